Context: an optimization exercise on an open-source flow, tuned for small area. The choices shown serve that exercise and are no tape-out recipe.
Where RTL was checked, it was by simulation tests only, not by an equivalence proof against the original.
Order is by start time. A run may have started before the one above it ended, and the first run may already hold edits.
The series may have gaps, and a smaller design here may also do less where the tests do not look.
For runs 1 to 3, 10 and 11, only the layout was checked, not whether the RTL still works.
Power figures rest on the tool's default switching activity, not on a simulated workload.

==> flow/design.v <==
module add16(input [15:0] a, input [15:0] b, input ci, output [15:0] s, output co);
wire [16:0] c;
assign c[0] = ci;
genvar i;
generate
    for (i = 0; i < 16; i = i + 1) begin : b_
        mfa u (.a(a[i]), .b(b[i]), .c(c[i]), .s(s[i]), .co(c[i+1]));
    end
endgenerate
assign co = c[16];
endmodule
module inc16(input [15:0] a, output [15:0] s);
wire [15:0] c;
assign s[0] = ~a[0];
assign c[0] = a[0];
genvar i;
generate
    for (i = 1; i < 16; i = i + 1) begin : b_
        mha u (.a(a[i]), .b(c[i-1]), .s(s[i]), .co(c[i]));
    end
endgenerate
endmodule
module add16_4(input [15:0] a, input [3:0] b, output [15:0] s);
wire [15:0] c;
mha u0 (.a(a[0]), .b(b[0]), .s(s[0]), .co(c[0]));
genvar i;
generate
    for (i = 1; i < 4; i = i + 1) begin : f_
        mfa u (.a(a[i]), .b(b[i]), .c(c[i-1]), .s(s[i]), .co(c[i]));
    end
    for (i = 4; i < 16; i = i + 1) begin : h_
        mha u (.a(a[i]), .b(c[i-1]), .s(s[i]), .co(c[i]));
    end
endgenerate
endmodule
module mfa(input a, input b, input c, output s, output co);
assign s  = a ^ b ^ c;
assign co = (a & b) | (a & c) | (b & c);
endmodule
module mha(input a, input b, output s, output co);
assign s  = a ^ b;
assign co = a & b;
endmodule
module ao222n(input a, input b, input c, input d, input e, input f, output y);
assign y = ~((a & b) | (c & d) | (e & f));
endmodule
module bsel(input one, input two, input neg, input x, input y, output q);
assign q = ((one & x) | (two & y)) ^ neg;
endmodule
module mul16(input [15:0] a, input [15:0] b, output [15:0] p);
wire one0 = b[0] ^ 1'b0;
wire two0 = (b[1] & ~b[0] & ~1'b0) | (~b[1] & b[0] & 1'b0);
wire neg0 = b[1];
wire q0_0 = one0 & a[0];
wire r0 = neg0 & ~q0_0;
wire q0_1; bsel g0_1 (.one(one0), .two(two0), .neg(neg0), .x(a[1]), .y(a[0]), .q(q0_1));
wire q0_2; bsel g0_2 (.one(one0), .two(two0), .neg(neg0), .x(a[2]), .y(a[1]), .q(q0_2));
wire q0_3; bsel g0_3 (.one(one0), .two(two0), .neg(neg0), .x(a[3]), .y(a[2]), .q(q0_3));
wire q0_4; bsel g0_4 (.one(one0), .two(two0), .neg(neg0), .x(a[4]), .y(a[3]), .q(q0_4));
wire q0_5; bsel g0_5 (.one(one0), .two(two0), .neg(neg0), .x(a[5]), .y(a[4]), .q(q0_5));
wire q0_6; bsel g0_6 (.one(one0), .two(two0), .neg(neg0), .x(a[6]), .y(a[5]), .q(q0_6));
wire q0_7; bsel g0_7 (.one(one0), .two(two0), .neg(neg0), .x(a[7]), .y(a[6]), .q(q0_7));
wire q0_8; bsel g0_8 (.one(one0), .two(two0), .neg(neg0), .x(a[8]), .y(a[7]), .q(q0_8));
wire q0_9; bsel g0_9 (.one(one0), .two(two0), .neg(neg0), .x(a[9]), .y(a[8]), .q(q0_9));
wire q0_10; bsel g0_10 (.one(one0), .two(two0), .neg(neg0), .x(a[10]), .y(a[9]), .q(q0_10));
wire q0_11; bsel g0_11 (.one(one0), .two(two0), .neg(neg0), .x(a[11]), .y(a[10]), .q(q0_11));
wire q0_12; bsel g0_12 (.one(one0), .two(two0), .neg(neg0), .x(a[12]), .y(a[11]), .q(q0_12));
wire q0_13; bsel g0_13 (.one(one0), .two(two0), .neg(neg0), .x(a[13]), .y(a[12]), .q(q0_13));
wire q0_14; bsel g0_14 (.one(one0), .two(two0), .neg(neg0), .x(a[14]), .y(a[13]), .q(q0_14));
wire q0_15; bsel g0_15 (.one(one0), .two(two0), .neg(neg0), .x(a[15]), .y(a[14]), .q(q0_15));
wire one1 = b[2] ^ b[1];
wire two1 = (b[3] & ~b[2] & ~b[1]) | (~b[3] & b[2] & b[1]);
wire neg1 = b[3];
wire q1_0 = one1 & a[0];
wire r1 = neg1 & ~q1_0;
wire q1_1; bsel g1_1 (.one(one1), .two(two1), .neg(neg1), .x(a[1]), .y(a[0]), .q(q1_1));
wire q1_2; bsel g1_2 (.one(one1), .two(two1), .neg(neg1), .x(a[2]), .y(a[1]), .q(q1_2));
wire q1_3; bsel g1_3 (.one(one1), .two(two1), .neg(neg1), .x(a[3]), .y(a[2]), .q(q1_3));
wire q1_4; bsel g1_4 (.one(one1), .two(two1), .neg(neg1), .x(a[4]), .y(a[3]), .q(q1_4));
wire q1_5; bsel g1_5 (.one(one1), .two(two1), .neg(neg1), .x(a[5]), .y(a[4]), .q(q1_5));
wire q1_6; bsel g1_6 (.one(one1), .two(two1), .neg(neg1), .x(a[6]), .y(a[5]), .q(q1_6));
wire q1_7; bsel g1_7 (.one(one1), .two(two1), .neg(neg1), .x(a[7]), .y(a[6]), .q(q1_7));
wire q1_8; bsel g1_8 (.one(one1), .two(two1), .neg(neg1), .x(a[8]), .y(a[7]), .q(q1_8));
wire q1_9; bsel g1_9 (.one(one1), .two(two1), .neg(neg1), .x(a[9]), .y(a[8]), .q(q1_9));
wire q1_10; bsel g1_10 (.one(one1), .two(two1), .neg(neg1), .x(a[10]), .y(a[9]), .q(q1_10));
wire q1_11; bsel g1_11 (.one(one1), .two(two1), .neg(neg1), .x(a[11]), .y(a[10]), .q(q1_11));
wire q1_12; bsel g1_12 (.one(one1), .two(two1), .neg(neg1), .x(a[12]), .y(a[11]), .q(q1_12));
wire q1_13; bsel g1_13 (.one(one1), .two(two1), .neg(neg1), .x(a[13]), .y(a[12]), .q(q1_13));
wire one2 = b[4] ^ b[3];
wire two2 = (b[5] & ~b[4] & ~b[3]) | (~b[5] & b[4] & b[3]);
wire neg2 = b[5];
wire q2_0 = one2 & a[0];
wire r2 = neg2 & ~q2_0;
wire q2_1; bsel g2_1 (.one(one2), .two(two2), .neg(neg2), .x(a[1]), .y(a[0]), .q(q2_1));
wire q2_2; bsel g2_2 (.one(one2), .two(two2), .neg(neg2), .x(a[2]), .y(a[1]), .q(q2_2));
wire q2_3; bsel g2_3 (.one(one2), .two(two2), .neg(neg2), .x(a[3]), .y(a[2]), .q(q2_3));
wire q2_4; bsel g2_4 (.one(one2), .two(two2), .neg(neg2), .x(a[4]), .y(a[3]), .q(q2_4));
wire q2_5; bsel g2_5 (.one(one2), .two(two2), .neg(neg2), .x(a[5]), .y(a[4]), .q(q2_5));
wire q2_6; bsel g2_6 (.one(one2), .two(two2), .neg(neg2), .x(a[6]), .y(a[5]), .q(q2_6));
wire q2_7; bsel g2_7 (.one(one2), .two(two2), .neg(neg2), .x(a[7]), .y(a[6]), .q(q2_7));
wire q2_8; bsel g2_8 (.one(one2), .two(two2), .neg(neg2), .x(a[8]), .y(a[7]), .q(q2_8));
wire q2_9; bsel g2_9 (.one(one2), .two(two2), .neg(neg2), .x(a[9]), .y(a[8]), .q(q2_9));
wire q2_10; bsel g2_10 (.one(one2), .two(two2), .neg(neg2), .x(a[10]), .y(a[9]), .q(q2_10));
wire q2_11; bsel g2_11 (.one(one2), .two(two2), .neg(neg2), .x(a[11]), .y(a[10]), .q(q2_11));
wire one3 = b[6] ^ b[5];
wire two3 = (b[7] & ~b[6] & ~b[5]) | (~b[7] & b[6] & b[5]);
wire neg3 = b[7];
wire q3_0 = one3 & a[0];
wire r3 = neg3 & ~q3_0;
wire q3_1; bsel g3_1 (.one(one3), .two(two3), .neg(neg3), .x(a[1]), .y(a[0]), .q(q3_1));
wire q3_2; bsel g3_2 (.one(one3), .two(two3), .neg(neg3), .x(a[2]), .y(a[1]), .q(q3_2));
wire q3_3; bsel g3_3 (.one(one3), .two(two3), .neg(neg3), .x(a[3]), .y(a[2]), .q(q3_3));
wire q3_4; bsel g3_4 (.one(one3), .two(two3), .neg(neg3), .x(a[4]), .y(a[3]), .q(q3_4));
wire q3_5; bsel g3_5 (.one(one3), .two(two3), .neg(neg3), .x(a[5]), .y(a[4]), .q(q3_5));
wire q3_6; bsel g3_6 (.one(one3), .two(two3), .neg(neg3), .x(a[6]), .y(a[5]), .q(q3_6));
wire q3_7; bsel g3_7 (.one(one3), .two(two3), .neg(neg3), .x(a[7]), .y(a[6]), .q(q3_7));
wire q3_8; bsel g3_8 (.one(one3), .two(two3), .neg(neg3), .x(a[8]), .y(a[7]), .q(q3_8));
wire q3_9; bsel g3_9 (.one(one3), .two(two3), .neg(neg3), .x(a[9]), .y(a[8]), .q(q3_9));
wire one4 = b[8] ^ b[7];
wire two4 = (b[9] & ~b[8] & ~b[7]) | (~b[9] & b[8] & b[7]);
wire neg4 = b[9];
wire q4_0 = one4 & a[0];
wire r4 = neg4 & ~q4_0;
wire q4_1; bsel g4_1 (.one(one4), .two(two4), .neg(neg4), .x(a[1]), .y(a[0]), .q(q4_1));
wire q4_2; bsel g4_2 (.one(one4), .two(two4), .neg(neg4), .x(a[2]), .y(a[1]), .q(q4_2));
wire q4_3; bsel g4_3 (.one(one4), .two(two4), .neg(neg4), .x(a[3]), .y(a[2]), .q(q4_3));
wire q4_4; bsel g4_4 (.one(one4), .two(two4), .neg(neg4), .x(a[4]), .y(a[3]), .q(q4_4));
wire q4_5; bsel g4_5 (.one(one4), .two(two4), .neg(neg4), .x(a[5]), .y(a[4]), .q(q4_5));
wire q4_6; bsel g4_6 (.one(one4), .two(two4), .neg(neg4), .x(a[6]), .y(a[5]), .q(q4_6));
wire q4_7; bsel g4_7 (.one(one4), .two(two4), .neg(neg4), .x(a[7]), .y(a[6]), .q(q4_7));
wire one5 = b[10] ^ b[9];
wire two5 = (b[11] & ~b[10] & ~b[9]) | (~b[11] & b[10] & b[9]);
wire neg5 = b[11];
wire q5_0 = one5 & a[0];
wire r5 = neg5 & ~q5_0;
wire q5_1; bsel g5_1 (.one(one5), .two(two5), .neg(neg5), .x(a[1]), .y(a[0]), .q(q5_1));
wire q5_2; bsel g5_2 (.one(one5), .two(two5), .neg(neg5), .x(a[2]), .y(a[1]), .q(q5_2));
wire q5_3; bsel g5_3 (.one(one5), .two(two5), .neg(neg5), .x(a[3]), .y(a[2]), .q(q5_3));
wire q5_4; bsel g5_4 (.one(one5), .two(two5), .neg(neg5), .x(a[4]), .y(a[3]), .q(q5_4));
wire q5_5; bsel g5_5 (.one(one5), .two(two5), .neg(neg5), .x(a[5]), .y(a[4]), .q(q5_5));
wire one6 = b[12] ^ b[11];
wire two6 = (b[13] & ~b[12] & ~b[11]) | (~b[13] & b[12] & b[11]);
wire neg6 = b[13];
wire q6_0 = one6 & a[0];
wire r6 = neg6 & ~q6_0;
wire q6_1; bsel g6_1 (.one(one6), .two(two6), .neg(neg6), .x(a[1]), .y(a[0]), .q(q6_1));
wire q6_2; bsel g6_2 (.one(one6), .two(two6), .neg(neg6), .x(a[2]), .y(a[1]), .q(q6_2));
wire q6_3; bsel g6_3 (.one(one6), .two(two6), .neg(neg6), .x(a[3]), .y(a[2]), .q(q6_3));
wire one7 = b[14] ^ b[13];
wire two7 = (b[15] & ~b[14] & ~b[13]) | (~b[15] & b[14] & b[13]);
wire neg7 = b[15];
wire q7_0 = one7 & a[0];
wire r7 = neg7 & ~q7_0;
wire q7_1; bsel g7_1 (.one(one7), .two(two7), .neg(neg7), .x(a[1]), .y(a[0]), .q(q7_1));
assign p[0] = q0_0;   
wire s1, c1; mha u1 (.a(q0_1), .b(r0), .s(s1), .co(c1));
assign p[1] = s1;   
wire s2, c2; mfa u2 (.a(q1_0), .b(q0_2), .c(c1), .s(s2), .co(c2));
assign p[2] = s2;   
wire s3, c3; mfa u3 (.a(q0_3), .b(q1_1), .c(r1), .s(s3), .co(c3));
wire s4, c4; mha u4 (.a(s3), .b(c2), .s(s4), .co(c4));
assign p[3] = s4;   
wire s5, c5; mfa u5 (.a(q2_0), .b(q0_4), .c(q1_2), .s(s5), .co(c5));
wire s6, c6; mfa u6 (.a(c3), .b(s5), .c(c4), .s(s6), .co(c6));
assign p[4] = s6;   
wire s7, c7; mfa u7 (.a(q0_5), .b(q1_3), .c(q2_1), .s(s7), .co(c7));
wire s8, c8; mfa u8 (.a(r2), .b(c5), .c(s7), .s(s8), .co(c8));
wire s9, c9; mha u9 (.a(s8), .b(c6), .s(s9), .co(c9));
assign p[5] = s9;   
wire s10, c10; mfa u10 (.a(q3_0), .b(q0_6), .c(q1_4), .s(s10), .co(c10));
wire s11, c11; mfa u11 (.a(q2_2), .b(c7), .c(s10), .s(s11), .co(c11));
wire s12, c12; mfa u12 (.a(c8), .b(s11), .c(c9), .s(s12), .co(c12));
assign p[6] = s12;   
wire s13, c13; mfa u13 (.a(q0_7), .b(q1_5), .c(q2_3), .s(s13), .co(c13));
wire s14, c14; mfa u14 (.a(q3_1), .b(r3), .c(c10), .s(s14), .co(c14));
wire s15, c15; mfa u15 (.a(s13), .b(c11), .c(s14), .s(s15), .co(c15));
wire s16, c16; mha u16 (.a(s15), .b(c12), .s(s16), .co(c16));
assign p[7] = s16;   
wire s17, c17; mfa u17 (.a(q4_0), .b(q0_8), .c(q1_6), .s(s17), .co(c17));
wire s18, c18; mfa u18 (.a(q2_4), .b(q3_2), .c(c13), .s(s18), .co(c18));
wire s19, c19; mfa u19 (.a(s17), .b(c14), .c(s18), .s(s19), .co(c19));
wire s20, c20; mfa u20 (.a(c15), .b(s19), .c(c16), .s(s20), .co(c20));
assign p[8] = s20;   
wire s21, c21; mfa u21 (.a(q0_9), .b(q1_7), .c(q2_5), .s(s21), .co(c21));
wire s22, c22; mfa u22 (.a(q3_3), .b(q4_1), .c(r4), .s(s22), .co(c22));
wire s23, c23; mfa u23 (.a(c17), .b(s21), .c(s22), .s(s23), .co(c23));
wire s24, c24; mfa u24 (.a(c18), .b(s23), .c(c19), .s(s24), .co(c24));
wire s25, c25; mha u25 (.a(s24), .b(c20), .s(s25), .co(c25));
assign p[9] = s25;   
wire s26, c26; mfa u26 (.a(q5_0), .b(q0_10), .c(q1_8), .s(s26), .co(c26));
wire s27, c27; mfa u27 (.a(q2_6), .b(q3_4), .c(q4_2), .s(s27), .co(c27));
wire s28, c28; mfa u28 (.a(c21), .b(c22), .c(s26), .s(s28), .co(c28));
wire s29, c29; mfa u29 (.a(s27), .b(c23), .c(s28), .s(s29), .co(c29));
wire s30, c30; mfa u30 (.a(s29), .b(c24), .c(c25), .s(s30), .co(c30));
assign p[10] = s30;   
wire s31, c31; mfa u31 (.a(q0_11), .b(q1_9), .c(q2_7), .s(s31), .co(c31));
wire s32, c32; mfa u32 (.a(q3_5), .b(q4_3), .c(q5_1), .s(s32), .co(c32));
wire s33, c33; mfa u33 (.a(r5), .b(c26), .c(c27), .s(s33), .co(c33));
wire s34, c34; mfa u34 (.a(s31), .b(s32), .c(c28), .s(s34), .co(c34));
wire s35, c35; mfa u35 (.a(s33), .b(c29), .c(s34), .s(s35), .co(c35));
wire s36, c36; mha u36 (.a(s35), .b(c30), .s(s36), .co(c36));
assign p[11] = s36;   
wire s37, c37; mfa u37 (.a(q6_0), .b(q0_12), .c(q1_10), .s(s37), .co(c37));
wire s38, c38; mfa u38 (.a(q2_8), .b(q3_6), .c(q4_4), .s(s38), .co(c38));
wire s39, c39; mfa u39 (.a(q5_2), .b(c31), .c(c32), .s(s39), .co(c39));
wire s40, c40; mfa u40 (.a(s37), .b(s38), .c(c33), .s(s40), .co(c40));
wire s41, c41; mfa u41 (.a(s39), .b(c34), .c(s40), .s(s41), .co(c41));
wire s42, c42; mfa u42 (.a(c35), .b(s41), .c(c36), .s(s42), .co(c42));
assign p[12] = s42;   
wire s43, c43; mfa u43 (.a(q0_13), .b(q1_11), .c(q2_9), .s(s43), .co(c43));
wire s44, c44; mfa u44 (.a(q3_7), .b(q4_5), .c(q5_3), .s(s44), .co(c44));
wire s45, c45; mfa u45 (.a(q6_1), .b(r6), .c(c37), .s(s45), .co(c45));
wire s46, c46; mfa u46 (.a(c38), .b(s43), .c(s44), .s(s46), .co(c46));
wire s47, c47; mfa u47 (.a(c39), .b(s45), .c(s46), .s(s47), .co(c47));
wire s48, c48; mfa u48 (.a(c40), .b(s47), .c(c41), .s(s48), .co(c48));
wire s49, c49; mha u49 (.a(s48), .b(c42), .s(s49), .co(c49));
assign p[13] = s49;   
wire s50, c50; mfa u50 (.a(q7_0), .b(q0_14), .c(q1_12), .s(s50), .co(c50));
wire s51, c51; mfa u51 (.a(q2_10), .b(q3_8), .c(q4_6), .s(s51), .co(c51));
wire s52, c52; mfa u52 (.a(q5_4), .b(q6_2), .c(c43), .s(s52), .co(c52));
wire s53, c53; mfa u53 (.a(c44), .b(s50), .c(s51), .s(s53), .co(c53));
wire s54, c54; mfa u54 (.a(c45), .b(c46), .c(s52), .s(s54), .co(c54));
wire s55, c55; mfa u55 (.a(s53), .b(c47), .c(s54), .s(s55), .co(c55));
wire s56, c56; mfa u56 (.a(s55), .b(c48), .c(c49), .s(s56), .co(c56));
assign p[14] = s56;   
wire x57 = q0_15 ^ q1_13;
wire x58 = q2_11 ^ q3_9;
wire x59 = q4_7 ^ q5_5;
wire x60 = q6_3 ^ q7_1;
wire x61 = r7 ^ x57;
wire x62 = x58 ^ x59;
wire x63 = x60 ^ c50;
wire x64 = c51 ^ x61;
wire x65 = x62 ^ x63;
wire x66 = x64 ^ c52;
wire x67 = c53 ^ x65;
wire x68 = x66 ^ x67;
wire x69 = c54 ^ x68;
wire x70 = x69 ^ c55;
wire x71 = x70 ^ c56;
assign p[15] = x71;   
endmodule
module rdport(input [15:0] sel, input [239:0] r, output [15:0] o);
genvar i;
generate
    for (i = 0; i < 16; i = i + 1) begin : b
        wire [4:0] x;
        ao222n u0 (sel[1],  r[  0+i], sel[2],  r[ 16+i], sel[3],  r[ 32+i], x[0]);
        ao222n u1 (sel[4],  r[ 48+i], sel[5],  r[ 64+i], sel[6],  r[ 80+i], x[1]);
        ao222n u2 (sel[7],  r[ 96+i], sel[8],  r[112+i], sel[9],  r[128+i], x[2]);
        ao222n u3 (sel[10], r[144+i], sel[11], r[160+i], sel[12], r[176+i], x[3]);
        ao222n u4 (sel[13], r[192+i], sel[14], r[208+i], sel[15], r[224+i], x[4]);
        assign o[i] = ~&x;
    end
endgenerate
endmodule
`timescale 1ns / 1ps
module part1(clk, rst, imem_addr, imem_data, dmem_addr, dmem_wdata, dmem_we, dmem_re, dmem_rdata, wb_we, wb_addr, wb_data);
input clk;
input rst;
output [15:0] imem_addr;
input  [15:0] imem_data;
output [15:0] dmem_addr;
output [15:0] dmem_wdata;
output dmem_we;
output dmem_re;
input  [15:0] dmem_rdata;
output wb_we;
output [3:0] wb_addr;
output [15:0] wb_data;
function [15:0] rev16;
    input [15:0] v;
    integer n;
    begin
        for (n = 0; n < 16; n = n + 1) rev16[n] = v[15-n];
    end
endfunction
reg [15:0] pc;
reg [15:0] a_x;      
reg [15:0] b_x;      
reg [15:0] npc_x;    
reg [3:0]  imm_x;    
reg [3:0]  op_x;     
reg [3:0]  wa_x;     
reg [15:0] res_m;
reg [15:0] sd_m;
reg [3:0]  wa_m;
reg        wen_m, we_m, re_m;
reg [15:0] wd_w;
reg [3:0]  wa_w;
reg        wen_w;
wire [15:0] wdr = wd_w & {16{~rst}};
wire [239:0] rf;
genvar gi;
generate
    for (gi = 1; gi < 16; gi = gi + 1) begin : g_rf
        reg [15:0] q;
        wire en = rst | (wen_w && wa_w == gi);
        wire [15:0] d = (gi == 1) ? (wdr | {13'd0, rst, 1'b0, rst}) : wdr;
        always @(posedge clk)
            if (en)
                q <= d;
        assign rf[(gi-1)*16 +: 16] = q;
    end
endgenerate
wire [15:0] inst = imem_data;
wire [3:0] op = inst[15:12];
wire [3:0] fA = inst[11:8];
wire [3:0] fB = inst[7:4];
wire [3:0] fC = inst[3:0];
wire d_sll = (op == 4'h4);
wire d_srl = (op == 4'h5);
wire d_sw  = (op == 4'h9);
wire d_beq = (op == 4'ha);
wire d_jr  = (op == 4'hb);
wire d_j   = (op == 4'hc);
wire d_jal = (op == 4'hd);
wire [3:0] ra2 = (d_sll | d_srl) ? 4'd0 : (d_sw | d_beq) ? fA : fC;
wire [15:0] sel1, sel2;
genvar gs;
generate
    for (gs = 0; gs < 16; gs = gs + 1) begin : g_sel
        assign sel1[gs] = (fB == gs);
        assign sel2[gs] = (ra2 == gs);
    end
endgenerate
wire [15:0] rd1, rd2;
rdport rp1 (.sel(sel1), .r(rf), .o(rd1));
rdport rp2 (.sel(sel2), .r(rf), .o(rd2));
wire x_beq = (op_x == 4'ha);
wire x_jal = (op_x == 4'hd);
wire x_mem = op_x[3];
wire x_sub = ~op_x[3] & ((op_x[2:0] == 3'd1) | (op_x[2:0] == 3'd6));
wire zero_x = (a_x == b_x);
wire [15:0] b2 = x_mem ? {12'd0, imm_x} : b_x;
wire [15:0] sum;
wire cout;
add16 u_add (.a(a_x), .b(b2 ^ {16{x_sub}}), .ci(x_sub), .s(sum), .co(cout));
wire le = ~cout | zero_x;
wire [15:0] prod;
mul16 u_mul (.a(a_x), .b(b_x), .p(prod));
reg [15:0] res;
always @(*) begin
    case (op_x[2:0])
        3'd0, 3'd1: res = sum;
        3'd2: res = a_x & b_x;
        3'd3: res = a_x ^ b_x;
        3'd5: res = rev16(prod);
        3'd6: res = {15'd0, le};
        default: res = prod;
    endcase
    if (x_jal) res = npc_x;
end
wire taken = x_beq & zero_x;
wire [15:0] btgt, pc1;
add16_4 u_bt (.a(npc_x), .b(imm_x), .s(btgt));
inc16 u_inc (.a(pc), .s(pc1));
wire [15:0] pc_n = d_jr ? rd1 :
                   (d_j | d_jal) ? {pc1[15:12], inst[11:0]} :
                   taken ? btgt : pc1;
wire x_wen = ~op_x[3] | (op_x == 4'h8) | x_jal;
always @(posedge clk) begin
    pc <= rst ? 16'd0 : pc_n;
    a_x   <= d_srl ? rev16(rd1) : rd1;
    b_x   <= rd2 | ({16{d_sll | d_srl}} & (16'd1 << fC));
    npc_x <= pc1;
    imm_x <= fC;
    op_x  <= rst ? 4'hf : op;
    wa_x  <= d_jal ? 4'hf : fA;
    res_m <= res;
    sd_m  <= b_x;
    wa_m  <= wa_x;
    wen_m <= ~rst & x_wen & (wa_x != 4'd0);
    we_m  <= ~rst & (op_x == 4'h9);
    re_m  <= ~rst & (op_x == 4'h8);
    wd_w  <= re_m ? dmem_rdata : res_m;
    wa_w  <= wa_m;
    wen_w <= ~rst & wen_m;
end
assign imem_addr  = pc;
assign dmem_addr  = res_m;
assign dmem_wdata = sd_m;
assign dmem_we    = we_m;
assign dmem_re    = re_m;
assign wb_we      = wen_w;
assign wb_addr    = wa_w;
assign wb_data    = wd_w;
endmodule
==> flow/run.sh <==
#!/bin/bash
# synth_recipe.tcl (not shown) runs the flow's synth.tcl, then flattens the netlist and writes it again
# the make line also repeats each setting of config.mk as NAME=value (left out here)
make -C /OpenROAD-flow-scripts/flow DESIGN_CONFIG=/design/flow/config.mk WORK_HOME=/design/flow/orfs CLKGATE_MAP_FILE= SYNTH_SCRIPT=/design/flow/synth_recipe.tcl finish
==> flow/config.mk <==
export PLATFORM = sky130hd
export DESIGN_NAME = part1
export DESIGN_NICKNAME = part1
export VERILOG_FILES = /design/flow/design.v
export SDC_FILE = /design/flow/constraint.sdc
export NUM_CORES = 4
export LEC_CHECK = 0
export CAP_MARGIN = 20
export CORE_MARGIN = 2
export CORE_UTILIZATION = 55
export CTS_BUF_LIST = sky130_fd_sc_hd__clkbuf_4
export SLEW_MARGIN = 20
export SYNTH_HIERARCHICAL = 1
==> flow/constraint.sdc <==
create_clock -name core_clock -period 10.0 [get_ports {clk}]
set_input_delay 2.0000 -clock core_clock [delete_from_list [all_inputs] [get_ports {clk}]]
set_output_delay 2.0000 -clock core_clock [all_outputs]
set_load 0.01 [all_outputs]
==> results.py, run 1 <==
metrics = {
    "run_status": {
        "outcome": "no timing/DRC/antenna violations",
    },
    "die": {
        "die_h_um": 190,
        "initial_utilization_pct": 55.5,
        "ioPinCount": 105,
        "coreArea_um2": 34300,
        "num_rows": 68,
        "dieArea_um2": 36100,
        "die_w_um": 190,
    },
    "power_and_ir_drop": {
        "pwr_density_cell_nw_per_um2": 390,
        "total_power_mw": 8.68,
        "p_leak_nw": 8.11,
        "ir_drop_mv": 0.979,
    },
    "sta": {
        "period_needed_ps": 8640,
        "setup_tns_ps": 0,
        "fmax_mhz": 116,
        "slew_headroom_pct": 23.2,
        "clock_skew_ps": 84.4,
        "hold_viol_final": 0,
        "report.final.setup_viol": 0,
        "rsz0062_at_grt": "no",
        "final-max-slew-violation-count": 0,
        "fin_crit_sh_pct": 86.4,
        "layout_setup_ws_ps": 1360,
        "tightest_slew_ps": 1140,
    },
    "setup_path": {
        "r2r_start": "op_x[0]",
        "end_kind": "flip-flop",
        "arrival_ps": 9350,
        "ff2ff_setup_slack_ps": 1360,
        "cp-start-kind": "flip-flop",
        "reg2regPathDepth": 25,
        "critical_path.max_fanout": 26,
        "worstReg2RegEnd": "res_m[15]",
        "worstSetupPathType": "reg -> reg",
        "critPathRequiredTime_ps": 10710,
    },
    "worst_hold_path": {
        "min_from": "wa_m[0]",
        "hold_depth": 0,
        "holdCritPathClass": "reg -> reg",
        "worstHoldEndpoint": "wa_w[0]",
    },
    "cells_and_area": {
        "final_cell_mix": "240 x edfxtp_1, 160 x a222oi_1, 136 x dfxtp_1, 131 x clkbuf_4, 104 x clkdlybuf4s50_1",
        "final_cell_count_no_fill": 2156,
        "final_common_cell": "edfxtp_1",
        "nets": 1786,
        "syn2layout_area_growth_pct": 16.7,
        "design_area_um2": 22200,
        "drive_above_1_share_pct": 21.0,
    },
    "detailed_routing": {
        "drc": 0,
        "first_pass_iters": 12,
        "drtIter0Drc": 1909,
        "route.vias.total": 14300,
        "ant_nets": 0,
        "routedWlPerCell_um": 27.7,
        "routed_wl_um": 59600,
        "viasPerCell": 6.64,
    },
    "clocking": {
        "cts_setup_buffers": 0,
        "cts_tree": "yes",
        "htreeDepth": 3,
        "cts_resized": 0,
        "clockBufferDepth": 3,
        "root_buffer": "clkbuf_4",
        "clk_pin_slew_ps": 60,
        "clock_sinks": 376,
        "clk_latency_ps": 820,
        "cts_buffers": 95,
        "hold_buffers": 0,
    },
    "global_route": {
        "grt_max_degree": 44,
        "grt_pass1_wl_um": 87900,
        "grt_overflow": 0,
        "antenna_found_initial": 2,
        "grt_pass1_vias": 14300,
        "track_usage_pct": 33.1,
    },
    "placement": {
        "hpwl_um": 40400,
        "detailed_place.area_um2": 21000,
        "gp_congestion": 0.847,
        "placed_cells": 1990,
        "place_ws_ps": 1480,
        "io_buffers": 104,
    },
    "synthesis": {
        "syn-num-nets": 1580,
        "syn_inst": 1427,
        "netlist_area_um2": 19000,
        "synth_warnings": 7,
        "avgSynthCellArea_um2": 13.3,
    },
    "flow_run": {
        "maxCapViolations": 0,
    },
}
-- per-layer routing --
layer	up-vias	track usage [%]	routed length, um
li1	6325	-	-
met2	723	55.4	29200
met5	-	0	0
met3	141	6.42	4470
met1	7120	41.8	23600
met4	0	15.0	2330
-- metrics by stage --
step | utilization [%] | hold WS (ps)
6_report | 64.8 | 330
5_1_grt | 64.8 | 345
4_1_cts | 64.7 | 331
3_5_place_dp | 61.3 | 315
3_3_place_gp | 61.3 | 312
2_1_floorplan | - | 310
-- state kept, by name, indices dropped and copies added, names as in the netlist, 16 cells and up --
signal  cells
g_rf.q    240
a_x        16
b_x        16
npc_x      16
pc         16
res_m      16
sd_m       16
wd_w       16
-- final cells by class --
type	instances	area (um^2)
clock inverters	33	190
flip-flops and latches	376	9930
fillers	2634	12100
clock buffers	130	976
well taps	455	569
inverters	6	22.5
multi-input cells	979	8950
diodes	2	5.00
repair buffers	175	1580
-- power by group --
| part | total [mW] | internal, mW | switching (mW) |
|---|---|---|---|
| sequential | 2.32 | 2.06 | 0.258 |
| combinational | 5.09 | 2.31 | 2.78 |
| clock | 1.28 | 0.652 | 0.624 |
-- worst max-delay path, stage by stage, from the launching register on --
cell and delay, ps:
dfxtp_1 350, buf_4 370, nand3b_1 190, o21a_1 130, buf_4 260, xor2_1 160, o21ai_0 120, fa_1 450
fa_1 400, fa_1 400, fa_1 400, fa_1 400, fa_1 390, fa_1 400, fa_1 410, fa_1 400
fa_1 390, fa_1 400, fa_1 410, fa_1 400, fa_1 400, fa_1 400, fa_1 490, nor2_1 40
a211oi_1 240, o22a_1 170
-- how the worst max path moves through the flow --
stage / slack (ps) / end / start / cells after the start
after floorplan: 2080 / res_m[15] / op_x[3] / 23
after global placement: 1630 / res_m[15] / op_x[0] / 25
after detailed placement: 1480 / res_m[15] / op_x[0] / 25
after CTS: 1480 / res_m[15] / op_x[0] / 25
after global routing: 1070 / res_m[15] / op_x[0] / 25
final: 1360 / res_m[15] / op_x[0] / 25
==> run 2: changes to the inputs <==
--- a/flow/config.mk
+++ b/flow/config.mk
@@ -9,4 +9,4 @@
 export CORE_MARGIN = 2
-export CORE_UTILIZATION = 55
-export CTS_BUF_LIST = sky130_fd_sc_hd__clkbuf_4
+export CORE_UTILIZATION = 40
+export CTS_BUF_LIST = sky130_fd_sc_hd__clkbuf_2 sky130_fd_sc_hd__clkbuf_4
 export SLEW_MARGIN = 20
==> run 2 against run 1 <==
Compared with the run above:
- still clean
- non-clock buffer count shrank 2
- worst setup slack lost 210 ps
- hold slack lost 4.7 ps
- clock power grew 6%
- clock-buffer cell count grew 18
- register-to-register slack lost 210 ps
- cell area grew 1.1%
- via count grew 1.6%
- total power grew 0.89%
- sequential share of layout area shrank 0.49 points
- wire length grew 4.9%
- global-route usage shrank 8.1 points
- critical path type unchanged
- largest cell class unchanged
- highest routed layer unchanged
==> results.py, run 2 <==
metrics = {
    "synthesis": {
        "synth_warnings": 7,
        "syn-num-nets": 1580,
        "netlist_area_um2": 19000,
        "syn_inst": 1427,
        "avgSynthCellArea_um2": 13.3,
    },
    "sta": {
        "hold_viol_final": 0,
        "setup_tns_ps": 0,
        "report.final.setup_viol": 0,
        "period_needed_ps": 8850,
        "slew_headroom_pct": 22.6,
        "fin_crit_sh_pct": 88.5,
        "final-max-slew-violation-count": 0,
        "rsz0062_at_grt": "no",
        "fmax_mhz": 113,
        "tightest_slew_ps": 1150,
        "timing.hold.ws_ps": 325,
        "clock_skew_ps": 43.7,
    },
    "cells_and_area": {
        "largest_reg_flops": 240,
        "final_cell_mix": "240 x edfxtp_1, 160 x a222oi_1, 148 x clkbuf_4, 135 x dfxtp_1, 104 x clkdlybuf4s50_1",
        "multi_input_area_um2": 8930,
        "final_common_cell": "edfxtp_1",
        "syn2layout_area_growth_pct": 18.0,
        "regMostFlops": "g_rf.q",
        "nets": 1789,
        "drive_above_1_share_pct": 21.6,
        "seqCellArea_um2": 9930,
        "n_fill_cell": 4207,
    },
    "die": {
        "ioPinCount": 105,
        "num_rows": 79,
        "die_w_um": 222,
        "coreArea_um2": 46800,
        "dieArea_um2": 49400,
        "initial_utilization_pct": 40.7,
        "die_h_um": 222,
    },
    "setup_path": {
        "worst_path_most_repeated_cell": "fa_1",
        "critical_path.max_fanout": 17,
        "cp-start-kind": "flip-flop",
        "end_kind": "flip-flop",
        "ff2ff_setup_slack_ps": 1150,
        "worstReg2RegEnd": "res_m[15]",
        "r2r_start": "op_x[0]",
        "cpPeakStageDelay_ps": 590,
        "critPathRequiredTime_ps": 10790,
        "worstSetupPathType": "reg -> reg",
        "crit_slowest_cell": "dfxtp_1",
        "arrival_ps": 9640,
        "reg2regPathDepth": 25,
    },
    "clocking": {
        "clk_pin_slew_ps": 70,
        "htreeDepth": 3,
        "clockBufferDepth": 3,
        "clk_latency_ps": 860,
        "clock_sinks": 376,
        "root_buffer": "clkbuf_4",
        "cts_resized": 0,
        "cts_tree": "yes",
        "hold_buffers": 0,
        "cts_buffers": 100,
        "cts_setup_buffers": 0,
    },
    "global_route": {
        "grt_max_degree": 32,
        "grt_pass1_vias": 14600,
        "grt_overflow": 0,
        "grt_pass1_wl_um": 92200,
        "antenna_found_initial": 2,
        "track_usage_pct": 25.0,
    },
    "power_and_ir_drop": {
        "pwr-share-comb_pct": 57.6,
        "p_leak_nw": 8.15,
        "p_switching_mw": 3.72,
        "ir_drop_mv": 0.787,
        "p_int_mw": 5.03,
        "swShare_pct": 42.5,
        "pwr_density_cell_nw_per_um2": 389,
        "p_clk_share_pct": 15.5,
        "p_seq_share_pct": 26.9,
    },
    "detailed_routing": {
        "first_pass_iters": 10,
        "ant_nets": 0,
        "route.vias.total": 14500,
        "drtIter0Drc": 2111,
        "viasPerCell": 6.27,
        "drc": 0,
        "routedWlPerCell_um": 27.0,
        "routed_wl_um": 62600,
    },
    "worst_hold_path": {
        "min_from": "wa_m[1]",
        "holdCritPathClass": "reg -> reg",
        "worstHoldEndpoint": "wa_w[1]",
        "hold_depth": 0,
    },
    "run_status": {
        "outcome": "no timing/DRC/antenna violations",
    },
    "placement": {
        "gp_congestion": 0.863,
        "io_buffers": 104,
        "hpwl_um": 41900,
    },
    "flow_run": {
        "maxCapViolations": 0,
    },
}
## run 2: layout make-up
class / count / share of cell area (%)
inverters: 6 / 0.100
diodes: 5 / 0.0557
multi-input cells: 979 / 39.7
flip-flops and latches: 376 / 44.2
clock inverters: 26 / 0.690
repair buffers: 173 / 6.94
well taps: 607 / 3.38
clock buffers: 148 / 4.94
## run 2: worst max-delay path, delay by kind of cell, from the launching register on
| family | cells | cell delay (ps) |
|---|---|---|
| buffers and inverters | 2 | 640 |
| flip-flops | 1 | 590 |
| AO/OA/AOI/OAI | 4 | 630 |
| adder cells (fa/ha/maj) | 16 | 6510 |
| AND/OR/NAND/NOR | 2 | 210 |
| XOR/XNOR | 1 | 180 |
## run 2: metal layers
layer  track usage, %  vias to the layer above  part of all wire (%)
met5                0                        -                     0
met2             41.3                      724                    48
met4             9.76                        0                   3.8
li1                 -                     6339                     -
met3             5.26                      162                   7.8
met1             32.3                     7318                    41
## run 2: worst max path at each step
stage / from / to
after floorplan: op_x[3] / res_m[15]
after global placement: op_x[0] / res_m[15]
after detailed placement: op_x[0] / res_m[15]
after CTS: op_x[0] / res_m[15]
after global routing: op_x[0] / res_m[15]
final: op_x[0] / res_m[15]
## run 2: power by group through the flow
stage | registers (mW) | clock network, mW | logic (mW)
6_report | 2.35 | 1.36 | 5.04
5_1_grt | 2.38 | 1.47 | 5.48
4_1_cts | 2.35 | 1.39 | 5.12
3_5_place_dp | 2.38 | 0 | 5.08
3_3_place_gp | 2.37 | 0 | 5.03
2_1_floorplan | 2.34 | 0 | 4.01
## run 2: stage by stage
stage	setup slack [ps]	instances	cell area [um^2]	power, mW	util [%]
5_1_grt	801	2319	22500	9.33	48.1
2_1_floorplan	2080	1427	19000	6.35	-
6_report	1150	2320	22500	8.75	48.1
3_3_place_gp	1390	2139	21200	7.40	45.3
4_1_cts	1210	2314	22400	8.86	48.0
3_5_place_dp	1230	2140	21200	7.46	45.3
==> run 3: changes to the inputs <==
--- a/flow/design.v
+++ b/flow/design.v
@@ -46,6 +46,15 @@
 endmodule
-module bsel(input one, input two, input neg, input x, input y, output q);
-assign q = ((one & x) | (two & y)) ^ neg;
+module oa22n(input a, input b, input c, input d, output y);
+assign y = ~((a | b) & (c | d));
+endmodule
+module xor2m(input a, input b, output y);
+assign y = a ^ b;
+endmodule
+module bsel(input onen, input twon, input neg, input xn, input yn, output q);
+wire t;
+oa22n u0 (.a(onen), .b(xn), .c(twon), .d(yn), .y(t));
+xor2m u1 (.a(t), .b(neg), .y(q));
 endmodule
 module mul16(input [15:0] a, input [15:0] b, output [15:0] p);
+wire [15:0] an = ~a;
 wire one0 = b[0] ^ 1'b0;
@@ -53,19 +62,21 @@
 wire neg0 = b[1];
+wire onen0 = ~one0;
+wire twon0 = ~two0;
 wire q0_0 = one0 & a[0];
 wire r0 = neg0 & ~q0_0;
-wire q0_1; bsel g0_1 (.one(one0), .two(two0), .neg(neg0), .x(a[1]), .y(a[0]), .q(q0_1));
-wire q0_2; bsel g0_2 (.one(one0), .two(two0), .neg(neg0), .x(a[2]), .y(a[1]), .q(q0_2));
-wire q0_3; bsel g0_3 (.one(one0), .two(two0), .neg(neg0), .x(a[3]), .y(a[2]), .q(q0_3));
-wire q0_4; bsel g0_4 (.one(one0), .two(two0), .neg(neg0), .x(a[4]), .y(a[3]), .q(q0_4));
-wire q0_5; bsel g0_5 (.one(one0), .two(two0), .neg(neg0), .x(a[5]), .y(a[4]), .q(q0_5));
-wire q0_6; bsel g0_6 (.one(one0), .two(two0), .neg(neg0), .x(a[6]), .y(a[5]), .q(q0_6));
-wire q0_7; bsel g0_7 (.one(one0), .two(two0), .neg(neg0), .x(a[7]), .y(a[6]), .q(q0_7));
-wire q0_8; bsel g0_8 (.one(one0), .two(two0), .neg(neg0), .x(a[8]), .y(a[7]), .q(q0_8));
-wire q0_9; bsel g0_9 (.one(one0), .two(two0), .neg(neg0), .x(a[9]), .y(a[8]), .q(q0_9));
-wire q0_10; bsel g0_10 (.one(one0), .two(two0), .neg(neg0), .x(a[10]), .y(a[9]), .q(q0_10));
-wire q0_11; bsel g0_11 (.one(one0), .two(two0), .neg(neg0), .x(a[11]), .y(a[10]), .q(q0_11));
-wire q0_12; bsel g0_12 (.one(one0), .two(two0), .neg(neg0), .x(a[12]), .y(a[11]), .q(q0_12));
-wire q0_13; bsel g0_13 (.one(one0), .two(two0), .neg(neg0), .x(a[13]), .y(a[12]), .q(q0_13));
-wire q0_14; bsel g0_14 (.one(one0), .two(two0), .neg(neg0), .x(a[14]), .y(a[13]), .q(q0_14));
-wire q0_15; bsel g0_15 (.one(one0), .two(two0), .neg(neg0), .x(a[15]), .y(a[14]), .q(q0_15));
+wire q0_1; bsel g0_1 (.onen(onen0), .twon(twon0), .neg(neg0), .xn(an[1]), .yn(an[0]), .q(q0_1));
+wire q0_2; bsel g0_2 (.onen(onen0), .twon(twon0), .neg(neg0), .xn(an[2]), .yn(an[1]), .q(q0_2));
+wire q0_3; bsel g0_3 (.onen(onen0), .twon(twon0), .neg(neg0), .xn(an[3]), .yn(an[2]), .q(q0_3));
+wire q0_4; bsel g0_4 (.onen(onen0), .twon(twon0), .neg(neg0), .xn(an[4]), .yn(an[3]), .q(q0_4));
+wire q0_5; bsel g0_5 (.onen(onen0), .twon(twon0), .neg(neg0), .xn(an[5]), .yn(an[4]), .q(q0_5));
+wire q0_6; bsel g0_6 (.onen(onen0), .twon(twon0), .neg(neg0), .xn(an[6]), .yn(an[5]), .q(q0_6));
+wire q0_7; bsel g0_7 (.onen(onen0), .twon(twon0), .neg(neg0), .xn(an[7]), .yn(an[6]), .q(q0_7));
+wire q0_8; bsel g0_8 (.onen(onen0), .twon(twon0), .neg(neg0), .xn(an[8]), .yn(an[7]), .q(q0_8));
+wire q0_9; bsel g0_9 (.onen(onen0), .twon(twon0), .neg(neg0), .xn(an[9]), .yn(an[8]), .q(q0_9));
+wire q0_10; bsel g0_10 (.onen(onen0), .twon(twon0), .neg(neg0), .xn(an[10]), .yn(an[9]), .q(q0_10));
+wire q0_11; bsel g0_11 (.onen(onen0), .twon(twon0), .neg(neg0), .xn(an[11]), .yn(an[10]), .q(q0_11));
+wire q0_12; bsel g0_12 (.onen(onen0), .twon(twon0), .neg(neg0), .xn(an[12]), .yn(an[11]), .q(q0_12));
+wire q0_13; bsel g0_13 (.onen(onen0), .twon(twon0), .neg(neg0), .xn(an[13]), .yn(an[12]), .q(q0_13));
+wire q0_14; bsel g0_14 (.onen(onen0), .twon(twon0), .neg(neg0), .xn(an[14]), .yn(an[13]), .q(q0_14));
+wire q0_15; bsel g0_15 (.onen(onen0), .twon(twon0), .neg(neg0), .xn(an[15]), .yn(an[14]), .q(q0_15));
 wire one1 = b[2] ^ b[1];
@@ -73,17 +84,19 @@
 wire neg1 = b[3];
+wire onen1 = ~one1;
+wire twon1 = ~two1;
 wire q1_0 = one1 & a[0];
 wire r1 = neg1 & ~q1_0;
-wire q1_1; bsel g1_1 (.one(one1), .two(two1), .neg(neg1), .x(a[1]), .y(a[0]), .q(q1_1));
-wire q1_2; bsel g1_2 (.one(one1), .two(two1), .neg(neg1), .x(a[2]), .y(a[1]), .q(q1_2));
-wire q1_3; bsel g1_3 (.one(one1), .two(two1), .neg(neg1), .x(a[3]), .y(a[2]), .q(q1_3));
-wire q1_4; bsel g1_4 (.one(one1), .two(two1), .neg(neg1), .x(a[4]), .y(a[3]), .q(q1_4));
-wire q1_5; bsel g1_5 (.one(one1), .two(two1), .neg(neg1), .x(a[5]), .y(a[4]), .q(q1_5));
-wire q1_6; bsel g1_6 (.one(one1), .two(two1), .neg(neg1), .x(a[6]), .y(a[5]), .q(q1_6));
-wire q1_7; bsel g1_7 (.one(one1), .two(two1), .neg(neg1), .x(a[7]), .y(a[6]), .q(q1_7));
-wire q1_8; bsel g1_8 (.one(one1), .two(two1), .neg(neg1), .x(a[8]), .y(a[7]), .q(q1_8));
-wire q1_9; bsel g1_9 (.one(one1), .two(two1), .neg(neg1), .x(a[9]), .y(a[8]), .q(q1_9));
-wire q1_10; bsel g1_10 (.one(one1), .two(two1), .neg(neg1), .x(a[10]), .y(a[9]), .q(q1_10));
-wire q1_11; bsel g1_11 (.one(one1), .two(two1), .neg(neg1), .x(a[11]), .y(a[10]), .q(q1_11));
-wire q1_12; bsel g1_12 (.one(one1), .two(two1), .neg(neg1), .x(a[12]), .y(a[11]), .q(q1_12));
-wire q1_13; bsel g1_13 (.one(one1), .two(two1), .neg(neg1), .x(a[13]), .y(a[12]), .q(q1_13));
+wire q1_1; bsel g1_1 (.onen(onen1), .twon(twon1), .neg(neg1), .xn(an[1]), .yn(an[0]), .q(q1_1));
+wire q1_2; bsel g1_2 (.onen(onen1), .twon(twon1), .neg(neg1), .xn(an[2]), .yn(an[1]), .q(q1_2));
+wire q1_3; bsel g1_3 (.onen(onen1), .twon(twon1), .neg(neg1), .xn(an[3]), .yn(an[2]), .q(q1_3));
+wire q1_4; bsel g1_4 (.onen(onen1), .twon(twon1), .neg(neg1), .xn(an[4]), .yn(an[3]), .q(q1_4));
+wire q1_5; bsel g1_5 (.onen(onen1), .twon(twon1), .neg(neg1), .xn(an[5]), .yn(an[4]), .q(q1_5));
+wire q1_6; bsel g1_6 (.onen(onen1), .twon(twon1), .neg(neg1), .xn(an[6]), .yn(an[5]), .q(q1_6));
+wire q1_7; bsel g1_7 (.onen(onen1), .twon(twon1), .neg(neg1), .xn(an[7]), .yn(an[6]), .q(q1_7));
+wire q1_8; bsel g1_8 (.onen(onen1), .twon(twon1), .neg(neg1), .xn(an[8]), .yn(an[7]), .q(q1_8));
+wire q1_9; bsel g1_9 (.onen(onen1), .twon(twon1), .neg(neg1), .xn(an[9]), .yn(an[8]), .q(q1_9));
+wire q1_10; bsel g1_10 (.onen(onen1), .twon(twon1), .neg(neg1), .xn(an[10]), .yn(an[9]), .q(q1_10));
+wire q1_11; bsel g1_11 (.onen(onen1), .twon(twon1), .neg(neg1), .xn(an[11]), .yn(an[10]), .q(q1_11));
+wire q1_12; bsel g1_12 (.onen(onen1), .twon(twon1), .neg(neg1), .xn(an[12]), .yn(an[11]), .q(q1_12));
+wire q1_13; bsel g1_13 (.onen(onen1), .twon(twon1), .neg(neg1), .xn(an[13]), .yn(an[12]), .q(q1_13));
 wire one2 = b[4] ^ b[3];
@@ -91,15 +104,17 @@
 wire neg2 = b[5];
+wire onen2 = ~one2;
+wire twon2 = ~two2;
 wire q2_0 = one2 & a[0];
 wire r2 = neg2 & ~q2_0;
-wire q2_1; bsel g2_1 (.one(one2), .two(two2), .neg(neg2), .x(a[1]), .y(a[0]), .q(q2_1));
-wire q2_2; bsel g2_2 (.one(one2), .two(two2), .neg(neg2), .x(a[2]), .y(a[1]), .q(q2_2));
-wire q2_3; bsel g2_3 (.one(one2), .two(two2), .neg(neg2), .x(a[3]), .y(a[2]), .q(q2_3));
-wire q2_4; bsel g2_4 (.one(one2), .two(two2), .neg(neg2), .x(a[4]), .y(a[3]), .q(q2_4));
-wire q2_5; bsel g2_5 (.one(one2), .two(two2), .neg(neg2), .x(a[5]), .y(a[4]), .q(q2_5));
-wire q2_6; bsel g2_6 (.one(one2), .two(two2), .neg(neg2), .x(a[6]), .y(a[5]), .q(q2_6));
-wire q2_7; bsel g2_7 (.one(one2), .two(two2), .neg(neg2), .x(a[7]), .y(a[6]), .q(q2_7));
-wire q2_8; bsel g2_8 (.one(one2), .two(two2), .neg(neg2), .x(a[8]), .y(a[7]), .q(q2_8));
-wire q2_9; bsel g2_9 (.one(one2), .two(two2), .neg(neg2), .x(a[9]), .y(a[8]), .q(q2_9));
-wire q2_10; bsel g2_10 (.one(one2), .two(two2), .neg(neg2), .x(a[10]), .y(a[9]), .q(q2_10));
-wire q2_11; bsel g2_11 (.one(one2), .two(two2), .neg(neg2), .x(a[11]), .y(a[10]), .q(q2_11));
+wire q2_1; bsel g2_1 (.onen(onen2), .twon(twon2), .neg(neg2), .xn(an[1]), .yn(an[0]), .q(q2_1));
+wire q2_2; bsel g2_2 (.onen(onen2), .twon(twon2), .neg(neg2), .xn(an[2]), .yn(an[1]), .q(q2_2));
+wire q2_3; bsel g2_3 (.onen(onen2), .twon(twon2), .neg(neg2), .xn(an[3]), .yn(an[2]), .q(q2_3));
+wire q2_4; bsel g2_4 (.onen(onen2), .twon(twon2), .neg(neg2), .xn(an[4]), .yn(an[3]), .q(q2_4));
+wire q2_5; bsel g2_5 (.onen(onen2), .twon(twon2), .neg(neg2), .xn(an[5]), .yn(an[4]), .q(q2_5));
+wire q2_6; bsel g2_6 (.onen(onen2), .twon(twon2), .neg(neg2), .xn(an[6]), .yn(an[5]), .q(q2_6));
+wire q2_7; bsel g2_7 (.onen(onen2), .twon(twon2), .neg(neg2), .xn(an[7]), .yn(an[6]), .q(q2_7));
+wire q2_8; bsel g2_8 (.onen(onen2), .twon(twon2), .neg(neg2), .xn(an[8]), .yn(an[7]), .q(q2_8));
+wire q2_9; bsel g2_9 (.onen(onen2), .twon(twon2), .neg(neg2), .xn(an[9]), .yn(an[8]), .q(q2_9));
+wire q2_10; bsel g2_10 (.onen(onen2), .twon(twon2), .neg(neg2), .xn(an[10]), .yn(an[9]), .q(q2_10));
+wire q2_11; bsel g2_11 (.onen(onen2), .twon(twon2), .neg(neg2), .xn(an[11]), .yn(an[10]), .q(q2_11));
 wire one3 = b[6] ^ b[5];
@@ -107,13 +122,15 @@
 wire neg3 = b[7];
+wire onen3 = ~one3;
+wire twon3 = ~two3;
 wire q3_0 = one3 & a[0];
 wire r3 = neg3 & ~q3_0;
-wire q3_1; bsel g3_1 (.one(one3), .two(two3), .neg(neg3), .x(a[1]), .y(a[0]), .q(q3_1));
-wire q3_2; bsel g3_2 (.one(one3), .two(two3), .neg(neg3), .x(a[2]), .y(a[1]), .q(q3_2));
-wire q3_3; bsel g3_3 (.one(one3), .two(two3), .neg(neg3), .x(a[3]), .y(a[2]), .q(q3_3));
-wire q3_4; bsel g3_4 (.one(one3), .two(two3), .neg(neg3), .x(a[4]), .y(a[3]), .q(q3_4));
-wire q3_5; bsel g3_5 (.one(one3), .two(two3), .neg(neg3), .x(a[5]), .y(a[4]), .q(q3_5));
-wire q3_6; bsel g3_6 (.one(one3), .two(two3), .neg(neg3), .x(a[6]), .y(a[5]), .q(q3_6));
-wire q3_7; bsel g3_7 (.one(one3), .two(two3), .neg(neg3), .x(a[7]), .y(a[6]), .q(q3_7));
-wire q3_8; bsel g3_8 (.one(one3), .two(two3), .neg(neg3), .x(a[8]), .y(a[7]), .q(q3_8));
-wire q3_9; bsel g3_9 (.one(one3), .two(two3), .neg(neg3), .x(a[9]), .y(a[8]), .q(q3_9));
+wire q3_1; bsel g3_1 (.onen(onen3), .twon(twon3), .neg(neg3), .xn(an[1]), .yn(an[0]), .q(q3_1));
+wire q3_2; bsel g3_2 (.onen(onen3), .twon(twon3), .neg(neg3), .xn(an[2]), .yn(an[1]), .q(q3_2));
+wire q3_3; bsel g3_3 (.onen(onen3), .twon(twon3), .neg(neg3), .xn(an[3]), .yn(an[2]), .q(q3_3));
+wire q3_4; bsel g3_4 (.onen(onen3), .twon(twon3), .neg(neg3), .xn(an[4]), .yn(an[3]), .q(q3_4));
+wire q3_5; bsel g3_5 (.onen(onen3), .twon(twon3), .neg(neg3), .xn(an[5]), .yn(an[4]), .q(q3_5));
+wire q3_6; bsel g3_6 (.onen(onen3), .twon(twon3), .neg(neg3), .xn(an[6]), .yn(an[5]), .q(q3_6));
+wire q3_7; bsel g3_7 (.onen(onen3), .twon(twon3), .neg(neg3), .xn(an[7]), .yn(an[6]), .q(q3_7));
+wire q3_8; bsel g3_8 (.onen(onen3), .twon(twon3), .neg(neg3), .xn(an[8]), .yn(an[7]), .q(q3_8));
+wire q3_9; bsel g3_9 (.onen(onen3), .twon(twon3), .neg(neg3), .xn(an[9]), .yn(an[8]), .q(q3_9));
 wire one4 = b[8] ^ b[7];
@@ -121,11 +138,13 @@
 wire neg4 = b[9];
+wire onen4 = ~one4;
+wire twon4 = ~two4;
 wire q4_0 = one4 & a[0];
 wire r4 = neg4 & ~q4_0;
-wire q4_1; bsel g4_1 (.one(one4), .two(two4), .neg(neg4), .x(a[1]), .y(a[0]), .q(q4_1));
-wire q4_2; bsel g4_2 (.one(one4), .two(two4), .neg(neg4), .x(a[2]), .y(a[1]), .q(q4_2));
-wire q4_3; bsel g4_3 (.one(one4), .two(two4), .neg(neg4), .x(a[3]), .y(a[2]), .q(q4_3));
-wire q4_4; bsel g4_4 (.one(one4), .two(two4), .neg(neg4), .x(a[4]), .y(a[3]), .q(q4_4));
-wire q4_5; bsel g4_5 (.one(one4), .two(two4), .neg(neg4), .x(a[5]), .y(a[4]), .q(q4_5));
-wire q4_6; bsel g4_6 (.one(one4), .two(two4), .neg(neg4), .x(a[6]), .y(a[5]), .q(q4_6));
-wire q4_7; bsel g4_7 (.one(one4), .two(two4), .neg(neg4), .x(a[7]), .y(a[6]), .q(q4_7));
+wire q4_1; bsel g4_1 (.onen(onen4), .twon(twon4), .neg(neg4), .xn(an[1]), .yn(an[0]), .q(q4_1));
+wire q4_2; bsel g4_2 (.onen(onen4), .twon(twon4), .neg(neg4), .xn(an[2]), .yn(an[1]), .q(q4_2));
+wire q4_3; bsel g4_3 (.onen(onen4), .twon(twon4), .neg(neg4), .xn(an[3]), .yn(an[2]), .q(q4_3));
+wire q4_4; bsel g4_4 (.onen(onen4), .twon(twon4), .neg(neg4), .xn(an[4]), .yn(an[3]), .q(q4_4));
+wire q4_5; bsel g4_5 (.onen(onen4), .twon(twon4), .neg(neg4), .xn(an[5]), .yn(an[4]), .q(q4_5));
+wire q4_6; bsel g4_6 (.onen(onen4), .twon(twon4), .neg(neg4), .xn(an[6]), .yn(an[5]), .q(q4_6));
+wire q4_7; bsel g4_7 (.onen(onen4), .twon(twon4), .neg(neg4), .xn(an[7]), .yn(an[6]), .q(q4_7));
 wire one5 = b[10] ^ b[9];
@@ -133,9 +152,11 @@
 wire neg5 = b[11];
+wire onen5 = ~one5;
+wire twon5 = ~two5;
 wire q5_0 = one5 & a[0];
 wire r5 = neg5 & ~q5_0;
-wire q5_1; bsel g5_1 (.one(one5), .two(two5), .neg(neg5), .x(a[1]), .y(a[0]), .q(q5_1));
-wire q5_2; bsel g5_2 (.one(one5), .two(two5), .neg(neg5), .x(a[2]), .y(a[1]), .q(q5_2));
-wire q5_3; bsel g5_3 (.one(one5), .two(two5), .neg(neg5), .x(a[3]), .y(a[2]), .q(q5_3));
-wire q5_4; bsel g5_4 (.one(one5), .two(two5), .neg(neg5), .x(a[4]), .y(a[3]), .q(q5_4));
-wire q5_5; bsel g5_5 (.one(one5), .two(two5), .neg(neg5), .x(a[5]), .y(a[4]), .q(q5_5));
+wire q5_1; bsel g5_1 (.onen(onen5), .twon(twon5), .neg(neg5), .xn(an[1]), .yn(an[0]), .q(q5_1));
+wire q5_2; bsel g5_2 (.onen(onen5), .twon(twon5), .neg(neg5), .xn(an[2]), .yn(an[1]), .q(q5_2));
+wire q5_3; bsel g5_3 (.onen(onen5), .twon(twon5), .neg(neg5), .xn(an[3]), .yn(an[2]), .q(q5_3));
+wire q5_4; bsel g5_4 (.onen(onen5), .twon(twon5), .neg(neg5), .xn(an[4]), .yn(an[3]), .q(q5_4));
+wire q5_5; bsel g5_5 (.onen(onen5), .twon(twon5), .neg(neg5), .xn(an[5]), .yn(an[4]), .q(q5_5));
 wire one6 = b[12] ^ b[11];
@@ -143,7 +164,9 @@
 wire neg6 = b[13];
+wire onen6 = ~one6;
+wire twon6 = ~two6;
 wire q6_0 = one6 & a[0];
 wire r6 = neg6 & ~q6_0;
-wire q6_1; bsel g6_1 (.one(one6), .two(two6), .neg(neg6), .x(a[1]), .y(a[0]), .q(q6_1));
-wire q6_2; bsel g6_2 (.one(one6), .two(two6), .neg(neg6), .x(a[2]), .y(a[1]), .q(q6_2));
-wire q6_3; bsel g6_3 (.one(one6), .two(two6), .neg(neg6), .x(a[3]), .y(a[2]), .q(q6_3));
+wire q6_1; bsel g6_1 (.onen(onen6), .twon(twon6), .neg(neg6), .xn(an[1]), .yn(an[0]), .q(q6_1));
+wire q6_2; bsel g6_2 (.onen(onen6), .twon(twon6), .neg(neg6), .xn(an[2]), .yn(an[1]), .q(q6_2));
+wire q6_3; bsel g6_3 (.onen(onen6), .twon(twon6), .neg(neg6), .xn(an[3]), .yn(an[2]), .q(q6_3));
 wire one7 = b[14] ^ b[13];
@@ -151,5 +174,7 @@
 wire neg7 = b[15];
+wire onen7 = ~one7;
+wire twon7 = ~two7;
 wire q7_0 = one7 & a[0];
 wire r7 = neg7 & ~q7_0;
-wire q7_1; bsel g7_1 (.one(one7), .two(two7), .neg(neg7), .x(a[1]), .y(a[0]), .q(q7_1));
+wire q7_1; bsel g7_1 (.onen(onen7), .twon(twon7), .neg(neg7), .xn(an[1]), .yn(an[0]), .q(q7_1));
 assign p[0] = q0_0;   
--- a/flow/config.mk
+++ b/flow/config.mk
@@ -10,3 +10,5 @@
 export CORE_UTILIZATION = 40
-export CTS_BUF_LIST = sky130_fd_sc_hd__clkbuf_2 sky130_fd_sc_hd__clkbuf_4
+export CTS_BUF_LIST = sky130_fd_sc_hd__clkbuf_16
+export CTS_CLUSTER_DIAMETER = 100
+export CTS_CLUSTER_SIZE = 30
 export SLEW_MARGIN = 20
==> run 3 against run 2 <==
Compared with the run above:
- sequential power shrank 2%
- total power decreased by 7.4%
- clock skew up 18 ps
- via count is 4.7% lower
- critical path depth stayed put
==> results.py, run 3 <==
metrics = {
    "placement": {
        "hpwl_um": 41800,
        "io_buffers": 104,
        "place_ws_ps": 1520,
        "gp_congestion": 0.875,
    },
    "clocking": {
        "clock_sinks": 376,
        "hold_buffers": 0,
        "cts_resized": 0,
        "clk_latency_ps": 590,
        "cts_buffers": 18,
        "clockBufferDepth": 3,
        "cts_setup_buffers": 0,
        "root_buffer": "clkbuf_16",
        "htreeDepth": 1,
        "clk_pin_slew_ps": 120,
        "cts_tree": "yes",
    },
    "sta": {
        "report.final.setup_viol": 0,
        "slew_headroom_pct": 25.1,
        "clock_skew_ps": 61.9,
        "period_needed_ps": 8540,
        "fmax_mhz": 117,
        "rsz0062_at_grt": "no",
        "fin_crit_sh_pct": 85.4,
        "tightest_slew_ps": 1120,
        "final-max-slew-violation-count": 0,
        "layout_setup_ws_ps": 1460,
        "setup_tns_ps": 0,
        "hold_viol_final": 0,
    },
    "synthesis": {
        "netlist_area_um2": 18700,
        "avgSynthCellArea_um2": 12.9,
        "synth_warnings": 7,
        "syn-num-nets": 1604,
        "syn_inst": 1451,
    },
    "setup_path": {
        "arrival_ps": 9070,
        "cp-start-kind": "flip-flop",
        "worst_path_most_repeated_cell": "fa_1",
        "worst-path-buf-inv": 2,
        "worstSetupPathType": "reg -> reg",
        "critical_path.max_fanout": 43,
        "critPathRequiredTime_ps": 10530,
        "crit_slowest_cell": "fa_1",
        "cpLargestDelayFamily": "adder cells",
        "end_kind": "flip-flop",
        "cpPeakStageDelay_ps": 490,
    },
    "detailed_routing": {
        "first_pass_iters": 7,
        "routedWlPerCell_um": 27.6,
        "drtIter0Drc": 2159,
        "drc": 0,
        "ant_nets": 0,
        "viasPerCell": 6.34,
        "route.vias.total": 13900,
        "routed_wl_um": 60200,
    },
    "die": {
        "die_w_um": 220,
        "coreArea_um2": 46400,
        "ioPinCount": 105,
        "dieArea_um2": 48500,
        "initial_utilization_pct": 40.4,
        "die_h_um": 220,
        "num_rows": 79,
    },
    "cells_and_area": {
        "drive_above_1_share_pct": 10.3,
        "multi_input_area_um2": 8530,
        "largest_reg_flops": 240,
        "fin_util_pct": 46.3,
        "nets": 1718,
        "final_cell_mix": "240 x edfxtp_1, 160 x a222oi_1, 136 x dfxtp_1, 104 x clkdlybuf4s50_1, 91 x xor2_1",
        "syn2layout_area_growth_pct": 14.7,
        "seqCellArea_um2": 9930,
        "regMostFlops": "g_rf.q",
        "n_fill_cell": 4102,
        "final_common_cell": "edfxtp_1",
    },
    "power_and_ir_drop": {
        "pwr-share-comb_pct": 60.1,
        "swShare_pct": 42.9,
        "ir_drop_mv": 0.832,
        "p_clk_share_pct": 11.6,
        "p_int_mw": 4.63,
        "total_power_mw": 8.11,
        "pwr_density_cell_nw_per_um2": 378,
        "p_leak_nw": 8.01,
        "p_switching_mw": 3.48,
        "p_seq_share_pct": 28.4,
    },
    "flow_run": {
        "maxCapViolations": 0,
    },
    "global_route": {
        "antenna_found_initial": 2,
        "grt_pass1_wl_um": 87500,
        "grt_overflow": 0,
        "grt_pass1_vias": 13500,
        "grt_max_degree": 44,
        "track_usage_pct": 24.5,
    },
    "worst_hold_path": {
        "holdCritPathClass": "reg -> reg",
    },
    "run_status": {
        "outcome": "no timing/DRC/antenna violations",
    },
}
run 3: metrics by stage:
| step | hold WS [ps] | instance area (um^2) | std cells |
|---|---|---|---|
| global route | 354 | 21400 | 2184 |
| floorplan | 310 | 18700 | 1451 |
| finish | 337 | 21400 | 2185 |
| global placement | 312 | 20700 | 2148 |
| detailed placement | 312 | 20800 | 2150 |
| CTS | 338 | 21400 | 2182 |
run 3: path summary, 6_finish.rpt:
check                           depth (start not counted)  slack [ps]  startpoint   endpoint
worst max register to register                         25        1460     op_x[1]  res_m[15]
worst min-delay path                                    0         340     wa_m[3]    wa_w[3]
worst max-delay path                                   25        1460     op_x[1]  res_m[15]
worst min register to register                          0         340     wa_m[3]    wa_w[3]
run 3: layout make-up:
cell class | instances | area share, %
well taps | 607 | 3.54
flip-flops and latches | 376 | 46.3
clock inverters | 14 | 0.881
multi-input cells | 979 | 39.8
clock buffers | 18 | 2.10
repair buffers | 160 | 6.88
inverters | 30 | 0.525
diodes | 1 | 0.0117
run 3: power by group through the flow:
| stage | sequential (mW) | combinational, mW | clock (mW) |
|---|---|---|---|
| 2_1_floorplan | 2.30 | 3.93 | 0 |
| 3_5_place_dp | 2.34 | 4.88 | 0 |
| 5_1_grt | 2.34 | 5.26 | 1.01 |
| 3_3_place_gp | 2.33 | 4.84 | 0 |
| 4_1_cts | 2.30 | 4.92 | 0.958 |
| 6_report | 2.30 | 4.87 | 0.937 |
run 3: per-layer routing:
metal / global-route usage (%) / up-vias / routed length [um]
met5: 0 / - / 0
met2: 41.0 / 663 / 29300
met1: 32.8 / 6983 / 24300
li1: - / 6107 / -
met3: 3.37 / 101 / 4660
met4: 7.94 / 0 / 1890
==> run 4: changes to the inputs <==
--- a/flow/design.v
+++ b/flow/design.v
@@ -358,3 +358,4 @@
 wire x_sub = ~op_x[3] & ((op_x[2:0] == 3'd1) | (op_x[2:0] == 3'd6));
-wire zero_x = (a_x == b_x);
+wire [15:0] xab = a_x ^ b_x;
+wire zero_x;
 wire [15:0] b2 = x_mem ? {12'd0, imm_x} : b_x;
@@ -363,2 +364,3 @@
 add16 u_add (.a(a_x), .b(b2 ^ {16{x_sub}}), .ci(x_sub), .s(sum), .co(cout));
+assign zero_x = ~|xab;
 wire le = ~cout | zero_x;
@@ -366,14 +368,21 @@
 mul16 u_mul (.a(a_x), .b(b_x), .p(prod));
-reg [15:0] res;
-always @(*) begin
-    case (op_x[2:0])
-        3'd0, 3'd1: res = sum;
-        3'd2: res = a_x & b_x;
-        3'd3: res = a_x ^ b_x;
-        3'd5: res = rev16(prod);
-        3'd6: res = {15'd0, le};
-        default: res = prod;
-    endcase
-    if (x_jal) res = npc_x;
-end
+wire s_sum = ~op_x[2] & ~op_x[1];                   
+wire s_and = ~op_x[3] & (op_x[2:0] == 3'd2);
+wire s_xor = ~op_x[3] & (op_x[2:0] == 3'd3);
+wire s_mul = ~op_x[3] & op_x[2] & ~(op_x[1] ^ op_x[0]);    
+wire s_srl = ~op_x[3] & (op_x[2:0] == 3'd5);
+wire s_com = ~op_x[3] & (op_x[2:0] == 3'd6);
+wire [15:0] res;
+genvar gr;
+generate
+    for (gr = 0; gr < 16; gr = gr + 1) begin : g_res
+        wire y0, y1;
+        ao222n u0 (s_sum, sum[gr], s_xor, xab[gr], s_mul, prod[gr], y0);
+        ao222n u1 (s_srl, prod[15-gr], x_jal, npc_x[gr], s_and, a_x[gr] & b_x[gr], y1);
+        if (gr == 0)
+            assign res[gr] = ~(y0 & y1) | (s_com & le);
+        else
+            assign res[gr] = ~(y0 & y1);
+    end
+endgenerate
 wire taken = x_beq & zero_x;
@@ -382,8 +391,24 @@
 inc16 u_inc (.a(pc), .s(pc1));
-wire [15:0] pc_n = d_jr ? rd1 :
-                   (d_j | d_jal) ? {pc1[15:12], inst[11:0]} :
-                   taken ? btgt : pc1;
+wire d_jmp = d_j | d_jal;
+wire p_jr = ~rst & d_jr;
+wire p_jp = ~rst & ~d_jr & d_jmp;
+wire p_tk = ~rst & ~d_jr & ~d_jmp & taken;
+wire p_nx = ~rst & ~d_jr & ~d_jmp & ~taken;
+wire [15:0] pc_n;
+genvar gp;
+generate
+    for (gp = 0; gp < 16; gp = gp + 1) begin : g_pc
+        wire y0;
+        if (gp < 12) begin : lo
+            ao222n u0 (p_jr, rd1[gp], p_jp, inst[gp], p_tk, btgt[gp], y0);
+            assign pc_n[gp] = ~y0 | (p_nx & pc1[gp]);
+        end else begin : hi
+            ao222n u0 (p_jr, rd1[gp], p_jp | p_nx, pc1[gp], p_tk, btgt[gp], y0);
+            assign pc_n[gp] = ~y0;
+        end
+    end
+endgenerate
 wire x_wen = ~op_x[3] | (op_x == 4'h8) | x_jal;
 always @(posedge clk) begin
-    pc <= rst ? 16'd0 : pc_n;
+    pc <= pc_n;
     a_x   <= d_srl ? rev16(rd1) : rd1;
==> flow/flow/run.sh (new file) <==
#!/bin/bash
# Layout: the standard ORFS flow (standard.sh), with two changes:
#  - the port buffers are the smallest buffer (buf_1) instead of ORFS's pick;
#  - the clock tree uses larger sink clusters and no dummy loads.
set -euo pipefail
export BUFFER_PORTS_ARGS="-buffer_cell sky130_fd_sc_hd__buf_1"
export CTS_ARGS="-sink_clustering_enable -repair_clock_nets -dont_use_dummy_load -sink_clustering_size 24 -sink_clustering_max_diameter 100 -buf_list sky130_fd_sc_hd__clkbuf_16"
bash standard.sh > standard.log 2>&1
==> flow/standard.sh (new file) <==
#!/bin/bash
# synth_recipe.tcl (not shown) runs the flow's synth.tcl, then flattens the netlist and writes it again
# the make line also repeats each setting of config.mk as NAME=value (left out here)
make -C /OpenROAD-flow-scripts/flow DESIGN_CONFIG=/design/flow/config.mk WORK_HOME=/design/flow/orfs CLKGATE_MAP_FILE= SYNTH_SCRIPT=/design/flow/synth_recipe.tcl "${@:-finish}"
--- a/flow/config.mk
+++ b/flow/config.mk
@@ -10,5 +10,2 @@
 export CORE_UTILIZATION = 40
-export CTS_BUF_LIST = sky130_fd_sc_hd__clkbuf_16
-export CTS_CLUSTER_DIAMETER = 100
-export CTS_CLUSTER_SIZE = 30
 export SLEW_MARGIN = 20
removed: flow/run.sh
==> run 4 against run 3 <==
Compared with the run above:
- sequential power down 11%
- total power down 21%
- flip-flop and latch count unchanged
- area after synthesis down 3.0%
- worst setup slack better by 210 ps
- clock skew down 6.0 ps
- largest cell class unchanged
==> results.py, run 4 <==
metrics = {
    "run_status": {
        "outcome": "no timing/DRC/antenna violations",
    },
    "cells_and_area": {
        "final_common_cell": "edfxtp_1",
        "drive_above_1_share_pct": 9.73,
        "nets": 1618,
        "largest_reg_flops": 240,
        "design_area_um2": 20100,
        "final_cell_mix": "240 x edfxtp_1, 208 x a222oi_1, 135 x dfxtp_1, 103 x buf_1, 74 x xor2_1",
        "regMostFlops": "g_rf.q",
        "syn2layout_area_growth_pct": 10.7,
        "insertedDiodeCount": 0,
    },
    "placement": {
        "io_buffers": 104,
        "hpwl_um": 39000,
        "detailed_place.area_um2": 19500,
        "gp_congestion": 0.902,
    },
    "global_route": {
        "track_usage_pct": 23.4,
        "grt_overflow": 0,
        "grt_pass1_wl_um": 82800,
        "grt_pass1_vias": 12900,
        "antenna_found_initial": 1,
        "grt_max_degree": 28,
    },
    "setup_path": {
        "cp-start-kind": "flip-flop",
        "critical_path.max_fanout": 16,
        "worstSetupPathType": "reg -> reg",
        "critPathRequiredTime_ps": 10430,
        "crit_slowest_cell": "dfxtp_1",
        "cpPeakStageDelay_ps": 650,
        "arrival_ps": 8760,
        "crit_chain": "mux2i_1 > nor2_2 > buf_4 > fa_1 > fa_1 > fa_1 > fa_1 > fa_1 > fa_1 > fa_1 > fa_1 > fa_1 > fa_1 > fa_1 > fa_1 > fa_1 > fa_1 > fa_1 > fa_1 > a222oi_1 > nand2_1",
        "ff2ff_setup_slack_ps": 1680,
        "end_kind": "flip-flop",
        "worst_path_most_repeated_cell": "fa_1",
    },
    "synthesis": {
        "syn-num-nets": 1493,
        "syn_inst": 1336,
        "synth_warnings": 7,
        "netlist_area_um2": 18100,
        "avgSynthCellArea_um2": 13.6,
    },
    "detailed_routing": {
        "routed_wl_um": 56400,
        "route.vias.total": 13100,
        "first_pass_iters": 10,
        "drtIter0Drc": 2315,
        "drc": 0,
        "routedWlPerCell_um": 27.4,
        "ant_nets": 0,
        "viasPerCell": 6.38,
    },
    "die": {
        "dieArea_um2": 47100,
        "num_rows": 78,
        "coreArea_um2": 45100,
        "ioPinCount": 105,
        "initial_utilization_pct": 40.2,
        "die_w_um": 217,
        "die_h_um": 217,
    },
    "sta": {
        "tightest_slew_ps": 1180,
        "period_needed_ps": 8320,
        "hold_viol_final": 0,
        "slew_headroom_pct": 21.0,
        "setup_tns_ps": 0,
        "rsz0062_at_grt": "no",
        "fmax_mhz": 120,
        "clock_skew_ps": 55.9,
        "fin_crit_sh_pct": 83.2,
        "report.final.setup_viol": 0,
        "final-max-slew-violation-count": 0,
    },
    "power_and_ir_drop": {
        "p_seq_share_pct": 31.9,
        "pwr_density_cell_nw_per_um2": 320,
        "p_switching_mw": 2.63,
        "p_clk_share_pct": 13.4,
        "p_int_mw": 3.81,
        "swShare_pct": 40.8,
        "total_power_mw": 6.43,
        "ir_drop_mv": 0.564,
        "pwr-share-comb_pct": 54.7,
        "p_leak_nw": 7.52,
    },
    "clocking": {
        "cts_tree": "yes",
        "clk_latency_ps": 560,
        "clk_pin_slew_ps": 100,
        "cts_buffers": 21,
        "cts_setup_buffers": 0,
        "htreeDepth": 1,
        "clock_sinks": 376,
        "clockBufferDepth": 3,
        "cts_resized": 0,
        "root_buffer": "clkbuf_16",
        "hold_buffers": 0,
    },
    "worst_hold_path": {
        "holdCritPathClass": "reg -> reg",
    },
    "flow_run": {
        "maxCapViolations": 0,
    },
}
==> run 4: per-layer routing <==
metal	routed length (um)	track usage, %	vias to the layer above
met3	4250	2.67	98
met2	28000	40.7	704
met4	1730	7.37	0
li1	-	-	5731
met5	0	0	-
met1	22400	30.7	6604
==> run 4: layout make-up <==
| type | count | area (um^2) |
|---|---|---|
| fillers | 4143 | 25000 |
| flip-flops and latches | 376 | 9930 |
| multi-input cells | 876 | 8020 |
| well taps | 600 | 751 |
| repair buffers | 141 | 677 |
| clock buffers | 21 | 526 |
| inverters | 45 | 169 |
==> run 4: stage by stage <==
stage / utilization [%] / worst slack [ps] / std cells / hold WS [ps]
CTS: 44.5 / 1750 / 2059 / 345
detailed placement: 43.3 / 1770 / 2038 / 314
floorplan: - / 2230 / 1336 / 310
global placement: 43.2 / 1870 / 2035 / 312
global route: 44.5 / 1430 / 2059 / 351
finish: 44.5 / 1680 / 2059 / 344
==> run 4: critical path, delay by kind of cell, from the launching register on <==
family	cells	cell delay, ps
multiplexers	1	270
AO/OA/AOI/OAI	1	310
AND/OR/NAND/NOR	2	170
buffers and inverters	1	240
adder cells (fa/ha/maj)	16	6590
flip-flops	1	650
==> run 4: final timing paths <==
kind,cells after the start,from,to
setup / recovery,21,op_x[2],res_m[15]
hold / removal,0,wa_m[1],wa_w[1]
setup reg to reg,21,op_x[2],res_m[15]
hold reg to reg,0,wa_m[1],wa_w[1]
==> run 4: power by group through the flow <==
stage                     clock network (mW)  registers (mW)  logic [mW]
after floorplan                            0            2.06        3.01
after global placement                     0            2.08        3.39
after detailed placement                   0            2.08        3.44
after CTS                              0.883            2.05        3.48
after global routing                   0.929            2.07        3.81
final                                  0.864            2.05        3.52
==> run 5: changes to the inputs <==
--- a/flow/config.mk
+++ b/flow/config.mk
@@ -7,6 +7,6 @@
 export LEC_CHECK = 0
-export CAP_MARGIN = 20
+export CAP_MARGIN = 0
 export CORE_MARGIN = 2
 export CORE_UTILIZATION = 40
-export SLEW_MARGIN = 20
+export SLEW_MARGIN = 0
 export SYNTH_HIERARCHICAL = 1
==> run 5 against run 4 <==
Compared with the run above:
- clock-buffer cell count is the same
- largest power group unchanged
- flip-flop and latch count unchanged
- first-iteration DRC count is 8.4% lower
- worst setup slack got worse by 11 ps
==> results.py, run 5 <==
metrics = {
    "worst_hold_path": {
        "worstHoldEndpoint": "wa_w[2]",
        "min_from": "wa_m[2]",
        "holdCritPathClass": "reg -> reg",
        "hold_depth": 0,
    },
    "synthesis": {
        "netlist_area_um2": 18100,
        "avgSynthCellArea_um2": 13.6,
        "syn_inst": 1336,
        "syn-num-nets": 1493,
        "synth_warnings": 7,
    },
    "clocking": {
        "htreeDepth": 1,
        "clockBufferDepth": 3,
        "clk_latency_ps": 560,
        "root_buffer": "clkbuf_16",
        "cts_tree": "yes",
        "cts_buffers": 21,
        "clk_pin_slew_ps": 100,
        "clock_sinks": 376,
        "hold_buffers": 0,
        "cts_resized": 0,
        "cts_setup_buffers": 0,
    },
    "sta": {
        "slew_headroom_pct": 16.2,
        "fmax_mhz": 120,
        "setup_tns_ps": 0,
        "tightest_slew_ps": 1250,
        "hold_viol_final": 0,
        "report.final.setup_viol": 0,
        "fin_crit_sh_pct": 83.4,
        "clock_skew_ps": 51.3,
        "rsz0062_at_grt": "no",
        "period_needed_ps": 8340,
        "final-max-slew-violation-count": 0,
    },
    "cells_and_area": {
        "drive_above_1_share_pct": 9.13,
        "n_fill_cell": 4118,
        "syn2layout_area_growth_pct": 10.3,
        "final_common_cell": "edfxtp_1",
        "final_cell_count_no_fill": 2056,
        "regMostFlops": "g_rf.q",
        "largest_reg_flops": 240,
        "final_cell_mix": "240 x edfxtp_1, 208 x a222oi_1, 136 x dfxtp_1, 103 x buf_1, 74 x xor2_1",
        "nets": 1615,
        "multi_input_area_um2": 7990,
        "seqCellArea_um2": 9930,
        "insertedDiodeCount": 0,
    },
    "setup_path": {
        "cpPeakStageDelay_ps": 440,
        "worstSetupPathType": "reg -> reg",
        "cpLargestDelayFamily": "adder cells",
        "worst_path_most_repeated_cell": "fa_1",
        "end_kind": "flip-flop",
        "worstReg2RegEnd": "res_m[15]",
        "ff2ff_setup_slack_ps": 1660,
        "crit_chain": "inv_1 > ha_1 > mux2i_1 > nor2_2 > buf_4 > fa_1 > fa_1 > fa_1 > fa_1 > fa_1 > fa_1 > fa_1 > fa_1 > fa_1 > fa_1 > fa_1 > fa_1 > fa_1 > fa_1 > fa_1 > fa_1 > a222oi_1 > nand2_1",
        "reg2regPathDepth": 23,
        "worst-path-buf-inv": 2,
        "cp-start-kind": "flip-flop",
        "cp_num_cells": 23,
        "critPathRequiredTime_ps": 10420,
        "r2r_start": "op_x[1]",
        "crit_slowest_cell": "fa_1",
        "arrival_ps": 8760,
        "critical_path.max_fanout": 16,
    },
    "detailed_routing": {
        "routed_wl_um": 56200,
        "viasPerCell": 6.33,
        "drtIter0Drc": 2120,
        "route.vias.total": 13000,
        "drc": 0,
        "routedWlPerCell_um": 27.4,
        "first_pass_iters": 9,
        "ant_nets": 0,
    },
    "placement": {
        "hpwl_um": 38800,
        "gp_congestion": 0.902,
        "io_buffers": 104,
        "placed_cells": 2035,
    },
    "die": {
        "dieArea_um2": 47100,
        "ioPinCount": 105,
        "num_rows": 78,
        "initial_utilization_pct": 40.2,
        "die_w_um": 217,
        "die_h_um": 217,
        "coreArea_um2": 45100,
    },
    "global_route": {
        "antenna_found_initial": 0,
        "grt_pass1_vias": 12900,
        "grt_max_degree": 28,
        "track_usage_pct": 23.5,
        "grt_overflow": 0,
        "grt_pass1_wl_um": 83100,
    },
    "flow_run": {
        "maxCapViolations": 0,
    },
    "power_and_ir_drop": {
        "total_power_mw": 6.40,
        "pwr_density_cell_nw_per_um2": 320,
        "ir_drop_mv": 0.568,
        "p_leak_nw": 7.48,
    },
    "run_status": {
        "outcome": "no timing/DRC/antenna violations",
    },
}
## run 5: report_power, final
part           switching (mW)  leakage, nW  internal, mW
Combinational            1.94         3.62          1.55
Clock                   0.484        0.259         0.375
Sequential              0.172         3.60          1.88
## run 5: metrics by stage
step	cell area [um^2]	utilization [%]	setup slack (ps)	hold slack, ps
final	20000	44.4	1660	342
after global routing	20000	44.4	1400	352
after CTS	20000	44.4	1730	345
after detailed placement	19500	43.2	1770	314
after global placement	19500	43.2	1870	312
after floorplan	18100	-	2230	310
## run 5: how the worst max path moves through the flow
stage	startpoint	end	slack, ps
final	op_x[1]	res_m[15]	1660
after global routing	op_x[1]	res_m[15]	1400
after CTS	op_x[1]	res_m[15]	1730
after detailed placement	op_x[1]	res_m[15]	1770
after global placement	op_x[0]	res_m[15]	1870
after floorplan	op_x[1]	res_m[15]	2230
## run 5: final cells by class
cell class                      count  area share [%]
Sequential cell                   376            49.6
Clock buffer                       21            2.63
Multi-Input combinational cell    876            39.9
Inverter                           45           0.844
Timing Repair Buffer              138            3.23
Tap cell                          600            3.75
## run 5: routing by layer
layer  GRT usage, %  up-vias  part of all wire [%]
li1               -     5723                     -
met1           30.8     6552                    40
met2           41.0      650                    50
met3           2.64       82                   7.1
met4           7.08        0                   2.6
met5              0        -                     0
==> run 6: changes to the inputs <==
==> flow/flow/run.sh (replaced) <==
#!/bin/bash
# Layout: the standard ORFS flow (standard.sh), with two changes:
#  - the port buffers are the smallest buffer (buf_1) instead of ORFS's pick;
#  - the clock tree uses larger sink clusters and no dummy loads.
set -euo pipefail
export BUFFER_PORTS_ARGS="-buffer_cell sky130_fd_sc_hd__buf_1"
export CTS_ARGS="-sink_clustering_enable -repair_clock_nets -dont_use_dummy_load -sink_clustering_size 28 -sink_clustering_max_diameter 120 -buf_list sky130_fd_sc_hd__clkbuf_16"
bash standard.sh > standard.log 2>&1
==> run 6 against run 5 <==
Compared with the run above:
- global-route usage is 0.24 points lower
- combinational power is essentially flat
- wire length decreased by 0.87%
- die area unchanged
- area after synthesis did not move
- critical endpoint unchanged
==> results.py, run 6 <==
metrics = {
    "sta": {
        "rsz0062_at_grt": "no",
        "hold_viol_final": 0,
        "fmax_mhz": 121,
        "clock_skew_ps": 28.4,
        "fin_crit_sh_pct": 82.9,
        "period_needed_ps": 8290,
        "setup_tns_ps": 0,
        "slew_headroom_pct": 17.7,
        "tightest_slew_ps": 1220,
        "final-max-slew-violation-count": 0,
        "report.final.setup_viol": 0,
        "layout_setup_ws_ps": 1710,
    },
    "power_and_ir_drop": {
        "ir_drop_mv": 0.571,
        "pwr-share-comb_pct": 55.1,
        "p_clk_share_pct": 12.5,
        "swShare_pct": 40.7,
        "p_seq_share_pct": 32.4,
        "pwr_density_cell_nw_per_um2": 317,
        "total_power_mw": 6.33,
        "p_leak_nw": 7.44,
        "p_int_mw": 3.75,
        "p_switching_mw": 2.58,
    },
    "setup_path": {
        "critPathRequiredTime_ps": 10400,
        "cp-start-kind": "flip-flop",
        "worstSetupPathType": "reg -> reg",
        "arrival_ps": 8690,
        "critical_path.max_fanout": 16,
        "worst_path_most_repeated_cell": "fa_1",
        "cpPeakStageDelay_ps": 440,
        "end_kind": "flip-flop",
        "crit_slowest_cell": "fa_1",
        "crit_chain": "inv_1 > ha_1 > mux2i_1 > nor2_2 > buf_4 > fa_1 > fa_1 > fa_1 > fa_1 > fa_1 > fa_1 > fa_1 > fa_1 > fa_1 > fa_1 > fa_1 > fa_1 > fa_1 > fa_1 > fa_1 > fa_1 > a222oi_1 > nand2_1",
    },
    "global_route": {
        "grt_pass1_vias": 12900,
        "antenna_found_initial": 0,
        "grt_pass1_wl_um": 82400,
        "grt_max_degree": 29,
        "grt_overflow": 0,
        "track_usage_pct": 23.3,
    },
    "clocking": {
        "htreeDepth": 1,
        "clk_latency_ps": 530,
        "clk_pin_slew_ps": 110,
        "cts_buffers": 18,
        "cts_setup_buffers": 0,
        "cts_tree": "yes",
        "clock_sinks": 376,
        "hold_buffers": 0,
        "clockBufferDepth": 3,
        "root_buffer": "clkbuf_16",
        "cts_resized": 0,
    },
    "cells_and_area": {
        "syn2layout_area_growth_pct": 9.95,
        "largest_reg_flops": 240,
        "nets": 1612,
        "n_fill_cell": 4125,
        "design_area_um2": 19900,
        "drive_above_1_share_pct": 8.95,
        "final_cell_mix": "240 x edfxtp_1, 208 x a222oi_1, 136 x dfxtp_1, 103 x buf_1, 74 x xor2_1",
        "regMostFlops": "g_rf.q",
        "final_common_cell": "edfxtp_1",
    },
    "placement": {
        "io_buffers": 104,
        "hpwl_um": 38800,
        "place_ws_ps": 1770,
        "gp_congestion": 0.902,
        "detailed_place.area_um2": 19500,
    },
    "detailed_routing": {
        "ant_nets": 0,
        "drc": 0,
        "route.vias.total": 13000,
        "drtIter0Drc": 2180,
        "first_pass_iters": 8,
        "routed_wl_um": 55800,
        "routedWlPerCell_um": 27.1,
        "viasPerCell": 6.33,
    },
    "die": {
        "dieArea_um2": 47100,
        "coreArea_um2": 45100,
        "ioPinCount": 105,
        "die_w_um": 217,
        "num_rows": 78,
        "die_h_um": 217,
        "initial_utilization_pct": 40.2,
    },
    "synthesis": {
        "syn-num-nets": 1493,
        "syn_inst": 1336,
        "avgSynthCellArea_um2": 13.6,
        "synth_warnings": 7,
        "netlist_area_um2": 18100,
    },
    "worst_hold_path": {
        "holdCritPathClass": "reg -> reg",
    },
    "run_status": {
        "outcome": "no timing/DRC/antenna violations",
    },
    "flow_run": {
        "maxCapViolations": 0,
    },
}
run 6: power groups by stage:
stage               Combinational, mW  Sequential (mW)  Clock [mW]
floorplan                        3.01             2.06           0
global placement                 3.39             2.08           0
detailed placement               3.41             2.08           0
CTS                              3.47             2.05       0.811
global route                     3.77             2.07       0.859
finish                           3.49             2.05       0.791
run 6: metrics by stage:
| stage | utilization, % | std cells | hold WS, ps |
|---|---|---|---|
| finish | 44.2 | 2055 | 345 |
| global route | 44.2 | 2053 | 353 |
| CTS | 44.2 | 2053 | 347 |
| detailed placement | 43.2 | 2035 | 314 |
| global placement | 43.2 | 2035 | 312 |
| floorplan | - | 1336 | 310 |
run 6: path summary, 6_finish.rpt:
kind	slack, ps	depth (start not counted)	endpoint	startpoint
setup / recovery	1710	23	res_m[15]	op_x[1]
hold reg to reg	350	0	wa_w[2]	wa_m[2]
setup reg to reg	1710	23	res_m[15]	op_x[1]
hold / removal	350	0	wa_w[2]	wa_m[2]
run 6: area by class of cell:
cell class                      instances  area (um^2)  area share (%)
Clock buffer                           18          450            2.26
Inverter                               45          169           0.847
Tap cell                              600          751            3.76
Multi-Input combinational cell        876         7990            40.1
Sequential cell                       376         9930            49.8
Timing Repair Buffer                  138          647            3.24
Antenna cell                            2         5.00          0.0251
run 6: routing by layer:
metal	part of all wire [%]	wire length (um)	up-vias	global-route usage (%)
met5	0	0	-	0
met1	40	22400	6524	30.5
met2	50	27700	651	40.5
met3	6.9	3850	108	2.31
met4	3.2	1770	0	7.53
li1	-	-	5723	-
run 6: critical path, delay by kind of cell, from the launching register on:
family	cells	cell delay, ps
adders and majority gates	17	6820
DFF	1	390
AOI/OAI and AO/OA	1	330
buffers and inverters	2	310
muxes	1	180
and+or+nand+nor	2	160
==> run 7: changes to the inputs <==
==> flow/flow/run.sh (replaced) <==
#!/bin/bash
# Layout: the standard ORFS flow (standard.sh), with two changes:
#  - the port buffers are the smallest buffer (buf_1) instead of ORFS's pick;
#  - the clock tree uses larger sink clusters and no dummy loads.
set -euo pipefail
export BUFFER_PORTS_ARGS="-buffer_cell sky130_fd_sc_hd__buf_1"
export CTS_ARGS="-sink_clustering_enable -repair_clock_nets -dont_use_dummy_load -sink_clustering_size 26 -sink_clustering_max_diameter 120 -buf_list sky130_fd_sc_hd__clkbuf_16"
bash standard.sh > standard.log 2>&1
==> run 7 against run 6 <==
Compared with the run above:
- first-iteration DRC count shrank 0.83%
- sequential power hardly changed
- die area is the same
- hold slack worse by 4.3 ps
- highest routed layer unchanged
- area after synthesis unchanged
- still clean on timing, DRC and antenna
==> results.py, run 7 <==
metrics = {
    "cells_and_area": {
        "nets": 1613,
        "final_cell_count_no_fill": 2054,
        "largest_reg_flops": 240,
        "final_common_cell": "edfxtp_1",
        "insertedDiodeCount": 0,
        "syn2layout_area_growth_pct": 10.1,
        "design_area_um2": 20000,
        "final_cell_mix": "240 x edfxtp_1, 208 x a222oi_1, 136 x dfxtp_1, 103 x buf_1, 74 x xor2_1",
        "drive_above_1_share_pct": 9.01,
        "regMostFlops": "g_rf.q",
        "fin_util_pct": 44.3,
    },
    "sta": {
        "slew_headroom_pct": 12.5,
        "report.final.setup_viol": 0,
        "rsz0062_at_grt": "no",
        "setup_tns_ps": 0,
        "fin_crit_sh_pct": 83.0,
        "period_needed_ps": 8300,
        "tightest_slew_ps": 1300,
        "fmax_mhz": 120,
        "clock_skew_ps": 27.4,
        "final-max-slew-violation-count": 0,
        "hold_viol_final": 0,
    },
    "global_route": {
        "grt_max_degree": 28,
        "antenna_found_initial": 0,
        "grt_overflow": 0,
        "grt_pass1_vias": 13000,
        "track_usage_pct": 23.3,
        "grt_pass1_wl_um": 82500,
    },
    "placement": {
        "hpwl_um": 38800,
        "io_buffers": 104,
        "placed_cells": 2035,
        "gp_congestion": 0.902,
        "detailed_place.area_um2": 19500,
    },
    "detailed_routing": {
        "drc": 0,
        "routed_wl_um": 55900,
        "first_pass_iters": 7,
        "ant_nets": 0,
        "routedWlPerCell_um": 27.2,
        "viasPerCell": 6.32,
        "drtIter0Drc": 2162,
        "route.vias.total": 13000,
    },
    "die": {
        "coreArea_um2": 45100,
        "initial_utilization_pct": 40.2,
        "die_h_um": 217,
        "num_rows": 78,
        "ioPinCount": 105,
        "dieArea_um2": 47100,
        "die_w_um": 217,
    },
    "setup_path": {
        "cp-start-kind": "flip-flop",
        "worstSetupPathType": "reg -> reg",
        "critPathRequiredTime_ps": 10410,
        "end_kind": "flip-flop",
        "critical_path.max_fanout": 16,
        "arrival_ps": 8710,
    },
    "clocking": {
        "cts_tree": "yes",
        "clockBufferDepth": 3,
        "cts_buffers": 19,
        "cts_setup_buffers": 0,
        "clock_sinks": 376,
        "htreeDepth": 1,
        "root_buffer": "clkbuf_16",
        "hold_buffers": 0,
        "clk_latency_ps": 530,
        "cts_resized": 0,
        "clk_pin_slew_ps": 90,
    },
    "synthesis": {
        "synth_warnings": 7,
        "syn_inst": 1336,
        "netlist_area_um2": 18100,
        "avgSynthCellArea_um2": 13.6,
        "syn-num-nets": 1493,
    },
    "worst_hold_path": {
        "holdCritPathClass": "reg -> reg",
    },
    "power_and_ir_drop": {
        "ir_drop_mv": 0.573,
        "pwr_density_cell_nw_per_um2": 317,
        "p_leak_nw": 7.46,
    },
    "flow_run": {
        "maxCapViolations": 0,
    },
    "run_status": {
        "outcome": "no timing/DRC/antenna violations",
    },
}
==> run 7: layout make-up <==
cell class / count / area [um^2]
tap: 600 / 751
fill: 4127 / 25100
sequential: 376 / 9930
timing repair buffer: 138 / 647
inverter: 45 / 169
multi-input combinational: 876 / 7990
clock buffer: 19 / 475
==> run 7: path summary, 6_finish.rpt <==
check               start   endpoint  slack [ps]  depth (start not counted)
setup / recovery  op_x[1]  res_m[15]        1700                         23
hold / removal    wa_m[2]    wa_w[2]         340                          0
setup reg to reg  op_x[1]  res_m[15]        1700                         23
hold reg to reg   wa_m[2]    wa_w[2]         340                          0
==> run 7: critical path: stages, from the launching register on <==
cell	delay, ps
dfxtp_1	380
inv_1	80
ha_1	240
mux2i_1	180
nor2_2	70
buf_4	230
fa_1	410
fa_1	400
fa_1	420
fa_1	440
fa_1	410
fa_1	390
fa_1	390
fa_1	410
fa_1	400
fa_1	420
fa_1	410
fa_1	430
fa_1	410
fa_1	430
fa_1	400
fa_1	440
a222oi_1	330
nand2_1	90
==> run 7: through the flow <==
stage          power, mW  hold slack (ps)  worst slack, ps
6_report            6.33              341             1700
5_1_grt             6.72              351             1420
4_1_cts             6.34              343             1740
3_5_place_dp        5.50              314             1770
3_3_place_gp        5.46              312             1870
2_1_floorplan       5.07              310             2230
==> run 7: routing by layer <==
| metal | track usage (%) | share of wire [%] | vias to the layer above |
|---|---|---|---|
| met4 | 7.44 | 2.8 | 0 |
| met5 | 0 | 0 | - |
| met2 | 40.7 | 50 | 623 |
| met1 | 30.6 | 41 | 6543 |
| met3 | 2.22 | 6.6 | 100 |
| li1 | - | - | 5720 |
==> run 7: power breakdown <==
part	total [mW]	switching, mW	leakage [nW]	internal, mW
combinational	3.48	1.93	3.62	1.55
sequential	2.05	0.172	3.60	1.88
clock	0.805	0.464	0.234	0.341
==> run 8: changes to the inputs <==
--- a/flow/design.v
+++ b/flow/design.v
@@ -267,3 +267,3 @@
 endmodule
-module rdport(input [15:0] sel, input [239:0] r, output [15:0] o);
+module rdport(input [15:0] sel, input [239:0] r, output [79:0] xo);
 genvar i;
@@ -277,3 +277,3 @@
         ao222n u4 (sel[13], r[192+i], sel[14], r[208+i], sel[15], r[224+i], x[4]);
-        assign o[i] = ~&x;
+        assign xo[5*i +: 5] = x;
     end
@@ -351,5 +351,15 @@
 endgenerate
-wire [15:0] rd1, rd2;
-rdport rp1 (.sel(sel1), .r(rf), .o(rd1));
-rdport rp2 (.sel(sel2), .r(rf), .o(rd2));
+wire [79:0] x1, x2;
+rdport rp1 (.sel(sel1), .r(rf), .xo(x1));
+rdport rp2 (.sel(sel2), .r(rf), .xo(x2));
+wire [15:0] oh = {16{d_sll | d_srl}} & (16'd1 << fC);
+wire [15:0] rd1, rd2, b_n;
+genvar go;
+generate
+    for (go = 0; go < 16; go = go + 1) begin : g_rd
+        assign rd1[go] = ~&x1[5*go +: 5];
+        assign rd2[go] = ~&x2[5*go +: 5];
+        assign b_n[go] = ~&x2[5*go +: 5] | oh[go];
+    end
+endgenerate
 wire x_beq = (op_x == 4'ha);
@@ -414,6 +424,6 @@
     a_x   <= d_srl ? rev16(rd1) : rd1;
-    b_x   <= rd2 | ({16{d_sll | d_srl}} & (16'd1 << fC));
+    b_x   <= b_n;
     npc_x <= pc1;
     imm_x <= fC;
-    op_x  <= rst ? 4'hf : op;
+    op_x  <= op | {rst, rst, rst, 1'b0};    
     wa_x  <= d_jal ? 4'hf : fA;
==> flow/flow/run.sh (replaced) <==
#!/bin/bash
# Layout: the standard ORFS flow (standard.sh), with two changes:
#  - the port buffers are the smallest buffer (buf_1) instead of ORFS's pick;
#  - the clock tree uses larger sink clusters and no dummy loads.
set -euo pipefail
export BUFFER_PORTS_ARGS="-buffer_cell sky130_fd_sc_hd__buf_1"
export CTS_ARGS="-sink_clustering_enable -repair_clock_nets -dont_use_dummy_load -sink_clustering_size 28 -sink_clustering_max_diameter 120 -buf_list sky130_fd_sc_hd__clkbuf_16"
bash standard.sh > standard.log 2>&1
--- a/flow/config.mk
+++ b/flow/config.mk
@@ -9,3 +9,3 @@
 export CORE_MARGIN = 2
-export CORE_UTILIZATION = 40
+export CORE_UTILIZATION = 60
 export SLEW_MARGIN = 0
==> run 8 against run 7 <==
Compared with the run above:
- combinational power fell by 2%
- highest routed layer unchanged
- hold slack improved by 0.51 ps
- register-to-register slack got worse by 500 ps
- non-clock buffer count rose by 5
- die area fell by 33%
- global-route usage rose by 11 points
- still clean on timing, DRC and antenna
==> results.py, run 8 <==
metrics = {
    "clocking": {
        "cts_tree": "yes",
        "hold_buffers": 0,
        "htreeDepth": 1,
        "clk_latency_ps": 530,
        "cts_setup_buffers": 0,
        "clock_sinks": 376,
        "cts_buffers": 17,
        "root_buffer": "clkbuf_16",
        "cts_resized": 0,
        "clk_pin_slew_ps": 110,
        "clockBufferDepth": 3,
    },
    "cells_and_area": {
        "regMostFlops": "g_rf.q",
        "design_area_um2": 19600,
        "largest_reg_flops": 240,
        "final_cell_count_no_fill": 1830,
        "drive_above_1_share_pct": 8.96,
        "final_cell_mix": "240 x edfxtp_1, 208 x a222oi_1, 136 x dfxtp_1, 104 x buf_1, 74 x xor2_1",
        "fin_util_pct": 66.2,
        "nets": 1598,
        "syn2layout_area_growth_pct": 8.49,
        "final_common_cell": "edfxtp_1",
    },
    "sta": {
        "tightest_slew_ps": 1230,
        "slew_headroom_pct": 17.8,
        "final-max-slew-violation-count": 0,
        "clock_skew_ps": 43.1,
        "rsz0062_at_grt": "no",
        "setup_tns_ps": 0,
        "period_needed_ps": 8800,
        "layout_setup_ws_ps": 1200,
        "report.final.setup_viol": 0,
        "fin_crit_sh_pct": 88.0,
        "hold_viol_final": 0,
        "fmax_mhz": 114,
    },
    "placement": {
        "io_buffers": 104,
        "placed_cells": 1812,
        "gp_congestion": 0.947,
        "hpwl_um": 39100,
        "detailed_place.area_um2": 19200,
        "place_ws_ps": 1330,
    },
    "global_route": {
        "grt_overflow": 0,
        "grt_pass1_wl_um": 79600,
        "grt_pass1_vias": 12500,
        "track_usage_pct": 34.1,
        "grt_max_degree": 30,
        "antenna_found_initial": 1,
    },
    "worst_hold_path": {
        "holdCritPathClass": "reg -> reg",
        "hold_depth": 0,
    },
    "power_and_ir_drop": {
        "swShare_pct": 41.3,
        "pwr-share-comb_pct": 55.5,
        "ir_drop_mv": 0.621,
        "p_leak_nw": 7.35,
        "p_clk_share_pct": 12.3,
        "p_seq_share_pct": 32.2,
        "pwr_density_cell_nw_per_um2": 314,
        "p_switching_mw": 2.55,
        "p_int_mw": 3.61,
    },
    "detailed_routing": {
        "drtIter0Drc": 2390,
        "route.vias.total": 13200,
        "first_pass_iters": 10,
        "drc": 0,
        "routedWlPerCell_um": 29.6,
        "viasPerCell": 7.20,
        "routed_wl_um": 54200,
        "ant_nets": 0,
    },
    "synthesis": {
        "syn-num-nets": 1475,
        "netlist_area_um2": 18100,
        "avgSynthCellArea_um2": 13.7,
        "synth_warnings": 7,
        "syn_inst": 1318,
    },
    "setup_path": {
        "crit_slowest_cell": "nor2_2",
        "critPathRequiredTime_ps": 10390,
        "arrival_ps": 9190,
        "end_kind": "flip-flop",
        "worstSetupPathType": "reg -> reg",
        "critical_path.max_fanout": 17,
        "reg2regPathDepth": 23,
        "worst_path_most_repeated_cell": "fa_1",
        "crit_chain": "inv_1 > ha_1 > mux2i_1 > nor2_2 > xnor2_1 > fa_1 > fa_1 > fa_1 > fa_1 > fa_1 > fa_1 > fa_1 > fa_1 > fa_1 > fa_1 > fa_1 > fa_1 > fa_1 > fa_1 > fa_1 > fa_1 > a222oi_1 > nand2_1",
        "cpPeakStageDelay_ps": 790,
        "cp-start-kind": "flip-flop",
    },
    "run_status": {
        "outcome": "no timing/DRC/antenna violations",
    },
    "die": {
        "num_rows": 63,
        "ioPinCount": 105,
        "coreArea_um2": 29600,
        "die_h_um": 178,
        "dieArea_um2": 31500,
        "initial_utilization_pct": 61.0,
        "die_w_um": 178,
    },
    "flow_run": {
        "maxCapViolations": 0,
    },
}
run 8: area by class of cell:
class / count / area, um^2
tap: 390 / 488
antenna: 1 / 2.50
fill: 2290 / 10000
timing repair buffer: 143 / 683
clock buffer: 17 / 425
sequential: 376 / 9930
multi-input combinational: 858 / 7920
inverter: 45 / 169
run 8: final timing paths:
path | startpoint | slack, ps | endpoint
setup / recovery | op_x[1] | 1200 | res_m[15]
hold / removal | wa_m[3] | 340 | wa_w[3]
setup reg to reg | op_x[1] | 1200 | res_m[15]
hold reg to reg | wa_m[3] | 340 | wa_w[3]
run 8: power groups by stage:
stage                     clock network [mW]  registers [mW]  logic [mW]
final                                  0.756            1.99        3.42
after global routing                   0.812            2.00        3.62
after CTS                              0.764            1.98        3.38
after detailed placement                   0            2.02        3.35
after global placement                     0            2.01        3.32
after floorplan                            0            2.02        2.81
run 8: per-stage QoR:
step           power (mW)  hold slack, ps
2_1_floorplan        4.83             310
3_3_place_gp         5.33             312
3_5_place_dp         5.37             315
4_1_cts              6.13             345
5_1_grt              6.44             356
6_report             6.16             341
run 8: critical path, delay by kind of cell (launching register included):
kind,cells,cell delay (ps)
AOI/OAI and AO/OA,1,310
muxes,1,100
and+or+nand+nor,2,890
buffers and inverters,1,80
xor gates and xnor gates,1,220
DFF,1,360
adders and majority gates,17,6690
run 8: layer usage:
layer / up-vias / part of all wire [%] / global-route usage (%) / wire [um]
met4: 0 / 2.4 / 7.17 / 1290
met1: 6527 / 39 / 47.1 / 20900
met5: - / 0 / 0 / 0
met2: 867 / 49 / 57.4 / 26400
li1: 5692 / - / - / -
met3: 86 / 10 / 5.31 / 5600
==> run 9: changes to the inputs <==
--- a/flow/config.mk
+++ b/flow/config.mk
@@ -9,3 +9,3 @@
 export CORE_MARGIN = 2
-export CORE_UTILIZATION = 60
+export CORE_UTILIZATION = 40
 export SLEW_MARGIN = 0
==> run 9 against run 8 <==
Compared with the run above:
- sequential power hardly changed
- die area is 49% higher
- global-route usage is 9.9 points lower
- register-to-register slack better by 390 ps
==> results.py, run 9 <==
metrics = {
    "global_route": {
        "grt_overflow": 0,
        "grt_max_degree": 30,
        "track_usage_pct": 24.2,
        "grt_pass1_wl_um": 84600,
        "grt_pass1_vias": 12800,
        "antenna_found_initial": 1,
    },
    "detailed_routing": {
        "drtIter0Drc": 2281,
        "first_pass_iters": 10,
        "viasPerCell": 6.52,
        "ant_nets": 0,
        "routedWlPerCell_um": 28.6,
        "drc": 0,
        "route.vias.total": 13300,
        "routed_wl_um": 58100,
    },
    "placement": {
        "place_ws_ps": 1680,
        "io_buffers": 104,
        "placed_cells": 2015,
        "hpwl_um": 41400,
        "detailed_place.area_um2": 19400,
        "gp_congestion": 0.927,
    },
    "setup_path": {
        "ff2ff_setup_slack_ps": 1590,
        "cp-start-kind": "flip-flop",
        "cpPeakStageDelay_ps": 440,
        "worst_path_most_repeated_cell": "fa_1",
        "crit_chain": "inv_1 > ha_1 > mux2i_1 > nor2_2 > buf_4 > xnor2_1 > fa_1 > fa_1 > fa_1 > fa_1 > fa_1 > fa_1 > fa_1 > fa_1 > fa_1 > fa_1 > fa_1 > fa_1 > fa_1 > fa_1 > fa_1 > fa_1 > a222oi_1 > nand2_1",
        "end_kind": "flip-flop",
        "arrival_ps": 8820,
        "critical_path.max_fanout": 17,
        "worst-path-buf-inv": 2,
        "worstSetupPathType": "reg -> reg",
        "worstReg2RegEnd": "res_m[15]",
        "crit_slowest_cell": "fa_1",
        "cpLargestDelayFamily": "adder cells",
        "r2r_start": "op_x[1]",
        "reg2regPathDepth": 24,
        "critPathRequiredTime_ps": 10410,
    },
    "cells_and_area": {
        "drive_above_1_share_pct": 9.16,
        "final_cell_mix": "240 x edfxtp_1, 208 x a222oi_1, 136 x dfxtp_1, 103 x buf_1, 74 x xor2_1",
        "syn2layout_area_growth_pct": 9.98,
        "nets": 1600,
        "largest_reg_flops": 240,
        "final_common_cell": "edfxtp_1",
        "insertedDiodeCount": 0,
        "fin_util_pct": 44.8,
        "design_area_um2": 19900,
        "final_cell_count_no_fill": 2033,
        "regMostFlops": "g_rf.q",
    },
    "flow_run": {
        "maxCapViolations": 0,
    },
    "sta": {
        "final-max-slew-violation-count": 0,
        "tightest_slew_ps": 1310,
        "rsz0062_at_grt": "no",
        "hold_viol_final": 0,
        "fmax_mhz": 119,
        "layout_setup_ws_ps": 1590,
        "fin_crit_sh_pct": 84.1,
        "setup_tns_ps": 0,
        "report.final.setup_viol": 0,
        "slew_headroom_pct": 12.4,
        "timing.hold.ws_ps": 341,
        "clock_skew_ps": 76.8,
        "period_needed_ps": 8410,
    },
    "synthesis": {
        "netlist_area_um2": 18100,
        "synth_warnings": 7,
        "avgSynthCellArea_um2": 13.7,
        "syn-num-nets": 1475,
        "syn_inst": 1318,
    },
    "clocking": {
        "cts_resized": 0,
        "clockBufferDepth": 3,
        "root_buffer": "clkbuf_16",
        "cts_setup_buffers": 0,
        "clk_latency_ps": 570,
        "cts_buffers": 18,
        "cts_tree": "yes",
        "clock_sinks": 376,
        "hold_buffers": 0,
        "htreeDepth": 1,
        "clk_pin_slew_ps": 110,
    },
    "power_and_ir_drop": {
        "pwr_density_cell_nw_per_um2": 307,
        "p_leak_nw": 7.37,
        "ir_drop_mv": 0.491,
        "total_power_mw": 6.11,
    },
    "worst_hold_path": {
        "worstHoldEndpoint": "wa_w[2]",
        "hold_depth": 0,
        "holdCritPathClass": "reg -> reg",
        "min_from": "wa_m[2]",
    },
    "die": {
        "die_h_um": 217,
        "dieArea_um2": 46900,
        "ioPinCount": 105,
        "coreArea_um2": 44400,
        "initial_utilization_pct": 40.7,
        "die_w_um": 217,
        "num_rows": 77,
    },
    "run_status": {
        "outcome": "no timing/DRC/antenna violations",
    },
}
[run 9: cell types whose count changed in the layout (fill, tap and decap cells not counted)]
cell	previous run	this run
buf_1	104	103
nor3_2	6	7
diode_2	1	0
clkbuf_2	0	1
nor3_1	1	0
clkbuf_16	17	18
nor4_2	11	13
nor2_2	3	2
buf_4	39	40
nor2_1	40	41
nor4_4	4	2
[run 9: final cells by class]
| type | count | area [um^2] |
|---|---|---|
| fillers | 4045 | 24500 |
| multi-input cells | 858 | 7910 |
| inverters | 45 | 169 |
| clock buffers | 18 | 450 |
| repair buffers | 144 | 692 |
| well taps | 592 | 741 |
| flip-flops and latches | 376 | 9930 |
[run 9: how the worst max path moves through the flow]
stage	to	slack (ps)	from	depth (start not counted)
global placement	res_m[15]	1710	op_x[0]	24
floorplan	res_m[15]	2230	op_x[1]	23
finish	res_m[15]	1590	op_x[1]	24
CTS	res_m[15]	1630	op_x[1]	24
detailed placement	res_m[15]	1680	op_x[1]	24
global route	res_m[15]	1310	op_x[1]	24
[run 9: per-layer routing]
metal | part of all wire (%) | GRT usage (%) | vias up
met5 | 0 | 0 | -
met4 | 2.6 | 6.07 | 0
met3 | 8.0 | 3.37 | 96
met2 | 48 | 40.8 | 692
met1 | 41 | 32.9 | 6762
li1 | - | - | 5700
[run 9: where the power goes]
part | total [mW] | internal [mW] | switching [mW]
Combinational | 3.30 | 1.45 | 1.85
Sequential | 2.00 | 1.85 | 0.152
Clock | 0.807 | 0.325 | 0.482
==> run 10: changes to the inputs <==
--- a/flow/design.v
+++ b/flow/design.v
@@ -57,2 +57,5 @@
 endmodule
+module and2m(input a, input b, output y);
+assign y = a & b;
+endmodule
 module mul16(input [15:0] a, input [15:0] b, output [15:0] p);
@@ -281,2 +284,19 @@
 endmodule
+module rdsel(input [3:0] a, output [15:0] sel);
+wire [3:0] lo, hi;
+assign lo[0] = ~a[1] & ~a[0];
+assign lo[1] = ~a[1] &  a[0];
+assign lo[2] =  a[1] & ~a[0];
+assign lo[3] =  a[1] &  a[0];
+assign hi[0] = ~a[3] & ~a[2];
+assign hi[1] = ~a[3] &  a[2];
+assign hi[2] =  a[3] & ~a[2];
+assign hi[3] =  a[3] &  a[2];
+genvar i;
+generate
+    for (i = 0; i < 16; i = i + 1) begin : s
+        and2m u (.a(lo[i % 4]), .b(hi[i / 4]), .y(sel[i]));
+    end
+endgenerate
+endmodule
 `timescale 1ns / 1ps
@@ -344,9 +364,4 @@
 wire [15:0] sel1, sel2;
-genvar gs;
-generate
-    for (gs = 0; gs < 16; gs = gs + 1) begin : g_sel
-        assign sel1[gs] = (fB == gs);
-        assign sel2[gs] = (ra2 == gs);
-    end
-endgenerate
+rdsel ds1 (.a(fB), .sel(sel1));
+rdsel ds2 (.a(ra2), .sel(sel2));
 wire [79:0] x1, x2;
==> run 10 against run 9 <==
Compared with the run above:
- via count rose by 1.8%
- clock-buffer cell count fell by 1
- worst setup slack got worse by 110 ps
- sequential share of layout area fell by 0.13 points
- flip-flop and latch count did not move
- critical path type unchanged
- largest power group unchanged
==> results.py, run 10 <==
metrics = {
    "sta": {
        "report.final.setup_viol": 0,
        "fin_crit_sh_pct": 85.1,
        "hold_viol_final": 0,
        "period_needed_ps": 8510,
        "clock_skew_ps": 25.8,
        "setup_tns_ps": 0,
        "layout_setup_ws_ps": 1490,
        "fmax_mhz": 117,
        "rsz0062_at_grt": "no",
        "final-max-slew-violation-count": 0,
        "tightest_slew_ps": 1180,
        "slew_headroom_pct": 21.3,
    },
    "clocking": {
        "clk_pin_slew_ps": 110,
        "clockBufferDepth": 3,
        "hold_buffers": 0,
        "clock_sinks": 376,
        "htreeDepth": 1,
        "cts_resized": 0,
        "cts_setup_buffers": 0,
        "cts_tree": "yes",
        "cts_buffers": 17,
        "clk_latency_ps": 540,
        "root_buffer": "clkbuf_16",
    },
    "setup_path": {
        "cp-start-kind": "flip-flop",
        "worstSetupPathType": "reg -> reg",
        "arrival_ps": 8920,
        "crit_slowest_cell": "nor2_4",
        "crit_chain": "inv_1 > ha_1 > mux2i_1 > nor2_4 > xnor2_1 > fa_1 > fa_1 > fa_1 > fa_1 > fa_1 > fa_1 > fa_1 > fa_1 > fa_1 > fa_1 > fa_1 > fa_1 > fa_1 > fa_1 > fa_1 > fa_1 > a222oi_1 > nand2_1",
        "worst_path_most_repeated_cell": "fa_1",
        "cpPeakStageDelay_ps": 500,
        "worst-path-buf-inv": 1,
        "end_kind": "flip-flop",
        "critical_path.max_fanout": 17,
        "critPathRequiredTime_ps": 10400,
        "cpLargestDelayFamily": "adder cells",
    },
    "cells_and_area": {
        "multi_input_area_um2": 8000,
        "drive_above_1_share_pct": 6.64,
        "seqCellArea_um2": 9930,
        "regMostFlops": "g_rf.q",
        "n_fill_cell": 4190,
        "final_cell_count_no_fill": 2076,
        "insertedDiodeCount": 0,
        "final_cell_mix": "240 x edfxtp_1, 208 x a222oi_1, 136 x dfxtp_1, 103 x buf_1, 74 x xor2_1",
        "fin_util_pct": 43.9,
        "final_common_cell": "edfxtp_1",
        "nets": 1635,
        "largest_reg_flops": 240,
        "syn2layout_area_growth_pct": 8.62,
    },
    "detailed_routing": {
        "ant_nets": 0,
        "wl_met3_um": 5520,
        "viasPerCell": 6.50,
        "drtIter0Drc": 2483,
        "route.vias.total": 13500,
        "first_pass_iters": 13,
        "drc": 0,
        "dr.max_layer_used": "met5",
        "wl_met1_um": 23600,
        "routed_wl_um": 58700,
        "routedWlPerCell_um": 28.3,
        "route.met2.wl_um": 28200,
    },
    "synthesis": {
        "syn-num-nets": 1524,
        "avgSynthCellArea_um2": 13.4,
        "synth_warnings": 7,
        "netlist_area_um2": 18400,
        "syn_inst": 1367,
    },
    "power_and_ir_drop": {
        "ir_drop_mv": 0.703,
        "p_leak_nw": 7.53,
        "total_power_mw": 6.46,
        "pwr_density_cell_nw_per_um2": 324,
    },
    "global_route": {
        "grt_overflow": 0,
        "antenna_found_initial": 2,
        "track_usage_pct": 24.2,
        "grt_pass1_vias": 13000,
        "grt_max_degree": 43,
        "grt_pass1_wl_um": 86100,
    },
    "die": {
        "die_h_um": 218,
        "coreArea_um2": 45400,
        "num_rows": 78,
        "ioPinCount": 105,
        "die_w_um": 218,
        "dieArea_um2": 47600,
        "initial_utilization_pct": 40.4,
    },
    "placement": {
        "hpwl_um": 42000,
        "place_ws_ps": 1570,
        "gp_congestion": 0.893,
        "io_buffers": 104,
        "placed_cells": 2059,
    },
    "worst_hold_path": {
        "holdCritPathClass": "reg -> reg",
    },
    "run_status": {
        "outcome": "no timing/DRC/antenna violations",
    },
    "flow_run": {
        "maxCapViolations": 0,
    },
}
## run 10: area by class of cell
type                       count  area share [%]
multi-input combinational    895            40.1
tap                          600            3.77
inverter                      51           0.960
sequential                   376            49.8
timing repair buffer         137            3.21
clock buffer                  17            2.13
## run 10: through the flow
step           cell area [um^2]  hold WS [ps]
6_report                  19900           339
4_1_cts                   19900           339
3_3_place_gp              19500           314
3_5_place_dp              19500           312
5_1_grt                   19900           349
2_1_floorplan             18400           310
## run 10: final timing paths
kind | cells past startpoint | startpoint | to | slack (ps)
max reg2reg | 23 | op_x[0] | res_m[15] | 1490
max | 23 | op_x[0] | res_m[15] | 1490
min reg2reg | 0 | wa_m[3] | wa_w[3] | 340
min | 0 | wa_m[3] | wa_w[3] | 340
## run 10: metal layers
layer  up-vias  GRT usage, %
li1       5818             -
met1      6796          33.5
met2       809          40.3
met3        67          3.06
met4         4          6.10
met5         -             0
## run 10: where the power goes
group          switching, mW  internal [mW]  leakage (nW)  total, mW
logic                   2.17           1.47          3.72       3.64
clock network          0.476          0.309         0.209      0.784
registers              0.163           1.87          3.60       2.04
total                   2.81           3.65          7.53       6.46
==> run 11: changes to the inputs <==
--- a/flow/design.v
+++ b/flow/design.v
@@ -60,2 +60,5 @@
 endmodule
+module and4m(input a, input b, input c, input d, output y);
+assign y = a & b & c & d;
+endmodule
 module mul16(input [15:0] a, input [15:0] b, output [15:0] p);
@@ -285,11 +288,3 @@
 module rdsel(input [3:0] a, output [15:0] sel);
-wire [3:0] lo, hi;
-assign lo[0] = ~a[1] & ~a[0];
-assign lo[1] = ~a[1] &  a[0];
-assign lo[2] =  a[1] & ~a[0];
-assign lo[3] =  a[1] &  a[0];
-assign hi[0] = ~a[3] & ~a[2];
-assign hi[1] = ~a[3] &  a[2];
-assign hi[2] =  a[3] & ~a[2];
-assign hi[3] =  a[3] &  a[2];
+wire [3:0] an = ~a;
 genvar i;
@@ -297,3 +292,4 @@
     for (i = 0; i < 16; i = i + 1) begin : s
-        and2m u (.a(lo[i % 4]), .b(hi[i / 4]), .y(sel[i]));
+        and4m u (.a(i[3] ? a[3] : an[3]), .b(i[2] ? a[2] : an[2]),
+                 .c(i[1] ? a[1] : an[1]), .d(i[0] ? a[0] : an[0]), .y(sel[i]));
     end
==> run 11 against run 10 <==
Compared with the run above:
- total power is 0.23% higher
- via count increased by 0.27%
- sequential power barely moved
- largest power group unchanged
==> results.py, run 11 <==
metrics = {
    "clocking": {
        "htreeDepth": 1,
        "clock_sinks": 376,
        "cts_tree": "yes",
        "root_buffer": "clkbuf_16",
        "cts_setup_buffers": 0,
        "cts_resized": 0,
        "clk_latency_ps": 540,
        "cts_buffers": 17,
        "hold_buffers": 0,
        "clk_pin_slew_ps": 110,
        "clockBufferDepth": 3,
    },
    "flow_run": {
        "maxCapViolations": 0,
    },
    "detailed_routing": {
        "routedWlPerCell_um": 28.2,
        "route.vias.total": 13500,
        "drc": 0,
        "drtIter0Drc": 2614,
        "routed_wl_um": 58400,
        "viasPerCell": 6.53,
        "ant_nets": 0,
        "first_pass_iters": 9,
    },
    "power_and_ir_drop": {
        "swShare_pct": 43.2,
        "p_clk_share_pct": 12.1,
        "p_int_mw": 3.68,
        "p_seq_share_pct": 31.4,
        "pwr_density_cell_nw_per_um2": 324,
        "pwr-share-comb_pct": 56.5,
        "p_switching_mw": 2.80,
        "p_leak_nw": 7.55,
        "ir_drop_mv": 0.845,
    },
    "placement": {
        "hpwl_um": 41400,
        "gp_congestion": 0.939,
        "io_buffers": 104,
        "detailed_place.area_um2": 19500,
        "placed_cells": 2056,
    },
    "global_route": {
        "grt_max_degree": 43,
        "grt.busiest_layer": "met2",
        "grt_overflow": 0,
        "track_usage_pct": 24.0,
        "met1_usage_pct": 33.5,
        "grt_pass1_wl_um": 85700,
        "antenna_found_initial": 2,
        "use_met3_pct": 2.98,
        "use_met2_pct": 39.9,
        "grt_pass1_vias": 12900,
    },
    "setup_path": {
        "crit_slowest_cell": "nor2_4",
        "arrival_ps": 8850,
        "cp-start-kind": "flip-flop",
        "end_kind": "flip-flop",
        "ff2ff_setup_slack_ps": 1570,
        "crit_chain": "inv_1 > ha_1 > mux2i_1 > nor2_4 > xnor2_1 > fa_1 > fa_1 > fa_1 > fa_1 > fa_1 > fa_1 > fa_1 > fa_1 > fa_1 > fa_1 > fa_1 > fa_1 > fa_1 > fa_1 > fa_1 > fa_1 > a222oi_1 > nand2_1",
        "critPathRequiredTime_ps": 10410,
        "cpPeakStageDelay_ps": 520,
        "worst_path_most_repeated_cell": "fa_1",
        "critical_path.max_fanout": 17,
        "worstSetupPathType": "reg -> reg",
    },
    "sta": {
        "final-max-slew-violation-count": 0,
        "tightest_slew_ps": 1170,
        "rsz0062_at_grt": "no",
        "clock_skew_ps": 25.1,
        "setup_tns_ps": 0,
        "slew_headroom_pct": 21.6,
        "report.final.setup_viol": 0,
        "hold_viol_final": 0,
        "fmax_mhz": 119,
        "period_needed_ps": 8430,
        "fin_crit_sh_pct": 84.3,
    },
    "cells_and_area": {
        "design_area_um2": 20000,
        "largest_reg_flops": 240,
        "final_common_cell": "edfxtp_1",
        "nets": 1632,
        "final_cell_count_no_fill": 2073,
        "regMostFlops": "g_rf.q",
        "syn2layout_area_growth_pct": 8.83,
        "n_fill_cell": 4213,
        "insertedDiodeCount": 0,
        "drive_above_1_share_pct": 6.18,
        "final_cell_mix": "240 x edfxtp_1, 208 x a222oi_1, 136 x dfxtp_1, 103 x buf_1, 74 x xor2_1",
    },
    "synthesis": {
        "synth_warnings": 7,
        "avgSynthCellArea_um2": 13.5,
        "netlist_area_um2": 18300,
        "syn-num-nets": 1516,
        "syn_inst": 1359,
    },
    "die": {
        "dieArea_um2": 47600,
        "die_w_um": 218,
        "die_h_um": 218,
        "num_rows": 78,
        "initial_utilization_pct": 40.5,
        "coreArea_um2": 45300,
        "ioPinCount": 105,
    },
    "run_status": {
        "outcome": "no timing/DRC/antenna violations",
    },
    "worst_hold_path": {
        "holdCritPathClass": "reg -> reg",
    },
}
## run 11: per-stage QoR
stage	setup WS [ps]	power (mW)	utilization [%]	hold slack, ps
after floorplan	2250	4.93	-	310
after global placement	1760	5.62	43.1	315
after detailed placement	1670	5.65	43.1	313
after CTS	1660	6.44	44.1	333
after global routing	1220	6.76	44.1	346
final	1570	6.47	44.1	330
## run 11: critical path: cells and delay by family, from the launching register on
family	cells	cell delay, ps
adder cells (fa/ha/maj)	17	6650
AND/OR/NAND/NOR	2	610
flip-flops	1	350
AO/OA/AOI/OAI	1	310
XOR/XNOR	1	190
multiplexers	1	130
buffers and inverters	1	80
## run 11: final cells by class
type / instances / area [um^2] / area share, %
Tap cell: 600 / 751 / 3.76
Inverter: 59 / 221 / 1.11
Timing Repair Buffer: 142 / 677 / 3.39
Sequential cell: 376 / 9930 / 49.7
Multi-Input combinational cell: 879 / 7960 / 39.9
Clock buffer: 17 / 425 / 2.13
## run 11: worst paths after layout
| path | cells past startpoint | from | to |
|---|---|---|---|
| max reg2reg | 23 | op_x[1] | res_m[15] |
| max | 23 | op_x[1] | res_m[15] |
| min reg2reg | 0 | wa_m[3] | wa_w[3] |
| min | 0 | wa_m[3] | wa_w[3] |
## run 11: power by group through the flow
stage          Clock, mW  Combinational, mW  Sequential, mW
3_3_place_gp           0               3.56            2.06
6_report           0.782               3.66            2.03
2_1_floorplan          0               2.88            2.05
3_5_place_dp           0               3.59            2.07
4_1_cts            0.799               3.61            2.03
5_1_grt            0.842               3.87            2.05
## run 11: per-layer routing
metal / part of all wire [%] / vias up
li1: - / 5846
met1: 40 / 6819
met2: 48 / 794
met3: 9.3 / 69
met4: 2.5 / 2
met5: 0.022 / -

==> re-timing with driven ports <==
Ports are ideal in the flow. The routed layouts listed here were re-timed in OpenROAD. Step 1: set_driving_cell puts a clkbuf_16 on clk and a buf_2 on each other input, an assumption about the parent block. Step 2 also shifts input and output timing later by t, the mid clock arrival at the registers, as if the neighbouring blocks saw the same clock. Slacks: ideal ports / drivers / drivers and shift; pairs: ideal ports / drivers.
run | t, ns | setup slack, ns | worst hold slack (ns)
run 1 | 0.822 | 1.360 / 1.360 / 1.360 | 0.330 / 0.330 / 0.330
run 2 | 0.882 | 1.151 / 1.151 / 1.151 | 0.325 / 0.325 / 0.325
run 3 | 0.600 | 1.462 / 1.462 / 1.462 | 0.337 / 0.337 / 0.337
run 4 | 0.592 | 1.676 / 1.676 / 1.676 | 0.344 / 0.344 / 0.344
run 5 | 0.585 | 1.665 / 1.665 / 1.665 | 0.342 / 0.342 / 0.342
run 6 | 0.571 | 1.709 / 1.709 / 1.709 | 0.345 / 0.345 / 0.345
run 7 | 0.572 | 1.700 / 1.700 / 1.700 | 0.341 / 0.341 / 0.341
run 8 | 0.564 | 1.204 / 1.204 / 1.204 | 0.341 / 0.341 / 0.341
run 9 | 0.587 | 1.592 / 1.592 / 1.592 | 0.341 / 0.341 / 0.341
run 10 | 0.580 | 1.486 / 1.486 / 1.486 | 0.339 / 0.339 / 0.339
run 11 | 0.586 | 1.566 / 1.566 / 1.566 | 0.330 / 0.330 / 0.330
After both steps every run listed still meets setup and hold.
